Context: an optimization exercise on an open-source flow, tuned for small area and a short achievable clock period. The choices shown serve that exercise and are no tape-out recipe.
At most, simulation tests tie the RTL to the original design; equivalence was not proved.
The runs stand in the order in which they began. Some may have run side by side, so a run need not build on the results above it, and the first need not be the original design.
Not every run is shown, and edits may drop behaviour that the tests do not exercise.
No functional check of the RTL was part of runs 2 and 3.
The flow treats the clock pin as an ideal source, which a real chip does not have.
No activity file was given, so power comes from the tool's default toggle rates.

==> constraint.sdc <==
create_clock -name core_clock -period 5.0 [get_ports {clk}]
set_input_delay 1.0000 -clock core_clock [delete_from_list [all_inputs] [get_ports {clk}]]
set_output_delay 1.0000 -clock core_clock [all_outputs]
set_load 0.01 [all_outputs]
==> run.sh <==
#!/bin/bash
# synth_recipe.tcl (not shown) runs the flow's synth.tcl, then flattens the netlist and writes it again
# the make line also repeats each setting of config.mk as NAME=value (left out here)
make -C /OpenROAD-flow-scripts/flow DESIGN_CONFIG=/design/flow/config.mk WORK_HOME=/design/flow/orfs CLKGATE_MAP_FILE= SYNTH_SCRIPT=/design/flow/synth_recipe.tcl finish
==> design.v <==
module multiple_add
  #(
    parameter int DATA_WIDTH=32,
    parameter int NUM_ADDERS=64
    )
   (
    input logic 		 clk,
    input logic 		 rst,
    input logic [DATA_WIDTH-1:0] in,
    output logic [NUM_ADDERS*DATA_WIDTH-1:0] out
    );
   localparam int LOW_BITS = 6;  
   localparam int HIGH_BITS = DATA_WIDTH - LOW_BITS;
   logic [DATA_WIDTH-1:0] in_r, in_rr, x;
   logic 		  valid;
   always_ff @(posedge clk or posedge rst) begin
      if (rst) begin
	 in_r <= '0;
	 in_rr <= '0;
	 x <= '0;
	 valid <= 1'b0;
      end
      else begin
	 in_r <= in;
	 in_rr <= in_r;
	 x <= in_rr;
	 valid <= 1'b1;
      end
   end
   logic [HIGH_BITS-1:0] hi, hi_inc, hi_v, hi_inc_v;
   assign hi = x[DATA_WIDTH-1:LOW_BITS];
   assign hi_inc = hi + 1'b1;
   assign hi_v = valid ? hi : '0;
   assign hi_inc_v = valid ? hi_inc : '0;
   for (genvar i = 0; i < NUM_ADDERS; i++) begin : g_sum
      logic [LOW_BITS:0] lo_sum;
      assign lo_sum = {1'b0, x[LOW_BITS-1:0]} + (LOW_BITS+1)'(i);
      assign out[i*DATA_WIDTH +: DATA_WIDTH] =
	{lo_sum[LOW_BITS] ? hi_inc_v : hi_v,
	 valid ? lo_sum[LOW_BITS-1:0] : LOW_BITS'(0)};
   end
endmodule
==> config.mk <==
export PLATFORM = sky130hd
export DESIGN_NAME = multiple_add
export DESIGN_NICKNAME = multiple_add
export VERILOG_FILES = /design/flow/design.v
export SDC_FILE = /design/flow/constraint.sdc
export NUM_CORES = 4
export LEC_CHECK = 0
export CAP_MARGIN = 20
export CORE_AREA = 10 10 710 710
export DIE_AREA = 0 0 720 720
export PLACE_DENSITY = 0.3
export SLEW_MARGIN = 20
==> out/results.tsv, run 1 <==
metric	value	unit
clock-sinks	97	
multiInputGateArea	27800	um^2
grt_pass1_vias	46464	
vias	48831	
core	489000	um^2
status	no timing/DRC/antenna violations	
hold_violations	0	
die_h	720	um
dieArea	518000	um^2
grt_start_max_net_pins	128	
p_total	0.00839	W
async_flop_share	1.00	
setup-violations-final	0	
post-route-period-util	0.978	
grt_util_met1	0.212	
intPower	0.00380	W
irDropWorstVdd	0.135	mV
ant_nets	0	
cap_violations	0	
p_clk_frac	0.097	
postLayoutCoreUtil	0.134	
numCtsBuffers	9	
combPwrFrac	0.798	
met3_usage	0.0368	
critPathLaunchType	flip-flop	
grt_use_total	0.170	
synth_nets	5557	
num_io_pins	2082	
drtIter0Drc	3700	
max_freq	0.204	GHz
syn-cell-area	34900	um^2
ys_seq_area_frac	0.0696	
grt_pass1_wl	581	mm
min_period	4890	ps
synth_edf_count	0	
hpwl	370	mm
ctsHoldBuffers	0	
portBuffers	2081	
grt_use_met2	0.301	
regArea	2480	um^2
post_dp_cell_area	64900	um^2
clockBufferDepth	2	
path_class	flip-flop to primary output	
rsz0062_at_grt	no	
gp_congestion	0.779	
cts_max_level	3	
ys_types	52	
nNetsFinal	7024	
p_sw	0.00458	W
vias_per_cell	3.62	
syn_avg_cell_area	6.34	um^2
overflow	0	
clock_latency	430	ps
worst-slew-pin-transition	1170	ps
antenna_found_initial	59	
seqPwrFrac	0.104	
row_count	257	
slew_headroom	0.220	
synthToLayoutAreaGrowth	88.1	%
p_leak	22.3	nW
setup_tns	0	ps
cts_tree	yes	
layout-drive-gt1-share	0.145	
swShare	0.547	
cp.arrival	3890	ps
start_util	0.0713	
clkTransAtPathRegs	110	ps
synth_seq_cells	97	
synth_cells	5501	
first_pass_iters	5	
grt.busiest_layer	met2	
wire_per_inst	34.7	um
synthFlopType	dfrtp_1	
final_area	65600	um^2
end_kind	primary output	
maxSlewViolCount	0	
worst-endpoint-required	4000	ps
path_max_fanout	53	
fill_cells	56413	
root_buffer	clkbuf_16	
hp-class	flip-flop to flip-flop	
yosysWarningCount	1	
powerDensity	128	nW/um^2
die_w	720	um
skew	21.2	ps
routed_wl	469	mm
route.detailed.drc	0	
## cells by family (layout without fill, tap and decap cells)
logic type,Yosys count,in the layout,share of synthesized area
AOI/OAI and AO/OA,1131,1131,0.187
xor gates and xnor gates,247,247,0.0620
adders and majority gates,22,22,0.00789
buffers and inverters,1180,2652,0.163
DFF,97,97,0.0696
muxes,703,703,0.202
other,1,58,0.000108
and+or+nand+nor,2120,2120,0.309
## through the flow
step	instances	setup WS [ps]	hold slack, ps
floorplan	5501	725	331
global placement	13420	-14.1	332
detailed placement	13420	-23.3	335
CTS	13448	2.08	329
global route	13450	10.9	350
finish	13505	108	334
## cell type report
class	instances	share of cell area
inverters	31	0.00223
diodes	57	0.00217
clock buffers	9	0.00343
repair buffers	2605	0.406
multi-input cells	4224	0.424
flip-flops and latches	97	0.0378
clock inverters	7	0.00139
well taps	6475	0.123
## power groups by stage
stage / Combinational, W / Clock [W] / Sequential (W)
5_1_grt: 0.00704 / 0.000885 / 0.000879
4_1_cts: 0.00690 / 0.000867 / 0.000874
3_3_place_gp: 0.00688 / 0 / 0.000890
3_5_place_dp: 0.00686 / 0 / 0.000890
6_report: 0.00670 / 0.000817 / 0.000873
2_1_floorplan: 0.00235 / 0 / 0.000853
## worst max-delay path: stages, from the launching register on
cell and delay, ps:
dfrtp_4 520, ha_2 200, nand4_1 230, buf_4 640, nor2_4 100, buf_12 200
nand4_1 290, mux2i_1 350, clkdlybuf4s50_1 660
## cell usage in the layout, fill, tap and decap left out, drive strengths merged, types with 23 or more instances in the layout
| cell | netlist | routed |
|---|---|---|
| a21oi | 280 | 280 |
| and2 | 78 | 78 |
| buf | 401 | 608 |
| clkdlybuf4s50 | 0 | 1996 |
| dfrtp | 97 | 97 |
| diode | 0 | 57 |
| inv | 28 | 31 |
| mux2i | 703 | 703 |
| nand2 | 638 | 638 |
| nand2b | 23 | 23 |
| nand3 | 354 | 354 |
| nand4 | 73 | 73 |
| nor2 | 315 | 315 |
| nor3 | 287 | 287 |
| nor4 | 108 | 108 |
| o211ai | 66 | 66 |
| o21a | 60 | 60 |
| o21ai | 648 | 648 |
| or3 | 197 | 197 |
| xnor2 | 222 | 222 |
| xor2 | 25 | 25 |
## per-layer routing
layer | up-vias | share of wire
met2 | 1965 | 0.49
met1 | 24876 | 0.43
met3 | 253 | 0.059
met4 | 12 | 0.020
met5 | - | 0.00017
li1 | 21725 | -
## sequential cells by signal (all words and copies together) (netlist names)
| signal | count |
|---|---|
| in_rr | 32 |
| in_r | 32 |
| valid | 1 |
| x | 32 |
## path summary, 6_finish.rpt
kind	start	end	slack [ps]	depth (start not counted)
hold reg to reg	in_rr[11]	x[11]	330	0
hold / removal	in_rr[11]	x[11]	330	0
max in group asynchronous	rst	x[12]	2950	3
min in group asynchronous	rst	x[31]	1110	2
setup / recovery	x[6]	out[1338]	110	8
setup reg to reg	in_rr[3]	x[3]	4350	0
## repair_timing
action / CTS / global route
setup buffers: 12 / 0
setup endpoints to repair: 61 / 4
pin swaps: 4 / 0
gates resized for setup: 12 / 5
## synthesized netlist by cell type, types with 4 or more instances
master	n	area [um^2]
and2_1	78	488
and3_1	9	56.3
nand4_1	73	457
a21boi_0	5	37.5
xnor2_1	222	1940
inv_2	6	22.5
or4_1	14	105
nand2b_1	23	144
buf_6	23	259
nor4_1	104	651
a31oi_1	12	75.1
buf_1	54	203
clkbuf_1	748	2810
a21o_1	7	52.6
nor3_1	169	846
nand2_1	638	2390
ha_1	22	275
nor3_2	118	1180
mux2i_1	703	7040
o21ai_1	4	20.0
buf_4	264	1980
a21bo_2	5	50.1
o21a_1	60	450
or3_1	196	1230
nor4_4	4	85.1
o21ai_0	643	3220
nor2b_1	11	68.8
dfrtp_1	97	2430
a31o_2	22	193
o31ai_1	10	75.1
nand3b_1	9	67.6
a21oi_1	280	1400
o211ai_1	6	45.0
xor2_1	25	219
o211ai_2	60	751
nor2_1	315	1180
o2111ai_1	10	87.6
inv_1	22	82.6
nand3_1	352	1760
buf_2	60	300
==> run 2: changes to the inputs <==
==> design.v (replaced) <==
module multiple_add
  #(
    parameter int DATA_WIDTH=32,
    parameter int NUM_ADDERS=64
    )
   (
    input logic 		 clk,
    input logic 		 rst,
    input logic [DATA_WIDTH-1:0] in,
    output logic [NUM_ADDERS*DATA_WIDTH-1:0] out
    );
   localparam int LOW_BITS = 6;  
   localparam int HIGH_BITS = DATA_WIDTH - LOW_BITS;
   logic [DATA_WIDTH-1:0] in_r, in_rr;
   always_ff @(posedge clk or posedge rst) begin
      if (rst) begin
	 in_r <= '0;
	 in_rr <= '0;
      end
      else begin
	 in_r <= in;
	 in_rr <= in_r;
      end
   end
   logic [LOW_BITS-1:0]   lo;
   logic [HIGH_BITS-1:0]  hi;
   logic [NUM_ADDERS-1:0] cy_d;
   logic [LOW_BITS-1:0][NUM_ADDERS-1:0] low_d;
   assign lo = in_rr[LOW_BITS-1:0];
   assign hi = in_rr[DATA_WIDTH-1:LOW_BITS];
   for (genvar i = 0; i < NUM_ADDERS; i++) begin : g_next
      logic [LOW_BITS:0] lo_sum;
      assign lo_sum = {1'b0, lo} + (LOW_BITS+1)'(i);
      assign cy_d[i] = lo_sum[LOW_BITS];
      for (genvar k = 0; k < LOW_BITS; k++) begin : g_bit
	 assign low_d[k][i] = lo_sum[k];
      end
   end
   logic [HIGH_BITS-1:0]  hi_n, hi_inc_n;
   logic [NUM_ADDERS-1:1] cy, cy_n;
   logic [LOW_BITS-1:0][NUM_ADDERS-1:0] low;
   always_ff @(posedge clk or posedge rst) begin
      if (rst) begin
	 hi_n <= '1;
	 hi_inc_n <= '1;
      end
      else begin
	 hi_n <= ~hi;
	 hi_inc_n <= ~(hi + 1'b1);
      end
   end
   always_ff @(posedge clk) begin
      cy <= cy_d[NUM_ADDERS-1:1];
      cy_n <= ~cy_d[NUM_ADDERS-1:1];
   end
   for (genvar k = 0; k < LOW_BITS; k++) begin : g_low
      always_ff @(posedge clk or posedge rst) begin
	 if (rst) low[k][2**(k+1)-1:0] <= '0;
	 else low[k][2**(k+1)-1:0] <= low_d[k][2**(k+1)-1:0];
      end
      if (k < LOW_BITS-1) begin : g_unused
	 assign low[k][NUM_ADDERS-1:2**(k+1)] = '0;
      end
   end
   for (genvar i = 0; i < NUM_ADDERS; i++) begin : g_out
      for (genvar k = 0; k < LOW_BITS; k++) begin : g_lo
	 assign out[i*DATA_WIDTH + k] = low[k][i % (2**(k+1))];
      end
      if (i == 0) begin : g_hi0
	 assign out[DATA_WIDTH-1:LOW_BITS] = ~hi_n;
      end
      else begin : g_hi
	 for (genvar j = 0; j < HIGH_BITS; j++) begin : g_bit
	    assign out[i*DATA_WIDTH + LOW_BITS + j] =
	      ~((cy[i] | hi_n[j]) & (cy_n[i] | hi_inc_n[j]));
	 end
      end
   end
endmodule
==> flow/run.sh (new file) <==
#!/bin/bash
# The standard layout, with the port buffers made of the smallest buffer
# (sky130_fd_sc_hd__buf_1) instead of the one buffer_ports picks by default.
set -euo pipefail
cd "$(dirname "$0")/.."
bash standard.sh "BUFFER_PORTS_ARGS=-buffer_cell sky130_fd_sc_hd__buf_1" finish > make_finish.log 2>&1
==> standard.sh (new file) <==
#!/bin/bash
# synth_recipe.tcl (not shown) runs the flow's synth.tcl, then flattens the netlist and writes it again
# the make line also repeats each setting of config.mk as NAME=value (left out here)
make -C /OpenROAD-flow-scripts/flow DESIGN_CONFIG=/design/flow/config.mk WORK_HOME=/design/flow/orfs CLKGATE_MAP_FILE= SYNTH_SCRIPT=/design/flow/synth_recipe.tcl "${@:-finish}"
--- a/config.mk
+++ b/config.mk
@@ -8,4 +8,4 @@
 export CAP_MARGIN = 20
-export CORE_AREA = 10 10 710 710
-export DIE_AREA = 0 0 720 720
+export CORE_AREA = 10 10 390 390
+export DIE_AREA = 0 0 400 400
 export PLACE_DENSITY = 0.3
removed: run.sh
==> run 2 against run 1 <==
Against the previous run: the flow now stops in I/O pin placement (3_2_place_iop); area after synthesis is 25% lower; synthesized cell count is 36% lower.
==> out/results.tsv, run 2 <==
metric	value	unit
synth_nets	3551	
ys_types	35	
synth_area_leaders	o22ai_1 39%, dfrtp_1 18%, clkbuf_1 10%, dfxtp_1 9.6%, buf_4 7.4%	
yosysWarningCount	6	
synthFlopType	dfrtp_1	
synth_top_area_frac	0.390	
die_w	400	um
ys_seq_area_frac	0.329	
synth_seq_cells	368	
synthTopCellsByCount	1,638 x o22ai_1, 732 x clkbuf_1, 258 x buf_4	
async_flop_share	0.658	
synth_top_area_cell	o22ai_1	
yosysMostFrequentCell	o22ai_1	
synth_edf_count	0	
row_count	139	
error_line	[ERROR PPL-0024] Number of IO pins (2082) exceeds maximum number of available positions (1446). Increase the die perimeter from 1600.00um to 2831.52um.	
synth_cells	3495	
status	aborted with a tool error	
start_util	0.183	
syn-cell-area	26200	um^2
lastStage	I/O pin placement (3_2_place_iop)	
die_h	400	um
syn_avg_cell_area	7.51	um^2
-- run 2: logic make-up after synthesis --
logic type | synth area share
and+or+nand+nor | 0.0261
xor gates and xnor gates | 0.0264
buffers and inverters | 0.209
adders and majority gates | 0.0105
AOI/OAI and AO/OA | 0.398
DFF | 0.329
==> run 3: changes to the inputs <==
--- a/config.mk
+++ b/config.mk
@@ -8,4 +8,4 @@
 export CAP_MARGIN = 20
-export CORE_AREA = 10 10 390 390
-export DIE_AREA = 0 0 400 400
+export CORE_AREA = 10 10 710 710
+export DIE_AREA = 0 0 720 720
 export PLACE_DENSITY = 0.3
==> run 3 against run 2 <==
Against the previous run: the run now finishes clean; area after synthesis is the same; synthesized cell count unchanged.
==> out/results.tsv, run 3 <==
metric	value	unit
synth_top_area_frac	0.390	
irDropWorstVdd	0.233	mV
synth_area_leaders	o22ai_1 39%, dfrtp_1 18%, clkbuf_1 10%, dfxtp_1 9.6%, buf_4 7.4%	
path_max_fanout	36	
max_freq	0.237	GHz
synthFlopType	dfrtp_1	
skew	54.5	ps
clock_latency	700	ps
cts_tree	yes	
largest_register_ffs	126	
start_util	0.0537	
ctsHoldBuffers	0	
r2r_slack	1390	ps
synthToLayoutAreaGrowth	59.3	%
synth_cells	3495	
clkTransAtPathRegs	60	ps
synth_top_area_cell	o22ai_1	
p_leak	12.2	nW
dp.cells	11239	
cts_max_level	2	
top_register	low	
die_h	720	um
mostFrequentLayoutCells	2,079 x buf_1, 1,637 x o22ai_1, 186 x dfrtp_1, 175 x inv_1, 163 x buf_4	
dieArea	518000	um^2
grt_pass1_wl	481	mm
ys_types	35	
ys_seq_area_frac	0.329	
core	489000	um^2
whs	341	ps
ant_nets	0	
reg_top3	low x126, cy x63, cy_n x63	
status	no timing/DRC/antenna violations	
die_w	720	um
synthTopCellsByCount	1,638 x o22ai_1, 732 x clkbuf_1, 258 x buf_4	
slew_headroom	0.181	
portBuffers	2081	
first_pass_iters	6	
route.detailed.drc	0	
syn-cell-area	26200	um^2
r2r_end	low[270]	
setup-violations-final	0	
post-route-period-util	0.843	
r2r-start	in_rr[3]	
path_class	flip-flop to primary output	
cts_resized	0	
cap_violations	0	
worst-endpoint-required	4000	ps
grt_pass1_vias	38770	
grt_start_max_net_pins	77	
vias_per_cell	3.65	
synth_nets	3551	
min_period	4210	ps
yosysMostFrequentCell	o22ai_1	
num_io_pins	2082	
nNetsFinal	4873	
gp_congestion	0.774	
dp_slack	1120	ps
synth_edf_count	0	
hpwl	309	mm
vias	41503	
maxSlewViolCount	0	
crit_start	hi_inc_n[22]	
layout-drive-gt1-share	0.0903	
synth_seq_cells	368	
antenna_found_initial	59	
hp-class	flip-flop to flip-flop	
hold_violations	0	
crit_path_end	out[1916]	
clockBufferDepth	3	
root_buffer	clkbuf_16	
wire_per_inst	35.0	um
overflow	0	
numCtsBuffers	51	
syn_avg_cell_area	7.51	um^2
rsz0062_at_grt	no	
clock-sinks	368	
powerDensity	320	nW/um^2
end_kind	primary output	
grt_use_total	0.142	
row_count	257	
fin_ws	785	ps
cp.arrival	3210	ps
async_flop_share	0.658	
yosysWarningCount	6	
postCtsSetupBuffers	0	
setup_tns	0	ps
routed_wl	398	mm
critPathLaunchType	flip-flop	
reg2regPathDepth	6	
final_common_cell	buf_1	
fin_cells	11373	
worst-slew-pin-transition	1230	ps
p_total	0.0134	W
drtIter0Drc	6145	
[run 3: routing by layer]
layer  wire (um)  vias up  track usage  part of all wire
met4       17000       28       0.0509             0.043
met5         658        -      0.00109            0.0017
met1      154000    21205        0.166              0.39
li1            -    15563            -                 -
met2      183000     3845        0.231              0.46
met3       44100      862       0.0590              0.11
[run 3: worst min-delay path by stage]
stage	from	to	slack (ps)	cells past startpoint
6_report	in_r[16]	in_rr[16]	340	0
5_1_grt	in[4]	in_r[4]	310	1
4_1_cts	in[4]	in_r[4]	280	1
3_5_place_dp	in_r[16]	in_rr[16]	330	0
3_3_place_gp	in_r[18]	in_rr[18]	330	0
2_1_floorplan	in_r[0]	in_rr[0]	330	0
[run 3: power breakdown]
part | switching [W] | internal (W) | total (W)
sequential | 0.00117 | 0.00322 | 0.00439
clock | 0.00173 | 0.00231 | 0.00405
combinational | 0.00360 | 0.00133 | 0.00493
[run 3: cell families (layout without fill, tap and decap cells)]
family | count (synthesis) | in the layout | synth area share
xor gates and xnor gates | 79 | 79 | 0.0264
AOI/OAI and AO/OA | 1676 | 1676 | 0.398
and+or+nand+nor | 147 | 147 | 0.0261
buffers and inverters | 1203 | 2568 | 0.209
other | 0 | 38 | 0
DFF | 368 | 368 | 0.329
adders and majority gates | 22 | 22 | 0.0105
[run 3: through the flow]
step | utilization | cell area [um^2]
floorplan | - | 26200
global placement | 0.0815 | 39900
detailed placement | 0.0816 | 39900
CTS | 0.0853 | 41700
global route | 0.0853 | 41700
finish | 0.0855 | 41800
[run 3: critical path, cell delays in order (launching register included)]
cell     delay, ps
dfstp_4       1370
buf_4          660
o22ai_1        150
buf_1          250
[run 3: cell type report]
type	instances	area (um^2)
Multi-Input combinational cell	1924	12200
Clock buffer	64	1380
Clock inverter	32	418
Tap cell	6475	8100
Sequential cell	368	8940
Timing Repair Buffer	2293	10000
Antenna cell	38	95.1
Fill cell	58150	447000
Inverter	179	676
==> run 4: changes to the inputs <==
--- a/design.v
+++ b/design.v
@@ -1 +1,11 @@
+module multiple_add_sel
+  (
+   input logic  b,
+   input logic  a1,
+   input logic  b_n,
+   input logic  b1,
+   output logic y
+   );
+   assign y = ~((b | a1) & (b_n | b1));
+endmodule
 module multiple_add
@@ -39,4 +49,5 @@
    logic [HIGH_BITS-1:0]  hi_n, hi_inc_n;
-   logic [NUM_ADDERS-1:1] cy, cy_n;
-   logic [LOW_BITS-1:0][NUM_ADDERS-1:0] low;
+   logic [NUM_ADDERS-1:1] cy;
+   logic [LOW_BITS-1:0][NUM_ADDERS/2-1:0] low;
+   logic 		  valid_n;
    always_ff @(posedge clk or posedge rst) begin
@@ -45,2 +56,3 @@
 	 hi_inc_n <= '1;
+	 valid_n <= 1'b1;
       end
@@ -49,2 +61,3 @@
 	 hi_inc_n <= ~(hi + 1'b1);
+	 valid_n <= 1'b0;
       end
@@ -53,3 +66,2 @@
       cy <= cy_d[NUM_ADDERS-1:1];
-      cy_n <= ~cy_d[NUM_ADDERS-1:1];
    end
@@ -57,7 +69,7 @@
       always_ff @(posedge clk or posedge rst) begin
-	 if (rst) low[k][2**(k+1)-1:0] <= '0;
-	 else low[k][2**(k+1)-1:0] <= low_d[k][2**(k+1)-1:0];
+	 if (rst) low[k][2**k-1:0] <= '0;
+	 else low[k][2**k-1:0] <= low_d[k][2**k-1:0];
       end
       if (k < LOW_BITS-1) begin : g_unused
-	 assign low[k][NUM_ADDERS-1:2**(k+1)] = '0;
+	 assign low[k][NUM_ADDERS/2-1:2**k] = '0;
       end
@@ -66,3 +78,9 @@
       for (genvar k = 0; k < LOW_BITS; k++) begin : g_lo
-	 assign out[i*DATA_WIDTH + k] = low[k][i % (2**(k+1))];
+	 localparam int M = i % (2**(k+1));
+	 if (M < 2**k) begin : g_reg
+	    assign out[i*DATA_WIDTH + k] = low[k][M];
+	 end
+	 else begin : g_inv
+	    assign out[i*DATA_WIDTH + k] = ~(low[k][M - 2**k] | valid_n);
+	 end
       end
@@ -73,4 +91,5 @@
 	 for (genvar j = 0; j < HIGH_BITS; j++) begin : g_bit
-	    assign out[i*DATA_WIDTH + LOW_BITS + j] =
-	      ~((cy[i] | hi_n[j]) & (cy_n[i] | hi_inc_n[j]));
+	    multiple_add_sel u_sel
+	      (.b(cy[i]), .a1(hi_n[j]), .b_n(~cy[i]), .b1(hi_inc_n[j]),
+	       .y(out[i*DATA_WIDTH + LOW_BITS + j]));
 	 end
--- a/config.mk
+++ b/config.mk
@@ -12 +12,2 @@
 export SLEW_MARGIN = 20
+export SYNTH_HIERARCHICAL = 1
==> run 4 against run 3 <==
Against the previous run: setup slack better by 39 ps; critical path depth rose by 1; still clean; clock power decreased by about 20%; synthesized cell count down 25%.
==> out/results.tsv, run 4 <==
metric	value	unit
status	no timing/DRC/antenna violations	
synth_top_area_frac	0.495	
ctsHoldBuffers	0	
grt_pass1_vias	39014	
crit_chain	buf_4, inv_1, o22ai_1, buf_1	
muxShareOfSynthArea	0	
yosysMostFrequentCell	o22ai_1	
final_common_cell	buf_1	
irDropWorstVdd	0.259	mV
die_h	720	um
die_w	720	um
regArea	6070	um^2
start_util	0.0423	
r2r_slack	1980	ps
slowest_stage	dfxtp_1	
p_leak	10.8	nW
p_sw	0.00588	W
cts_resized	0	
reg2regPathDepth	6	
maxSlewViolCount	0	
hold_violations	0	
cpPeakStageDelay	710	ps
vias	40579	
grt_pass1_wl	454	mm
portBuffers	2081	
layout-drive-gt1-share	0.0828	
drtIter0Drc	5378	
critPathLaunchType	flip-flop	
min_path_cells	0	
synth_edf_count	0	
ant_nets	0	
clock_latency	690	ps
synthFlopType	dfrtp_1	
clock-sinks	243	
cts_max_level	2	
final_area	38900	um^2
dp_slack	1530	ps
rsz0062_at_grt	no	
end_kind	primary output	
synth_area_leaders	o22ai_1 49%, dfrtp_1 15%, buf_4 9.4%, dfstp_2 6.7%, dfxtp_1 6.1%	
synth_xor_area_frac	0.0321	
root_buffer	clkbuf_16	
hpwl	285	mm
synth_seq_cells	243	
clkTransAtPathRegs	60	ps
worst-slew-pin-transition	1270	ps
routed_wl	370	mm
ys_types	33	
antenna_found_initial	52	
syn-cell-area	20700	um^2
whs	341	ps
path_class	flip-flop to primary output	
synth_top_family_by_area	compound AO/OA/AOI/OAI gates	
post_dp_cell_area	37400	um^2
vias_per_cell	3.61	
overflow	0	
setup_tns	0	ps
first_pass_iters	6	
row_count	257	
cap_violations	0	
postLayoutCoreUtil	0.0796	
numCtsBuffers	43	
gp_congestion	0.752	
max_freq	0.239	GHz
route.detailed.drc	0	
dieArea	518000	um^2
grt_use_total	0.132	
cp.arrival	3180	ps
synthTopCellsByCount	1,638 x o22ai_1, 258 x buf_4, 136 x inv_1	
worst-endpoint-required	4000	ps
ys_seq_area_frac	0.282	
reg_top3	cy x63, low x63	
setup-violations-final	0	
core	489000	um^2
fill_cells	58161	
intPower	0.00534	W
slew_headroom	0.160	
wire_per_inst	32.9	um
p_clk_frac	0.289	
synth_simple_gate_area_frac	0.0427	
grt_start_max_net_pins	101	
swShare	0.524	
seqPwrFrac	0.259	
clockBufferDepth	3	
synth_top_area_cell	o22ai_1	
min_period	4180	ps
fin_ws	824	ps
multiInputGateArea	12400	um^2
synthToLayoutAreaGrowth	88.0	%
post-route-period-util	0.835	
synth_compound_area_frac	0.506	
synth_cells	2638	
hp-class	flip-flop to flip-flop	
syn_avg_cell_area	7.85	um^2
yosysWarningCount	12	
synth_nets	2694	
synth_fa_ha_area_frac	0.0133	
num_io_pins	2082	
path_max_fanout	27	
cts_tree	yes	
combPwrFrac	0.452	
postCtsSetupBuffers	0	
skew	38.5	ps
mostFrequentLayoutCells	2,080 x buf_1, 1,638 x o22ai_1, 155 x buf_4, 127 x inv_1, 123 x dfrtp_1	
nNetsFinal	4754	
async_flop_share	0.741	
powerDensity	288	nW/um^2
==> run 4: cell type report <==
| class | instances | area share |
|---|---|---|
| timing repair buffer | 2303 | 0.266 |
| sequential | 243 | 0.156 |
| inverter | 137 | 0.0133 |
| clock buffer | 66 | 0.0322 |
| clock inverter | 14 | 0.00466 |
| tap | 6475 | 0.208 |
| antenna | 32 | 0.00206 |
| multi-input combinational | 1970 | 0.318 |
==> run 4: cell families after synthesis <==
logic type	Yosys count
AOI/OAI and AO/OA	1681
xor gates and xnor gates	76
adders and majority gates	22
buffers and inverters	425
DFF	243
other	1
and+or+nand+nor	190
==> run 4: per-stage QoR <==
stage | power [W] | instances
2_1_floorplan | 0.00475 | 2638
3_3_place_gp | 0.00802 | 11127
3_5_place_dp | 0.00795 | 11128
4_1_cts | 0.0115 | 11208
5_1_grt | 0.0117 | 11220
6_report | 0.0112 | 11240
==> run 4: worst max-delay path, delay by kind of cell (launching register included) <==
kind,cells,cell delay [ps]
buffers and inverters,3,1250
flip-flops,1,710
AO/OA/AOI/OAI,1,490
==> run 4: routing by layer <==
metal | routed length (um) | GRT usage | up-vias
li1 | - | - | 15230
met1 | 137000 | 0.150 | 20338
met2 | 176000 | 0.225 | 4015
met3 | 34900 | 0.0393 | 986
met4 | 22300 | 0.0624 | 10
met5 | 68 | 0 | -
==> run 4: power by group through the flow <==
stage	sequential (W)	clock [W]	combinational (W)
6_report	0.00291	0.00324	0.00507
3_3_place_gp	0.00294	0	0.00508
2_1_floorplan	0.00266	0	0.00209
3_5_place_dp	0.00294	0	0.00501
5_1_grt	0.00292	0.00354	0.00524
4_1_cts	0.00291	0.00356	0.00503
==> run 4: final timing paths <==
path | from | end
worst max-delay path | cy[48] | out[1551]
worst min-delay path | in_r[12] | in_rr[12]
worst max register to register | in_rr[3] | cy[27]
worst min register to register | in_r[12] | in_rr[12]
max in group asynchronous | rst | in_r[1]
min in group asynchronous | rst | low[141]
==> run 4: modules after synthesis (local to each module, per instance) <==
module | flops+latches | times used | area, um^2
multiple_add | 243 | 1 | 10500
multiple_add_sel | 0 | 1638 | 6.26
==> run 5: changes to the inputs <==
==> flow/run.sh (replaced) <==
#!/bin/bash
# The standard layout, with these changes:
# - the port buffers are made of the smallest buffer (sky130_fd_sc_hd__buf_1)
#   instead of the one buffer_ports picks by default;
# - before the floorplan's and clock tree's timing repair, the per-bit output
#   gates and the port buffers are marked dont_touch (flow/dont_touch.tcl),
#   so that repair toward SETUP_SLACK_MARGIN reworks only the fan-out nets.
set -euo pipefail
cd "$(dirname "$0")/.."
hook="$PWD/flow/dont_touch.tcl"
bash standard.sh "BUFFER_PORTS_ARGS=-buffer_cell sky130_fd_sc_hd__buf_1" \
     "PRE_FLOORPLAN_TCL=$hook" "PRE_CTS_TCL=$hook" "PRE_GLOBAL_ROUTE_TCL=$hook" \
     finish > make_finish.log 2>&1
==> flow/dont_touch.tcl (new file) <==
# Keep the per-bit output gates (o22ai) and the port buffers at their
# smallest size: timing repair may then only rework the nets that fan out to
# them (the third-stage registers, their buffers and inverters).
set n 0
foreach inst [[ord::get_db_block] getInsts] {
  set master [[$inst getMaster] getName]
  set name [$inst getName]
  if {[string match "*o22ai*" $master] || [regexp {^(input|output)[0-9]+$} $name]} {
    $inst setDoNotTouch 1
    incr n
  }
}
puts "dont_touch.tcl: $n instances kept as they are"
--- a/config.mk
+++ b/config.mk
@@ -11,2 +11,3 @@
 export PLACE_DENSITY = 0.3
+export SETUP_SLACK_MARGIN = 2.0
 export SLEW_MARGIN = 20
==> run 5 against run 4 <==
Against the previous run: the flow now stops in global placement (3_3_place_gp); synthesized cell count is the same; area after synthesis unchanged.
==> out/results.tsv, run 5 <==
metric	value	unit
status	aborted with a tool error	
lastStage	global placement (3_3_place_gp)	
error_line	[ERROR RSZ-3006] Failed to insert buffer before loads for net g_out\[55\].g_hi.g_bit\[0\].u_sel.b_n	
synthFlopType	dfrtp_1	
ys_seq_area_frac	0.282	
die_h	720	um
synth_top_area_frac	0.495	
synth_simple_gate_area_frac	0.0427	
syn-cell-area	20700	um^2
yosysWarningCount	12	
syn_avg_cell_area	7.85	um^2
async_flop_share	0.741	
synth_nets	2694	
synth_xor_area_frac	0.0321	
num_io_pins	2082	
synth_top_area_cell	o22ai_1	
synth_top_family_by_area	compound AO/OA/AOI/OAI gates	
synth_compound_area_frac	0.506	
synth_fa_ha_area_frac	0.0133	
yosysMostFrequentCell	o22ai_1	
start_util	0.0423	
portBuffers	443	
synth_area_leaders	o22ai_1 49%, dfrtp_1 15%, buf_4 9.4%, dfstp_2 6.7%, dfxtp_1 6.1%	
synth_seq_cells	243	
synth_cells	2638	
ys_types	33	
synthTopCellsByCount	1,638 x o22ai_1, 258 x buf_4, 136 x inv_1	
synth_edf_count	0	
die_w	720	um
row_count	257	
muxShareOfSynthArea	0	
-- run 5: cell counts after synthesis --
No cell type changed its count.
-- run 5: logic make-up after synthesis --
group                    after synthesis
other                                  1
AO/OA/AOI/OAI                       1681
flip-flops                           243
XOR/XNOR                              76
AND/OR/NAND/NOR                      190
adder cells (fa/ha/maj)               22
buffers and inverters                425
-- run 5: modules after synthesis (local to each module, per instance) --
module / copies in the design / area (um^2) / flip-flops and latches / cells
multiple_add: 1 / 10500 / 243 / 1000
multiple_add_sel: 1638 / 6.26 / 0 / 1
==> run 6: changes to the inputs <==
==> flow/run.sh (replaced) <==
#!/bin/bash
# The standard layout, with these changes:
# - the port buffers are made of the smallest buffer (sky130_fd_sc_hd__buf_1)
#   instead of the one buffer_ports picks by default;
# - flow/dont_use.tcl, run at the start of each step that resizes, keeps the
#   per-bit output gates (o22ai) at their smallest size;
# - flow/pin_groups.tcl, run before pin placement, keeps each sum's 32 output
#   pins together on the die's edge.
set -euo pipefail
cd "$(dirname "$0")/.."
hook="$PWD/flow/dont_use.tcl"
bash standard.sh "BUFFER_PORTS_ARGS=-buffer_cell sky130_fd_sc_hd__buf_1" \
     "PRE_FLOORPLAN_TCL=$hook" "PRE_GLOBAL_PLACE_TCL=$hook" "PRE_RESIZE_TCL=$hook" \
     "PRE_DETAIL_PLACE_TCL=$hook" "PRE_CTS_TCL=$hook" "PRE_GLOBAL_ROUTE_TCL=$hook" \
     "PRE_IO_PLACEMENT_TCL=$PWD/flow/pin_groups.tcl" \
     finish > make_finish.log 2>&1
==> flow/dont_use.tcl (new file) <==
# Keep the per-bit output gates (o22ai) at their smallest size: timing repair
# may not upsize them, so it reworks the nets that fan out to them instead.
set_dont_use {sky130_fd_sc_hd__o22ai_2 sky130_fd_sc_hd__o22ai_4}
==> flow/pin_groups.tcl (new file) <==
# Keep the 32 bits of each sum together, in bit order, on the die's edge:
# the pins of one sum then share one neighbourhood, and the nets that are
# per sum (its carry select) stay short.
for {set i 0} {$i < 64} {incr i} {
  set names {}
  for {set j 0} {$j < 32} {incr j} { lappend names "out\[[expr {$i*32+$j}]\]" }
  set_io_pin_constraint -group -order -pin_names $names
}
--- a/config.mk
+++ b/config.mk
@@ -11,3 +11,3 @@
 export PLACE_DENSITY = 0.3
-export SETUP_SLACK_MARGIN = 2.0
+export SETUP_SLACK_MARGIN = 1.5
 export SLEW_MARGIN = 20
removed: flow/dont_touch.tcl
==> run 6 against run 5 <==
Against the previous run: the run now finishes clean; synthesized cell count unchanged; area after synthesis unchanged.
==> out/results.tsv, run 6 <==
metric	value	unit
num_io_pins	2082	
synth_edf_count	0	
slew_headroom	0.297	
synth_top_area_frac	0.495	
clock-sinks	243	
hold_violations	0	
cap_violations	0	
status	no timing/DRC/antenna violations	
final_area	41900	um^2
die_h	720	um
route.detailed.drc	0	
cp.arrival	2520	ps
antenna_found_initial	61	
p_clk_frac	0.296	
path_class	flip-flop to primary output	
crit_chain	buf_12, o22ai_1, buf_1	
vias	40466	
rsz0062_at_grt	yes	
swShare	0.531	
layout-drive-gt1-share	0.141	
clkTransAtPathRegs	60	ps
maxSlewViolCount	0	
reg_top3	cy x63, low x63	
worst-slew-pin-transition	1050	ps
synth_nets	2694	
gp_congestion	0.739	
dp_slack	1480	ps
syn_avg_cell_area	7.85	um^2
p_sw	0.00663	W
min_period	3520	ps
vias_per_cell	3.56	
routed_wl	435	mm
dieArea	518000	um^2
clock_latency	720	ps
post_dp_cell_area	37200	um^2
seqPwrFrac	0.209	
whs	298	ps
intPower	0.00584	W
yosysWarningCount	12	
worst-endpoint-required	4000	ps
setup-violations-final	0	
nNetsFinal	4888	
combPwrFrac	0.495	
grt_use_total	0.155	
hp-class	primary input to async pin	
row_count	257	
fin_cells	11382	
ys_types	33	
dp.cells	11077	
end_kind	primary output	
synth_cells	2638	
path_max_fanout	35	
async_flop_share	0.741	
grt_start_max_net_pins	112	
fin_ws	1480	ps
core	489000	um^2
final_common_cell	buf_1	
critPathLaunchType	flip-flop	
max_freq	0.284	GHz
yosysMostFrequentCell	o22ai_1	
syn-cell-area	20700	um^2
worst-path-buf-inv	2	
synth_seq_cells	243	
skew	48.3	ps
irDropWorstVdd	0.257	mV
cts_tree	yes	
cpPeakStageDelay	860	ps
post-route-period-util	0.703	
start_util	0.0423	
grt_pass1_wl	507	mm
ys_seq_area_frac	0.282	
slowest_stage	dfstp_4	
first_pass_iters	6	
p_leak	12.1	nW
synthTopCellsByCount	1,638 x o22ai_1, 258 x buf_4, 136 x inv_1	
synth_top_area_cell	o22ai_1	
ant_nets	0	
synthToLayoutAreaGrowth	103	%
portBuffers	2081	
drtIter0Drc	6544	
powerDensity	297	nW/um^2
synthFlopType	dfrtp_1	
grt_pass1_vias	33991	
synth_area_leaders	o22ai_1 49%, dfrtp_1 15%, buf_4 9.4%, dfstp_2 6.7%, dfxtp_1 6.1%	
ctsHoldBuffers	0	
hpwl	322	mm
die_w	720	um
numCtsBuffers	43	
overflow	0	
wire_per_inst	38.3	um
mostFrequentLayoutCells	2,013 x buf_1, 1,638 x o22ai_1, 173 x buf_4, 153 x buf_12, 119 x inv_1	
crit_family	flip-flops	
## run 6: cell counts after synthesis
Identical to the previous run, type by type.
## run 6: path summary, 6_finish.rpt
check | from | to | slack (ps) | depth (start not counted)
setup / recovery | hi_n[13] | out[1427] | 1480 | 3
hold / removal | rst | in_r[4] | 300 | 2
setup reg to reg | in_rr[2] | cy[5] | 2150 | 4
hold reg to reg | in_r[0] | in_rr[0] | 330 | 0
max in group asynchronous | rst | hi_inc_n[19] | 3340 | 4
min in group core_clock | in_r[0] | in_rr[0] | 330 | 0
## run 6: area by class of cell
cell class	instances	area, um^2
inverter	137	578
tap	6475	8100
clock buffer	46	1120
sequential	243	6140
antenna	40	100
multi-input combinational	1970	12500
timing repair buffer	2421	12800
timing repair inverter	16	90.1
fill	58048	447000
clock inverter	34	482
## run 6: per-module statistics from Yosys, one instance, submodules excluded
module            cells  flops+latches  copies in the design
multiple_add       1000            243                     1
multiple_add_sel      1              0                  1638
## run 6: timing repair
item | 4_1_cts | 5_1_grt
cloned | 9 | 9
setup buffers | 163 | 4
setup endpoints to repair | 1659 | 169
pin swaps | 9 | 0
gates resized for setup | 171 | 32
## run 6: power groups by stage
stage / registers, W / logic, W / clock network (W)
after floorplan: 0.00266 / 0.00209 / 0
after global placement: 0.00301 / 0.00544 / 0
after detailed placement: 0.00300 / 0.00541 / 0
after CTS: 0.00263 / 0.00616 / 0.00398
after global routing: 0.00264 / 0.00635 / 0.00401
final: 0.00260 / 0.00617 / 0.00370
## run 6: logic make-up (layout without fill, tap and decap cells)
kind of cell	Yosys count	in the layout	synth area share
AOI/OAI and AO/OA	1681	1681	0.506
buffers and inverters	425	2654	0.124
DFF	243	243	0.282
and+or+nand+nor	190	190	0.0427
xor gates and xnor gates	76	76	0.0321
adders and majority gates	22	22	0.0133
other	1	41	0.000181
## run 6: per-stage QoR
step                total power, W  TNS [ps]  utilization
floorplan                  0.00475         0            -
global placement           0.00845     -1900       0.0758
detailed placement         0.00841         0       0.0761
CTS                         0.0128         0       0.0852
global route                0.0130         0       0.0856
finish                      0.0125         0       0.0858
## run 6: per-layer routing
metal / GRT usage / part of all wire / vias to the layer above
li1: - / - / 15534
met2: 0.261 / 0.47 / 3991
met4: 0.0584 / 0.050 / 14
met5: 0 / 0.00018 / -
met1: 0.183 / 0.38 / 20111
met3: 0.0509 / 0.10 / 816
==> run 7: changes to the inputs <==
--- a/flow/run.sh
+++ b/flow/run.sh
@@ -5,5 +5,3 @@
 # - flow/dont_use.tcl, run at the start of each step that resizes, keeps the
-#   per-bit output gates (o22ai) at their smallest size;
-# - flow/pin_groups.tcl, run before pin placement, keeps each sum's 32 output
-#   pins together on the die's edge.
+#   per-bit output gates (o22ai) at their smallest size.
 set -euo pipefail
@@ -14,3 +12,2 @@
      "PRE_DETAIL_PLACE_TCL=$hook" "PRE_CTS_TCL=$hook" "PRE_GLOBAL_ROUTE_TCL=$hook" \
-     "PRE_IO_PLACEMENT_TCL=$PWD/flow/pin_groups.tcl" \
      finish > make_finish.log 2>&1
removed: flow/pin_groups.tcl
==> run 7 against run 6 <==
Against the previous run: final area rose by 0.71%; synthesized cell count did not move; global-route usage fell by 1.2 points; non-clock buffer count rose by 101; sequential share of layout area fell by 0.20 points; clock power fell by 12%; combinational power fell by 2%; still clean; fmax barely moved; largest power group unchanged.
==> out/results.tsv, run 7 <==
metric	value	unit
status	no timing/DRC/antenna violations	
vias	42269	
setup-violations-final	0	
cpPeakStageDelay	850	ps
num_io_pins	2082	
die_w	720	um
synth_seq_cells	243	
crit_chain	buf_12, o22ai_1, buf_1	
synth_cells	2638	
syn-cell-area	20700	um^2
mostFrequentLayoutCells	2,076 x buf_1, 1,638 x o22ai_1, 259 x buf_4, 156 x buf_12, 123 x dfrtp_1	
grt_pass1_vias	39762	
drtIter0Drc	5635	
synthTopCellsByCount	1,638 x o22ai_1, 258 x buf_4, 136 x inv_1	
crit_family	flip-flops	
ys_types	33	
dp.cells	11128	
min_period	3510	ps
async_flop_share	0.741	
overflow	0	
row_count	257	
yosysWarningCount	12	
irDropWorstVdd	0.260	mV
p_leak	12.2	nW
cp.arrival	2510	ps
r2r_slack	2050	ps
post-route-period-util	0.703	
slew_headroom	0.248	
antenna_found_initial	65	
wire_per_inst	35.0	um
synth_top_area_cell	o22ai_1	
worst-path-buf-inv	2	
grt_pass1_wl	487	mm
nNetsFinal	4999	
path_max_fanout	32	
hold_violations	0	
rsz0062_at_grt	yes	
portBuffers	2081	
hold_end	in_rr[12]	
setup_tns	0	ps
min_path_cells	0	
clock_latency	700	ps
synthFlopType	dfrtp_1	
r2r_end	cy[27]	
ys_seq_area_frac	0.282	
cts_tree	yes	
end_kind	primary output	
final_common_cell	buf_1	
hp-class	flip-flop to flip-flop	
syn_avg_cell_area	7.85	um^2
skew	41.5	ps
reg_top3	cy x63, low x63	
numCtsBuffers	43	
synth_area_leaders	o22ai_1 49%, dfrtp_1 15%, buf_4 9.4%, dfstp_2 6.7%, dfxtp_1 6.1%	
powerDensity	278	nW/um^2
synth_top_area_frac	0.495	
cap_violations	0	
synthToLayoutAreaGrowth	104	%
first_pass_iters	8	
yosysMostFrequentCell	o22ai_1	
final_area	42200	um^2
grt_use_total	0.144	
synth_nets	2694	
post_dp_cell_area	37400	um^2
slowest_stage	dfstp_4	
r2r-start	in_rr[3]	
layout-drive-gt1-share	0.138	
route.detailed.drc	0	
p_total	0.0117	W
critPathLaunchType	flip-flop	
die_h	720	um
dieArea	518000	um^2
clkTransAtPathRegs	60	ps
worst-slew-pin-transition	1130	ps
clock-sinks	243	
fin_cells	11499	
maxSlewViolCount	0	
vias_per_cell	3.68	
worstHoldStart	in_r[12]	
start_util	0.0423	
grt_start_max_net_pins	101	
routed_wl	403	mm
core	489000	um^2
max_freq	0.285	GHz
hpwl	285	mm
synth_edf_count	0	
reg2regPathDepth	6	
worst-endpoint-required	4000	ps
gp_congestion	0.752	
ant_nets	0	
path_class	flip-flop to primary output	
[run 7: worst max-delay path by stage]
stage / from / to / slack [ps] / depth (start not counted)
5_1_grt: cy[54] / out[1743] / 1430 / 3
3_5_place_dp: cy[48] / out[1551] / 1530 / 4
3_3_place_gp: cy[34] / out[1111] / 1400 / 3
4_1_cts: cy[6] / out[220] / 1430 / 4
2_1_floorplan: rst / in_r[0] / 1730 / 1
6_report: hi_n[25] / out[1759] / 1490 / 3
[run 7: layer usage]
metal	up-vias	wire length, um	global-route usage
met3	1078	38300	0.0450
met4	22	26000	0.0710
met1	21221	152000	0.166
met5	-	216	0
met2	4188	186000	0.239
li1	15760	-	-
[run 7: cell families after synthesis]
kind of cell               share of synthesized area
buffers and inverters                          0.124
other                                       0.000181
xor gates and xnor gates                      0.0321
and+or+nand+nor                               0.0427
AOI/OAI and AO/OA                              0.506
DFF                                            0.282
adders and majority gates                     0.0133
[run 7: modules after synthesis (local to each module, per instance)]
| module | cells | times used |
|---|---|---|
| multiple_add | 1000 | 1 |
| multiple_add_sel | 1 | 1638 |
[run 7: power breakdown]
part	internal, W	switching (W)	total, W
registers	0.00213	0.000342	0.00247
logic	0.00161	0.00441	0.00602
clock network	0.00184	0.00141	0.00325
total	0.00558	0.00617	0.0117
[run 7: per-stage QoR]
stage / utilization / hold slack (ps) / worst slack, ps
final: 0.0864 / 342 / 1490
after detailed placement: 0.0765 / 335 / 1530
after global routing: 0.0862 / 343 / 1430
after global placement: 0.0764 / 334 / 1400
after CTS: 0.0858 / 299 / 1430
after floorplan: - / 331 / 1730
[run 7: final cells by class]
type	instances	area [um^2]
Multi-Input combinational cell	1970	12400
Timing Repair Buffer	2522	13300
Antenna cell	46	115
Tap cell	6475	8100
Inverter	137	627
Clock inverter	14	181
Sequential cell	243	6090
Clock buffer	66	1250
Timing Repair inverter	26	188
Fill cell	57960	447000
[run 7: repair_timing]
item / in CTS / in global routing
hold buffers: 0 / 0
pin swaps: 3 / 1
gates resized for setup: 102 / 14
endpoints found under the hold margin: 0 / 0
endpoints found under the setup margin: 1358 / 173
cloned: 21 / 5
setup buffers: 209 / 10
==> run 8: changes to the inputs <==
--- a/flow/run.sh
+++ b/flow/run.sh
@@ -5,3 +5,8 @@
 # - flow/dont_use.tcl, run at the start of each step that resizes, keeps the
-#   per-bit output gates (o22ai) at their smallest size.
+#   per-bit output gates (o22ai) at their smallest size;
+# - flow/pin_groups.tcl, run before pin placement, keeps each sum's 32 output
+#   pins together on the die's edge;
+# - the pins go on the top and bottom edges only (vertical met2 pins), one
+#   routing track apart instead of two, so that the 2082 pins fit on a
+#   smaller die.
 set -euo pipefail
@@ -12,2 +17,4 @@
      "PRE_DETAIL_PLACE_TCL=$hook" "PRE_CTS_TCL=$hook" "PRE_GLOBAL_ROUTE_TCL=$hook" \
+     "PRE_IO_PLACEMENT_TCL=$PWD/flow/pin_groups.tcl" \
+     "PLACE_PINS_ARGS=-min_distance 1 -min_distance_in_tracks -exclude left:* -exclude right:*" \
      finish > make_finish.log 2>&1
==> flow/pin_groups.tcl (new file) <==
# Keep the 32 bits of each sum together, in bit order, on the die's edge:
# the pins of one sum then share one neighbourhood, and the nets that are
# per sum (its carry select) stay short.
for {set i 0} {$i < 64} {incr i} {
  set names {}
  for {set j 0} {$j < 32} {incr j} { lappend names "out\[[expr {$i*32+$j}]\]" }
  set_io_pin_constraint -group -order -pin_names $names
}
--- a/config.mk
+++ b/config.mk
@@ -8,4 +8,4 @@
 export CAP_MARGIN = 20
-export CORE_AREA = 10 10 710 710
-export DIE_AREA = 0 0 720 720
+export CORE_AREA = 5 5 515 355
+export DIE_AREA = 0 0 520 360
 export PLACE_DENSITY = 0.3
==> run 8 against run 7 <==
Against the previous run: the run now fails in global routing (5_1_grt); area after synthesis did not move; synthesized cell count did not move.
==> out/results.tsv, run 8 <==
metric	value	unit
gp_congestion	1.01	
grt_use_total	0.364	
hpwl	226	mm
yosysWarningCount	12	
grt_pass1_wl	451	mm
overflow	16	
synth_area_leaders	o22ai_1 49%, dfrtp_1 15%, buf_4 9.4%, dfstp_2 6.7%, dfxtp_1 6.1%	
lastStage	global routing (5_1_grt)	
async_flop_share	0.741	
synth_top_area_frac	0.495	
synth_seq_cells	243	
synthFlopType	dfrtp_1	
synthTopCellsByCount	1,638 x o22ai_1, 258 x buf_4, 136 x inv_1	
synth_top_area_cell	o22ai_1	
die_h	360	um
error_line	[ERROR GRT-0116] Global routing finished with congestion. Check the congestion regions in the DRC Viewer.	
grt_pass1_vias	38269	
ys_seq_area_frac	0.282	
portBuffers	2081	
ys_types	33	
synth_edf_count	0	
syn_avg_cell_area	7.85	um^2
status	aborted with a tool error	
synth_cells	2638	
clock-sinks	243	
row_count	128	
grt_start_max_net_pins	129	
synth_nets	2694	
ctsHoldBuffers	0	
start_util	0.117	
die_w	520	um
syn-cell-area	20700	um^2
num_io_pins	2082	
numCtsBuffers	30	
dp.cells	6899	
yosysMostFrequentCell	o22ai_1	
==> run 8: Yosys stat by module, one instance, submodules excluded <==
module,times used,cell area [um^2],cells inside,flops+latches
multiple_add,1,10500,1000,243
multiple_add_sel,1638,6.26,1,0
==> run 8: power groups by stage <==
stage	registers, W	logic [W]	clock network, W
detailed placement	0.00319	0.00448	0
floorplan	0.00266	0.00209	0
global placement	0.00322	0.00450	0
CTS	0.00295	0.00502	0.00241
==> run 8: worst min-delay path by stage <==
stage | end | slack (ps) | cells after the start
3_5_place_dp | in_rr[19] | 330 | 0
3_3_place_gp | in_rr[15] | 330 | 0
2_1_floorplan | in_rr[0] | 330 | 0
4_1_cts | in_rr[28] | 350 | 0
==> run 8: cells by family after synthesis <==
group / Yosys count / synth area share
fa+ha+maj: 22 / 0.0133
flops: 243 / 0.282
xor+xnor: 76 / 0.0321
buf+inv: 425 / 0.124
compound gates: 1681 / 0.506
other cells: 1 / 0.000181
simple gates: 190 / 0.0427
==> run 8: through the flow <==
step | area [um^2] | total power [W] | utilization | setup slack [ps]
after CTS | 33200 | 0.0104 | 0.187 | 1500
after detailed placement | 30800 | 0.00767 | 0.173 | 1720
after global placement | 30600 | 0.00772 | 0.172 | 1320
after floorplan | 20700 | 0.00475 | - | 1730
==> run 8: metal layers <==
| layer | GRT overflow | track usage |
|---|---|---|
| met5 | 0 | 0.0260 |
| met3 | 0 | 0.157 |
| met1 | 0 | 0.424 |
| met2 | 15 | 0.486 |
| met4 | 1 | 0.351 |
==> run 8: repair_timing <==
action                      CTS
setup buffers                59
pin swaps                     2
gates resized for setup      64
setup endpoints to repair  1724
==> run 9: changes to the inputs <==
--- a/flow/run.sh
+++ b/flow/run.sh
@@ -10,3 +10,4 @@
 #   routing track apart instead of two, so that the 2082 pins fit on a
-#   smaller die.
+#   smaller die;
+# - global routing reserves 10% of each layer instead of 20%.
 set -euo pipefail
@@ -19,2 +20,3 @@
      "PLACE_PINS_ARGS=-min_distance 1 -min_distance_in_tracks -exclude left:* -exclude right:*" \
+     "ROUTING_LAYER_ADJUSTMENT=0.1" \
      finish > make_finish.log 2>&1
--- a/config.mk
+++ b/config.mk
@@ -8,4 +8,4 @@
 export CAP_MARGIN = 20
-export CORE_AREA = 5 5 515 355
-export DIE_AREA = 0 0 520 360
+export CORE_AREA = 5 5 595 355
+export DIE_AREA = 0 0 600 360
 export PLACE_DENSITY = 0.3
==> run 9 against run 8 <==
Against the previous run: synthesized cell count unchanged; the run again fails in global routing (5_1_grt); area after synthesis stayed put.
==> out/results.tsv, run 9 <==
metric	value	unit
num_io_pins	2082	
ys_types	33	
synth_area_leaders	o22ai_1 49%, dfrtp_1 15%, buf_4 9.4%, dfstp_2 6.7%, dfxtp_1 6.1%	
overflow	23	
error_line	[ERROR GRT-0116] Global routing finished with congestion. Check the congestion regions in the DRC Viewer.	
synth_nets	2694	
dp.cells	7285	
start_util	0.101	
ctsHoldBuffers	0	
die_h	360	um
synth_seq_cells	243	
synth_edf_count	0	
clock-sinks	243	
grt_pass1_wl	449	mm
syn_avg_cell_area	7.85	um^2
gp_congestion	1.00	
async_flop_share	0.741	
yosysWarningCount	12	
grt_pass1_vias	38630	
lastStage	global routing (5_1_grt)	
post_dp_cell_area	31400	um^2
synthFlopType	dfrtp_1	
ys_seq_area_frac	0.282	
row_count	128	
portBuffers	2081	
yosysMostFrequentCell	o22ai_1	
synth_top_area_frac	0.495	
synth_cells	2638	
dp_slack	1410	ps
synth_top_area_cell	o22ai_1	
status	aborted with a tool error	
synthTopCellsByCount	1,638 x o22ai_1, 258 x buf_4, 136 x inv_1	
grt_use_total	0.314	
die_w	600	um
hpwl	225	mm
grt_start_max_net_pins	106	
numCtsBuffers	31	
syn-cell-area	20700	um^2
run 9: cell counts after synthesis:
Identical to the previous run, type by type.
run 9: cell families after synthesis:
group,share of synthesized area
simple gates,0.0427
other cells,0.000181
xor+xnor,0.0321
fa+ha+maj,0.0133
compound gates,0.506
buf+inv,0.124
flops,0.282
run 9: layer usage:
metal,GRT usage,overflow
met5,0.0503,0
met4,0.260,1
met3,0.153,0
met2,0.422,22
met1,0.366,0
run 9: worst max-delay path by stage:
stage                  from        to  slack, ps
floorplan               rst   in_r[0]       1730
detailed placement  valid_n  out[516]       1410
global placement    valid_n  out[516]       1480
CTS                 valid_n  out[516]       1160
run 9: per-stage QoR:
stage | power, W | hold WS, ps
CTS | 0.0105 | 348
detailed placement | 0.00768 | 335
global placement | 0.00775 | 334
floorplan | 0.00475 | 331
run 9: per-module statistics from Yosys, one instance, submodules excluded:
module            flops+latches  times used
multiple_add                243           1
multiple_add_sel              0        1638
run 9: power groups by stage:
stage	clock, W	sequential, W	combinational (W)
floorplan	0	0.00266	0.00209
detailed placement	0	0.00319	0.00449
CTS	0.00250	0.00297	0.00501
global placement	0	0.00320	0.00455
run 9: what timing repair did:
action	4_1_cts
setup buffers	67
gates resized for setup	72
setup endpoints to repair	1674
pin swaps	5
cloned	1
==> run 10: changes to the inputs <==
--- a/config.mk
+++ b/config.mk
@@ -8,4 +8,4 @@
 export CAP_MARGIN = 20
-export CORE_AREA = 5 5 595 355
-export DIE_AREA = 0 0 600 360
+export CORE_AREA = 5 5 675 315
+export DIE_AREA = 0 0 680 320
 export PLACE_DENSITY = 0.3
==> run 10 against run 9 <==
Against the previous run: the run now finishes clean; area after synthesis did not move; synthesized cell count did not move.
==> out/results.tsv, run 10 <==
metric	value	unit
status	no timing/DRC/antenna violations	
setup_tns	0	ps
worst-slew-pin-transition	1350	ps
portBuffers	2081	
slowest_stage	nor2_1	
worstHoldStart	in_r[16]	
end_kind	primary output	
hpwl	214	mm
synthTopCellsByCount	1,638 x o22ai_1, 258 x buf_4, 136 x inv_1	
max_freq	0.274	GHz
route.detailed.drc	0	
row_count	113	
final_common_cell	buf_1	
synthFlopType	dfrtp_1	
synth_seq_cells	243	
rsz0062_at_grt	yes	
antenna_found_initial	61	
slew_headroom	0.0996	
p_leak	10.6	nW
synth_top_area_frac	0.495	
setup-violations-final	0	
syn-cell-area	20700	um^2
die_h	320	um
dieArea	218000	um^2
skew	16.4	ps
core	206000	um^2
path_max_fanout	8	
crit_chain	buf_12, nor2_1, buf_1	
worst-endpoint-required	4000	ps
grt_use_total	0.269	
grt_pass1_vias	34534	
num_io_pins	2082	
ant_nets	0	
r2r-start	in_rr[2]	
critPathLaunchType	flip-flop	
ys_seq_area_frac	0.282	
layout-drive-gt1-share	0.0823	
vias	44010	
gp_congestion	0.972	
grt_pass1_wl	393	mm
min_period	3650	ps
synth_top_area_cell	o22ai_1	
whs	342	ps
fill_cells	24257	
cp.arrival	2650	ps
routed_wl	338	mm
ys_types	33	
clkTransAtPathRegs	70	ps
reg_top3	cy x63, low x63	
crit_start	valid_n	
yosysWarningCount	12	
numCtsBuffers	26	
synth_edf_count	0	
vias_per_cell	5.89	
irDropWorstVdd	0.241	mV
synth_area_leaders	o22ai_1 49%, dfrtp_1 15%, buf_4 9.4%, dfstp_2 6.7%, dfxtp_1 6.1%	
cts_tree	yes	
yosysMostFrequentCell	o22ai_1	
async_flop_share	0.741	
first_pass_iters	12	
p_total	0.0106	W
synthToLayoutAreaGrowth	64.5	%
die_w	680	um
powerDensity	311	nW/um^2
mostFrequentLayoutCells	2,074 x buf_1, 1,638 x o22ai_1, 132 x inv_1, 121 x dfrtp_1, 100 x buf_4	
hold_violations	0	
post-route-period-util	0.730	
maxSlewViolCount	0	
nNetsFinal	4702	
wire_per_inst	45.3	um
synth_cells	2638	
grt_start_max_net_pins	134	
overflow	0	
hp-class	flip-flop to flip-flop	
clock-sinks	243	
synth_nets	2694	
drtIter0Drc	8924	
cap_violations	0	
start_util	0.101	
postLayoutCoreUtil	0.165	
syn_avg_cell_area	7.85	um^2
clock_latency	610	ps
cpPeakStageDelay	1010	ps
path_class	flip-flop to primary output	
[run 10: cell counts after synthesis]
Identical to the previous run, type by type.
[run 10: kinds of logic after synthesis]
| family | Yosys count | share of synthesized area |
|---|---|---|
| xor+xnor | 76 | 0.0321 |
| other cells | 1 | 0.000181 |
| flops | 243 | 0.282 |
| simple gates | 190 | 0.0427 |
| fa+ha+maj | 22 | 0.0133 |
| buf+inv | 425 | 0.124 |
| compound gates | 1681 | 0.506 |
[run 10: what timing repair did]
action                      CTS  global route
resized for setup            73            10
hold buffers                  0             0
hold endpoints to repair      0             0
cloned                        0             3
setup endpoints to repair  1665           309
setup buffers                56            35
pin swaps                     8             2
[run 10: power breakdown]
part / total (W) / leakage, nW / switching [W] / internal (W)
Sequential: 0.00300 / 2.58 / 0.000865 / 0.00214
Clock: 0.00233 / 0.477 / 0.000989 / 0.00134
Combinational: 0.00527 / 7.51 / 0.00390 / 0.00138
Total: 0.0106 / 10.6 / 0.00575 / 0.00486
[run 10: per-layer routing]
metal | global-route usage | wire length, um | vias up
met1 | 0.318 | 121000 | 21912
met5 | 0.00644 | 195 | -
li1 | - | - | 15151
met4 | 0.254 | 42600 | 16
met2 | 0.378 | 132000 | 5024
met3 | 0.0933 | 42300 | 1907
[run 10: final timing paths]
check,slack (ps),endpoint,cells past startpoint
max in group asynchronous,3460,low[67],3
setup reg to reg,1750,cy[47],5
hold / removal,340,in_rr[16],0
setup / recovery,1350,out[580],3
hold reg to reg,340,in_rr[16],0
min in group asynchronous,370,in_r[30],2
[run 10: Yosys stat by module (local to each module, per instance)]
module,cell area (um^2),cells inside
multiple_add,10500,1000
multiple_add_sel,6.26,1
[run 10: final cells by class]
class,count,area (um^2),share of cell area
repair inverters,3,17.5,0.000514
clock inverters,21,320,0.00940
clock buffers,27,664,0.0195
repair buffers,2265,10400,0.307
inverters,137,529,0.0155
well taps,2760,3450,0.101
multi-input cells,1970,12400,0.364
flip-flops and latches,243,6110,0.179
diodes,44,110,0.00323
[run 10: critical path, delay by kind of cell (launching register included)]
family                 cells  cell delay (ps)
buffers and inverters      2              530
and+or+nand+nor            1             1010
DFF                        1              500
[run 10: metrics by stage]
step                std cells  cell area [um^2]  setup slack [ps]
detailed placement       7284             31000              1360
finish                   7470             34100              1350
global placement         7281             30900              1370
floorplan                2638             20700              1730
CTS                      7388             33200              1410
global route             7449             34000              1440
==> run 11: changes to the inputs <==
--- a/design.v
+++ b/design.v
@@ -48,3 +48,3 @@
    end
-   logic [HIGH_BITS-1:0]  hi_n, hi_inc_n;
+   logic [HIGH_BITS-1:0]  hi_q, hi_inc_q, hi_n, hi_inc_n;
    logic [NUM_ADDERS-1:1] cy;
@@ -54,4 +54,4 @@
       if (rst) begin
-	 hi_n <= '1;
-	 hi_inc_n <= '1;
+	 hi_q <= '0;
+	 hi_inc_q <= '0;
 	 valid_n <= 1'b1;
@@ -59,4 +59,4 @@
       else begin
-	 hi_n <= ~hi;
-	 hi_inc_n <= ~(hi + 1'b1);
+	 hi_q <= hi;
+	 hi_inc_q <= hi + 1'b1;
 	 valid_n <= 1'b0;
@@ -64,2 +64,4 @@
    end
+   assign hi_n = ~hi_q;
+   assign hi_inc_n = ~hi_inc_q;
    always_ff @(posedge clk) begin
@@ -87,3 +89,3 @@
       if (i == 0) begin : g_hi0
-	 assign out[DATA_WIDTH-1:LOW_BITS] = ~hi_n;
+	 assign out[DATA_WIDTH-1:LOW_BITS] = hi_q;
       end
--- a/flow/run.sh
+++ b/flow/run.sh
@@ -7,7 +7,3 @@
 # - flow/pin_groups.tcl, run before pin placement, keeps each sum's 32 output
-#   pins together on the die's edge;
-# - the pins go on the top and bottom edges only (vertical met2 pins), one
-#   routing track apart instead of two, so that the 2082 pins fit on a
-#   smaller die;
-# - global routing reserves 10% of each layer instead of 20%.
+#   pins together on the die's edge.
 set -euo pipefail
@@ -19,4 +15,2 @@
      "PRE_IO_PLACEMENT_TCL=$PWD/flow/pin_groups.tcl" \
-     "PLACE_PINS_ARGS=-min_distance 1 -min_distance_in_tracks -exclude left:* -exclude right:*" \
-     "ROUTING_LAYER_ADJUSTMENT=0.1" \
      finish > make_finish.log 2>&1
--- a/config.mk
+++ b/config.mk
@@ -8,6 +8,6 @@
 export CAP_MARGIN = 20
-export CORE_AREA = 5 5 675 315
-export DIE_AREA = 0 0 680 320
+export CORE_AREA = 10 10 710 710
+export DIE_AREA = 0 0 720 720
 export PLACE_DENSITY = 0.3
-export SETUP_SLACK_MARGIN = 1.5
+export SETUP_SLACK_MARGIN = 1.8
 export SLEW_MARGIN = 20
==> run 11 against run 10 <==
Against the previous run: still clean; combinational power increased by 31%; fmax increased by 7.2%; die area increased by 140%; hold slack got worse by 160 ps; wire length increased by 43%; non-clock buffer count increased by 243; sequential power decreased by 11%; final area increased by 40%; critical path depth increased by 3; total power increased by 25%; clock-buffer cell count increased by 31; critical path type unchanged.
==> out/results.tsv, run 11 <==
metric	value	unit
gp_congestion	0.748	
max_freq	0.294	GHz
die_w	720	um
path_max_fanout	8	
synth_xor_area_frac	0.0322	
ys_types	37	
start_util	0.0422	
worst-endpoint-required	4000	ps
fin_cells	11589	
muxShareOfSynthArea	0	
worst-slew-pin-transition	986	ps
routed_wl	484	mm
final_common_cell	buf_1	
antenna_found_initial	77	
clock-sinks	243	
layout-drive-gt1-share	0.233	
core	489000	um^2
synth_compound_area_frac	0.506	
synth_nets	2695	
hpwl	313	mm
async_flop_share	0.741	
hold_violations	0	
portBuffers	2081	
powerDensity	279	nW/um^2
synthTopCellsByCount	1,638 x o22ai_1, 259 x buf_4, 179 x dfrtp_1	
yosysWarningCount	12	
rsz0062_at_grt	yes	
cp.arrival	2400	ps
p_leak	14.3	nW
clkTransAtPathRegs	60	ps
vias_per_cell	3.63	
grt_pass1_vias	36247	
syn_avg_cell_area	7.83	um^2
slew_headroom	0.345	
setup_tns	0	ps
setup-violations-final	0	
fin_ws	1600	ps
num_io_pins	2082	
route.detailed.drc	0	
critPathLaunchType	flip-flop	
clock_latency	760	ps
min_period	3400	ps
die_h	720	um
synth_area_leaders	o22ai_1 50%, dfrtp_1 22%, buf_4 9.4%, dfxtp_1 6.1%, xnor2_1 2.7%	
reg_top3	cy x63, low x63	
cts_tree	yes	
synthToLayoutAreaGrowth	130	%
irDropWorstVdd	0.277	mV
dp.cells	11065	
postLayoutCoreUtil	0.0972	
end_kind	primary output	
synthFlopType	dfrtp_1	
ys_seq_area_frac	0.279	
first_pass_iters	6	
post-route-period-util	0.681	
synth_top_area_cell	o22ai_1	
hp-class	primary input to async pin	
mostFrequentLayoutCells	1,859 x buf_1, 1,638 x o22ai_1, 183 x buf_4, 142 x buf_6, 140 x clkinvlp_4	
dieArea	518000	um^2
syn-cell-area	20700	um^2
synth_top_area_frac	0.496	
synth_edf_count	0	
nNetsFinal	5099	
synth_cells	2640	
drtIter0Drc	6405	
status	no timing/DRC/antenna violations	
whs	178	ps
skew	79.4	ps
grt_start_max_net_pins	109	
grt_use_total	0.173	
ant_nets	0	
vias	42069	
synth_simple_gate_area_frac	0.0455	
path_class	flip-flop to primary output	
maxSlewViolCount	0	
synth_top_family_by_area	compound AO/OA/AOI/OAI gates	
numCtsBuffers	45	
synth_fa_ha_area_frac	0.0127	
synth_seq_cells	243	
wire_per_inst	41.8	um
dp_slack	1320	ps
cap_violations	0	
yosysMostFrequentCell	o22ai_1	
row_count	257	
overflow	0	
grt_pass1_wl	559	mm
[run 11: cell types whose count changed in the layout (fill, tap and decap cells not counted), moves of 52 or more]
cell,previous run,this run
buf_1,2074,1859
buf_6,4,142
clkinvlp_4,7,140
inv_1,132,18
buf_4,100,183
buf_12,52,132
inv_6,1,57
dfxtp_2,58,5
dfstp_4,53,1
[run 11: final timing paths]
path,from,to,slack [ps],cells after the start
setup / recovery,valid_n,out[480],1600,6
hold / removal,rst,low[98],180,2
setup reg to reg,in_rr[3],cy[45],1960,5
hold reg to reg,in_r[25],in_rr[25],330,0
max in group asynchronous,rst,low[101],3290,4
min in group core_clock,in_r[25],in_rr[25],330,0
[run 11: what timing repair did]
action                      CTS  global route
resized for setup          1218           280
hold buffers                  0             0
buffers inserted            215            21
hold endpoints to repair      0             0
setup endpoints to repair  1904           394
cloned                      159            12
pin swaps                    35            27
[run 11: logic make-up after synthesis]
group,after synthesis
buffers and inverters,424
adder cells (fa/ha/maj),21
other,1
XOR/XNOR,76
flip-flops,243
AO/OA/AOI/OAI,1674
AND/OR/NAND/NOR,201
[run 11: worst max-delay path, cell delays in order, from the launching register on]
cell     delay [ps]
dfstp_4         720
buf_12          130
buf_16          160
nor2_4           60
buf_12          130
buf_12          140
buf_6           220
[run 11: cell type report]
type	instances	area, um^2
diodes	33	82.6
clock buffers	58	1250
clock inverters	26	372
fillers	57648	442000
inverters	136	1660
multi-input cells	1973	12800
flip-flops and latches	243	6120
well taps	6475	8100
repair buffers	2508	16000
repair inverters	137	1140
[run 11: through the flow]
step,cell area [um^2],power (W)
2_1_floorplan,20700,0.00473
5_1_grt,47500,0.0137
3_5_place_dp,36600,0.00822
6_report,47500,0.0133
4_1_cts,46300,0.0134
3_3_place_gp,36500,0.00827
[run 11: per-module statistics from Yosys (local to each module, per instance)]
module            times used  flops+latches
multiple_add               1            243
multiple_add_sel        1638              0
[run 11: where the power goes]
group | switching, W | internal [W]
Combinational | 0.00492 | 0.00200
Clock | 0.00160 | 0.00207
Sequential | 0.000580 | 0.00209
[run 11: metal layers]
metal,vias up,GRT usage,part of all wire
met5,-,0.00390,0.00067
li1,16028,-,-
met1,21006,0.208,0.39
met3,912,0.0536,0.099
met4,10,0.0729,0.054
met2,4113,0.283,0.46
==> run 12: changes to the inputs <==
--- a/flow/run.sh
+++ b/flow/run.sh
@@ -7,3 +7,6 @@
 # - flow/pin_groups.tcl, run before pin placement, keeps each sum's 32 output
-#   pins together on the die's edge.
+#   pins together, and puts the data pins on the top and bottom edges
+#   (vertical met2 pins) and the clock pin alone on the left edge;
+# - pins may sit one routing track apart instead of two, so that the 2082
+#   pins fit on a smaller die.
 set -euo pipefail
@@ -15,2 +18,3 @@
      "PRE_IO_PLACEMENT_TCL=$PWD/flow/pin_groups.tcl" \
+     "PLACE_PINS_ARGS=-min_distance 1 -min_distance_in_tracks" \
      finish > make_finish.log 2>&1
==> flow/pin_groups.tcl (replaced) <==
# Keep the 32 bits of each sum together, in bit order: sums 0..31 on the
# bottom edge and 32..63 on the top edge; the data and reset inputs split
# the same way, and the clock alone on the left edge.
for {set i 0} {$i < 64} {incr i} {
  set names {}
  for {set j 0} {$j < 32} {incr j} { lappend names "out\[[expr {$i*32+$j}]\]" }
  set edge [expr {$i < 32 ? "bottom" : "top"}]
  set_io_pin_constraint -pin_names $names -region $edge:* -group -order
}
set lo {}; set hi {}
for {set j 0} {$j < 16} {incr j} { lappend lo "in\[$j\]"; lappend hi "in\[[expr {$j+16}]\]" }
set_io_pin_constraint -pin_names $lo -region bottom:*
set_io_pin_constraint -pin_names [concat $hi rst] -region top:*
set_io_pin_constraint -pin_names clk -region left:*
--- a/config.mk
+++ b/config.mk
@@ -8,4 +8,4 @@
 export CAP_MARGIN = 20
-export CORE_AREA = 10 10 710 710
-export DIE_AREA = 0 0 720 720
+export CORE_AREA = 5 5 675 315
+export DIE_AREA = 0 0 680 320
 export PLACE_DENSITY = 0.3
==> run 12 against run 11 <==
Against the previous run: hold slack improved by 170 ps; highest routed layer unchanged; synthesized cell count unchanged; global-route usage increased by 7.6 points.
==> out/results.tsv, run 12 <==
metric	value	unit
synthToLayoutAreaGrowth	68.2	%
grt_pass1_wl	371	mm
synth_cells	2640	
fin_cells	7463	
synth_compound_area_frac	0.506	
overflow	0	
setup-violations-final	0	
antenna_found_initial	41	
ctsHoldBuffers	0	
portBuffers	2081	
rsz0062_at_grt	yes	
core	206000	um^2
mostFrequentLayoutCells	2,036 x buf_1, 1,638 x o22ai_1, 169 x dfrtp_1, 128 x clkinvlp_4, 63 x xnor2_1	
synth_top_family_by_area	compound AO/OA/AOI/OAI gates	
numCtsBuffers	27	
cts_tree	yes	
final_common_cell	buf_1	
critPathLaunchType	flip-flop	
path_class	flip-flop to primary output	
vias	41525	
grt_pass1_vias	34242	
worst-slew-pin-transition	1020	ps
syn-cell-area	20700	um^2
fill_cells	24271	
worst-path-buf-inv	3	
ant_nets	0	
slew_headroom	0.323	
clock-sinks	243	
ys_types	37	
layout-drive-gt1-share	0.108	
synth_seq_cells	243	
crit_chain	clkinv_8, buf_8, o22ai_1, buf_1	
muxShareOfSynthArea	0	
row_count	113	
min_period	3180	ps
drtIter0Drc	6784	
route.detailed.drc	0	
synth_top_area_cell	o22ai_1	
async_flop_share	0.741	
cp.arrival	2180	ps
die_w	680	um
vias_per_cell	5.56	
nNetsFinal	4712	
dp.cells	7282	
reg_top3	cy x63, low x63	
crit_family	buffers and inverters	
max_freq	0.315	GHz
path_max_fanout	32	
post-route-period-util	0.636	
p_leak	10.3	nW
hpwl	226	mm
slowest_stage	dfrtp_1	
powerDensity	295	nW/um^2
grt_use_total	0.249	
clock_latency	630	ps
clkTransAtPathRegs	70	ps
hold_violations	0	
synth_xor_area_frac	0.0322	
setup_tns	0	ps
synthTopCellsByCount	1,638 x o22ai_1, 259 x buf_4, 179 x dfrtp_1	
ys_seq_area_frac	0.279	
syn_avg_cell_area	7.83	um^2
synth_simple_gate_area_frac	0.0455	
hp-class	flip-flop to flip-flop	
synthFlopType	dfrtp_1	
synth_edf_count	0	
skew	14.1	ps
cpPeakStageDelay	460	ps
status	no timing/DRC/antenna violations	
yosysWarningCount	12	
synth_nets	2695	
irDropWorstVdd	0.274	mV
num_io_pins	2082	
maxSlewViolCount	0	
dieArea	218000	um^2
grt_start_max_net_pins	92	
end_kind	primary output	
worst-endpoint-required	4000	ps
yosysMostFrequentCell	o22ai_1	
cap_violations	0	
die_h	320	um
gp_congestion	0.956	
routed_wl	294	mm
synth_top_area_frac	0.496	
synth_area_leaders	o22ai_1 50%, dfrtp_1 22%, buf_4 9.4%, dfxtp_1 6.1%, xnor2_1 2.7%	
wire_per_inst	39.3	um
synth_fa_ha_area_frac	0.0127	
first_pass_iters	9	
start_util	0.100	
## run 12: through the flow
step	total power (W)	util	setup slack, ps	area [um^2]	hold WS [ps]
after global placement	0.00744	0.149	1620	30700	332
after detailed placement	0.00740	0.149	1670	30700	335
after CTS	0.00999	0.164	1760	33800	337
after floorplan	0.00473	-	1690	20700	331
final	0.0103	0.169	1820	34800	348
after global routing	0.0104	0.169	1790	34700	355
## run 12: cells by family after synthesis
| kind of cell | Yosys count |
|---|---|
| compound gates | 1674 |
| buf+inv | 424 |
| flops | 243 |
| simple gates | 201 |
| xor+xnor | 76 |
| fa+ha+maj | 21 |
| other cells | 1 |
## run 12: per-module statistics from Yosys (local to each module, per instance)
module,copies in the design,cells
multiple_add,1,1002
multiple_add_sel,1638,1
## run 12: metal layers
layer,track usage,share of wire
met5,0.000430,0.00086
met1,0.282,0.36
met2,0.364,0.41
met3,0.0662,0.079
met4,0.265,0.15
## run 12: area by class of cell
class	instances	area, um^2	share of cell area
Tap cell	2760	3450	0.0994
Multi-Input combinational cell	1973	12500	0.359
Antenna cell	25	62.6	0.00180
Clock buffer	35	736	0.0212
Inverter	136	1700	0.0490
Timing Repair inverter	65	484	0.0139
Clock inverter	15	253	0.00727
Timing Repair Buffer	2211	9570	0.275
Sequential cell	243	6010	0.173
## run 12: worst paths after layout
check                      startpoint        end  slack, ps  cells past startpoint
hold reg to reg              in_r[15]  in_rr[15]        350                      0
setup reg to reg             in_rr[2]     cy[11]       2240                      5
hold / removal               in_r[15]  in_rr[15]        350                      0
setup / recovery             hi_q[24]  out[1694]       1820                      4
min in group asynchronous         rst   in_r[27]        400                      2
max in group asynchronous         rst    low[96]       3690                      3
## run 12: timing repair
| item | CTS | global route |
|---|---|---|
| pin swaps | 12 | 3 |
| gates cloned | 59 | 6 |
| gates resized for setup | 392 | 189 |
| setup endpoints to repair | 1811 | 1205 |
| buffers inserted | 34 | 7 |
## run 12: report_power, final
part / leakage [nW] / total (W) / switching, W / internal (W)
clock network: 0.480 / 0.00237 / 0.00101 / 0.00136
registers: 2.63 / 0.00251 / 0.000430 / 0.00208
logic: 7.22 / 0.00539 / 0.00399 / 0.00140
total: 10.3 / 0.0103 / 0.00543 / 0.00484
==> run 13: changes to the inputs <==
--- a/config.mk
+++ b/config.mk
@@ -11,3 +11,3 @@
 export PLACE_DENSITY = 0.3
-export SETUP_SLACK_MARGIN = 1.8
+export SETUP_SLACK_MARGIN = 2.1
 export SLEW_MARGIN = 20
==> run 13 against run 12 <==
Against the previous run: critical path depth up 1; die area stayed put; first-iteration DRC count increased by 27%; sequential power about the same; setup slack better by 100 ps; via count increased by 9.4%; fmax rose by 3.2%; combinational power is 16% higher; clock power is 8.9% lower; area after synthesis unchanged; hold slack got worse by 1.6 ps.
==> out/results.tsv, run 13 <==
metric	value	unit
clkTransAtPathRegs	70	ps
skew	17.8	ps
min_period	3080	ps
yosysMostFrequentCell	o22ai_1	
end_kind	primary output	
path_max_fanout	7	
route.detailed.drc	0	
layout-drive-gt1-share	0.310	
fin_ws	1920	ps
vias_per_cell	5.77	
clock_latency	610	ps
cp.arrival	2080	ps
worst-slew-pin-transition	1050	ps
ys_seq_area_frac	0.279	
ctsHoldBuffers	0	
dp_slack	1860	ps
hold_violations	0	
powerDensity	269	nW/um^2
reg_top3	cy x63, low x63	
die_w	680	um
yosysWarningCount	12	
critPathLaunchType	flip-flop	
synthTopCellsByCount	1,638 x o22ai_1, 259 x buf_4, 179 x dfrtp_1	
status	no timing/DRC/antenna violations	
synthFlopType	dfrtp_1	
syn-cell-area	20700	um^2
row_count	113	
syn_avg_cell_area	7.83	um^2
clock-sinks	243	
setup_tns	0	ps
path_class	flip-flop to primary output	
crit_start	valid_n	
overflow	0	
synth_seq_cells	243	
async_flop_share	0.741	
synthToLayoutAreaGrowth	95.5	%
postLayoutCoreUtil	0.196	
setup-violations-final	0	
hp-class	primary input to async pin	
max_freq	0.325	GHz
synth_cells	2640	
grt_start_max_net_pins	138	
synth_nets	2695	
antenna_found_initial	54	
grt_pass1_wl	391	mm
dieArea	218000	um^2
slew_headroom	0.301	
synth_area_leaders	o22ai_1 50%, dfrtp_1 22%, buf_4 9.4%, dfxtp_1 6.1%, xnor2_1 2.7%	
r2r-start	in_rr[5]	
maxSlewViolCount	0	
worst-endpoint-required	4000	ps
grt_pass1_vias	35566	
num_io_pins	2082	
die_h	320	um
grt_use_total	0.266	
start_util	0.100	
ys_types	37	
cap_violations	0	
p_leak	14.0	nW
synth_top_area_cell	o22ai_1	
hpwl	224	mm
cts_tree	yes	
fin_cells	7866	
numCtsBuffers	27	
routed_wl	324	mm
rsz0062_at_grt	yes	
irDropWorstVdd	0.297	mV
synth_top_area_frac	0.496	
post-route-period-util	0.616	
wire_per_inst	41.2	um
first_pass_iters	8	
portBuffers	2081	
core	206000	um^2
final_common_cell	o22ai_1	
drtIter0Drc	8617	
vias	45414	
ant_nets	0	
mostFrequentLayoutCells	1,638 x o22ai_1, 1,423 x buf_1, 444 x buf_2, 206 x clkinvlp_4, 169 x buf_4	
dp.cells	7284	
synth_edf_count	0	
nNetsFinal	5105	
gp_congestion	0.934	
-- run 13: cell counts after synthesis --
Identical to the previous run, type by type.
-- run 13: kinds of logic after synthesis --
logic type               synth area share
other                            0.000182
XOR/XNOR                           0.0322
AND/OR/NAND/NOR                    0.0455
AO/OA/AOI/OAI                       0.506
flip-flops                          0.279
buffers and inverters               0.124
adder cells (fa/ha/maj)            0.0127
-- run 13: power breakdown --
group	leakage, nW	internal, W	switching, W
Combinational	11.0	0.00182	0.00442
Clock	0.439	0.00115	0.00100
Sequential	2.58	0.00208	0.000398
Total	14.0	0.00506	0.00582
-- run 13: area by class of cell --
| class | instances | area (um^2) |
|---|---|---|
| Fill cell | 23896 | 165000 |
| Multi-Input combinational cell | 1973 | 12600 |
| Inverter | 136 | 1400 |
| Antenna cell | 35 | 87.6 |
| Tap cell | 2760 | 3450 |
| Clock buffer | 35 | 736 |
| Timing Repair Buffer | 2450 | 14100 |
| Clock inverter | 15 | 156 |
| Sequential cell | 243 | 6070 |
| Timing Repair inverter | 219 | 1780 |
-- run 13: per-module statistics from Yosys (local to each module, per instance) --
module	area, um^2	flip-flops and latches
multiple_add_sel	6.26	0
multiple_add	10400	243
-- run 13: metrics by stage --
step	hold WS [ps]	instance area [um^2]	total power [W]
floorplan	331	20700	0.00473
global placement	333	30700	0.00741
detailed placement	335	30800	0.00739
CTS	330	37300	0.0102
global route	352	40400	0.0110
finish	346	40400	0.0109
-- run 13: repair_timing --
item                       4_1_cts  5_1_grt
setup endpoints to repair     1837     1373
pin swaps                       16        9
cloned                         195       29
setup buffers                  156      117
gates resized for setup       1119      525
-- run 13: final timing paths --
| check | to | slack (ps) | cells past startpoint |
|---|---|---|---|
| min | in_r[28] | 350 | 2 |
| max reg2reg | cy[33] | 2210 | 5 |
| max in group asynchronous | low[64] | 3410 | 3 |
| max | out[930] | 1920 | 5 |
| min in group core_clock | in_rr[21] | 350 | 0 |
| min reg2reg | in_rr[21] | 350 | 0 |
-- run 13: worst max-delay path: stages (launching register included) --
cell,delay (ps)
dfstp_4,660
buf_8,140
clkbuf_16,200
nor2_4,60
buf_12,180
buf_6,160
-- run 13: layer usage --
layer / vias to the layer above / part of all wire / global-route usage
li1: 16059 / - / -
met1: 22636 / 0.36 / 0.326
met2: 4718 / 0.39 / 0.372
met3: 1987 / 0.10 / 0.0663
met4: 14 / 0.14 / 0.266
met5: - / 0.0011 / 0
==> run 14: changes to the inputs <==
--- a/config.mk
+++ b/config.mk
@@ -8,6 +8,6 @@
 export CAP_MARGIN = 20
-export CORE_AREA = 5 5 675 315
-export DIE_AREA = 0 0 680 320
+export CORE_AREA = 5 5 635 315
+export DIE_AREA = 0 0 640 320
 export PLACE_DENSITY = 0.3
-export SETUP_SLACK_MARGIN = 2.1
+export SETUP_SLACK_MARGIN = 1.8
 export SLEW_MARGIN = 20
==> run 14 against run 13 <==
Against the previous run: still clean on timing, DRC and antenna; setup slack worse by 140 ps; hold slack worse by 3.6 ps; clock power is 5% lower; sequential share of layout area up 2.6 points; non-clock buffer count fell by 247; critical path type unchanged; largest cell class is now multi-input gates; largest power group unchanged; highest routed layer unchanged.
==> out/results.tsv, run 14 <==
metric	value	unit
hpwl	225	mm
die_w	640	um
ys_types	37	
dieArea	205000	um^2
fin_cells	7297	
max_freq	0.311	GHz
reg2regPathDepth	4	
synth_top_area_cell	o22ai_1	
async_flop_share	0.741	
clock_latency	610	ps
irDropWorstVdd	0.259	mV
routed_wl	285	mm
status	no timing/DRC/antenna violations	
dp.cells	7111	
post_dp_cell_area	30600	um^2
layout-drive-gt1-share	0.102	
slew_headroom	0.361	
ys_seq_area_frac	0.279	
ant_nets	0	
synth_seq_cells	243	
r2r-start	in_rr[5]	
cap_violations	0	
powerDensity	289	nW/um^2
synthToLayoutAreaGrowth	65.0	%
r2r_slack	2160	ps
route.detailed.drc	0	
vias_per_cell	5.56	
numCtsBuffers	26	
rsz0062_at_grt	yes	
mostFrequentLayoutCells	2,050 x buf_1, 1,638 x o22ai_1, 168 x dfrtp_1, 126 x clkinvlp_4, 63 x xnor2_1	
critPathLaunchType	flip-flop	
setup-violations-final	0	
grt_use_total	0.256	
worst-slew-pin-transition	958	ps
whs	343	ps
path_class	flip-flop to primary output	
final_area	34100	um^2
worst-endpoint-required	4000	ps
cp.arrival	2220	ps
grt_pass1_wl	361	mm
setup_tns	0	ps
yosysMostFrequentCell	o22ai_1	
gp_congestion	0.944	
drtIter0Drc	5909	
row_count	113	
overflow	0	
clkTransAtPathRegs	70	ps
p_leak	10.2	nW
syn_avg_cell_area	7.83	um^2
first_pass_iters	6	
worstHoldStart	in_r[13]	
path_max_fanout	16	
synth_nets	2695	
synthFlopType	dfrtp_1	
hold_end	in_rr[13]	
grt_start_max_net_pins	102	
synth_edf_count	0	
die_h	320	um
min_path_cells	0	
reg_top3	cy x63, low x63	
vias	40548	
hp-class	flip-flop to flip-flop	
nNetsFinal	4702	
min_period	3220	ps
grt_pass1_vias	34113	
maxSlewViolCount	0	
post-route-period-util	0.643	
yosysWarningCount	12	
antenna_found_initial	40	
r2r_end	cy[39]	
core	194000	um^2
synth_area_leaders	o22ai_1 50%, dfrtp_1 22%, buf_4 9.4%, dfxtp_1 6.1%, xnor2_1 2.7%	
clock-sinks	243	
wire_per_inst	39.1	um
syn-cell-area	20700	um^2
skew	17.6	ps
synth_top_area_frac	0.496	
end_kind	primary output	
hold_violations	0	
final_common_cell	buf_1	
start_util	0.107	
portBuffers	2081	
num_io_pins	2082	
synthTopCellsByCount	1,638 x o22ai_1, 259 x buf_4, 179 x dfrtp_1	
synth_cells	2640	
cts_tree	yes	
run 14: cell counts after synthesis:
No cell type changed its count.
run 14: layout make-up:
class / count / area, um^2
inverter: 136 / 1530
clock buffer: 34 / 721
timing repair buffer: 2203 / 9390
clock inverter: 14 / 143
multi-input combinational: 1973 / 12500
fill: 22700 / 159000
timing repair inverter: 64 / 472
antenna: 43 / 108
tap: 2587 / 3240
sequential: 243 / 6010
run 14: worst max-delay path by stage:
stage | endpoint | startpoint | cells after the start | slack (ps)
global placement | out[804] | valid_n | 2 | 1680
floorplan | hi_inc_q[0] | rst | 1 | 1690
CTS | out[2020] | valid_n | 3 | 1750
finish | out[864] | valid_n | 5 | 1780
global route | out[1315] | valid_n | 6 | 1750
detailed placement | out[1824] | valid_n | 3 | 1850
run 14: per-module statistics from Yosys, one instance, submodules excluded:
module	flip-flops and latches	cells inside
multiple_add_sel	0	1
multiple_add	243	1002
run 14: worst max-delay path, stage by stage, from the launching register on:
cell	delay (ps)
dfstp_4	750
buf_12	240
nor2_4	50
buf_4	170
buf_12	160
buf_1	200
run 14: power by group:
group	total (W)	switching, W	internal [W]
registers	0.00254	0.000461	0.00208
clock network	0.00206	0.000979	0.00108
logic	0.00525	0.00388	0.00137
run 14: routing by layer:
metal	global-route usage	wire (um)	up-vias
met5	0.0149	731	-
met4	0.247	37600	14
met3	0.0644	19600	1650
met2	0.386	122000	3311
met1	0.293	105000	20380
li1	-	-	15193
run 14: through the flow:
| step | util | total power (W) | setup slack, ps |
|---|---|---|---|
| after floorplan | - | 0.00473 | 1690 |
| after global placement | 0.158 | 0.00741 | 1680 |
| after detailed placement | 0.158 | 0.00738 | 1850 |
| after CTS | 0.171 | 0.00966 | 1750 |
| after global routing | 0.176 | 0.0101 | 1750 |
| final | 0.176 | 0.00986 | 1780 |
run 14: logic make-up after synthesis:
kind of cell             count (synthesis)  synth area share
AO/OA/AOI/OAI                         1674             0.506
XOR/XNOR                                76            0.0322
adder cells (fa/ha/maj)                 21            0.0127
buffers and inverters                  424             0.124
flip-flops                             243             0.279
other                                    1          0.000182
AND/OR/NAND/NOR                        201            0.0455
run 14: what timing repair did:
| item | in CTS | in global routing |
|---|---|---|
| hold buffers | 0 | 0 |
| endpoints found under the setup margin | 1767 | 1481 |
| cloned | 58 | 6 |
| buffers inserted | 25 | 6 |
| gates resized for setup | 324 | 217 |
| pin swaps | 10 | 2 |

[re-timing with driven ports]
The flow's constraints put no driver on any port. The routed layouts listed below were extracted and timed again, unchanged, in two steps. Step 1 (the two cells are an assumption about what drives the block):
set clk [get_ports {clk}]
set_driving_cell -lib_cell sky130_fd_sc_hd__clkbuf_16 $clk
set_driving_cell -lib_cell sky130_fd_sc_hd__buf_2 [delete_from_list [all_inputs] $clk]
Step 2 times the ports against the registers' clock, not the clock port: input delays grow and output delays shrink by t, the midpoint of the rising clock arrivals with the driver on. Three values: ideal ports, drivers, drivers and shift; two values: the first two.
run	t (ns)	setup WS [ns]	worst hold slack (ns)	worst setup path at the end	worst slew at a driven data input, ns
run 1	0.481	0.108 / 0.044 / 0.525	0.334 / 0.334 / 0.334	register to output	0.18
run 3	0.764	0.785 / 0.700 / 1.390	0.341 / 0.332 / 0.341	register to register	0.21
run 4	0.752	0.824 / 0.743 / 1.494	0.341 / 0.337 / 0.341	register to output	0.34
run 6	0.802	1.485 / 1.382 / 2.147	0.298 / 0.239 / 0.327	register to register	0.28
run 7	0.758	1.487 / 1.405 / 2.050	0.342 / 0.338 / 0.342	register to register	0.38
run 10	0.676	1.350 / 1.275 / 1.746	0.342 / 0.342 / 0.342	register to register	0.35
run 11	0.828	1.595 / 1.493 / 1.956	0.178 / 0.127 / 0.334	register to register	0.34
run 12	0.701	1.821 / 1.744 / 2.240	0.348 / 0.348 / 0.348	register to register	0.21
run 13	0.687	1.920 / 1.839 / 2.209	0.346 / 0.334 / 0.349	register to register	0.32
run 14	0.681	1.784 / 1.701 / 2.164	0.343 / 0.343 / 0.343	register to register	0.30
After both steps setup and hold are still met in every run listed.
